This is an optimization exercise on Yosys and OpenROAD, whose aim is small area, not a production implementation.
Function was checked by simulation only, so behaviour that the tests miss may differ from the original.
The runs stand in the order in which they began. Some may have run side by side, so a run need not build on the results above it, and the first need not be the original design.
Not every run is shown, and edits may drop behaviour that the tests do not exercise.

==> flow/design.v <==
module key_scan(
	input							clk   ,        
	input							rst_n ,        
	input			[4:0]		   key_in,
	output      [4:0]	   	key_out
);
reg [5:0]		timer;
reg [4:0]		new_key;
reg [4:0]		last_key;
wire				flag_up;
always @(posedge clk,negedge rst_n)
begin
	if(!rst_n)
	begin
		timer <=6'd0;
		new_key <= 5'b11111;
	end
	else if(timer == 6'd49)
	begin	
		timer <=6'd0;
		new_key[0] <= key_in[0];
		new_key[1] <= key_in[1];
		new_key[2] <= key_in[2];
		new_key[3] <= key_in[3];
		new_key[4] <= key_in[4];
	end
	else	timer <= timer + 1'b1;
end
always @(posedge clk,negedge rst_n)
if(!rst_n)
	last_key <= 5'b11111;
else
begin
	last_key[0] <= new_key[0];
	last_key[1] <= new_key[1];
	last_key[2] <= new_key[2];
	last_key[3] <= new_key[3];
	last_key[4] <= new_key[4];
end
assign			key_out[0] = (last_key[0])&~new_key[0];
assign			key_out[1] = (last_key[1])&~new_key[1];
assign			key_out[2] = (last_key[2])&~new_key[2];
assign			key_out[3] = (last_key[3])&~new_key[3];
assign			key_out[4] = (~last_key[4])&new_key[4];
endmodule
module count(
	input 					clk  ,     
	input 					rst_n,     
	input			[4:0]		key,
	output 	reg			flag,				 
	output 	reg			flag_001,		 
	output	reg			flag_0001,		 
	output	reg			flag_10s			 
);
parameter    MAX_NUM = 9'd500;    
reg	[8:0]	cnt;						     
always@(posedge clk or negedge rst_n) begin
	if(!rst_n) begin
		cnt  <= 9'b0;
		flag <= 1'b0;
	end
	else if(cnt < MAX_NUM - 1'b1) begin
		cnt  <= cnt + 1'b1;
		flag <= 1'b0;
	end
	else begin
		cnt  <= 9'b0;
		flag <= 1'b1;
	end
end
reg [2:0]			cnt_001;
always@(posedge clk or negedge rst_n ) begin
	if(!rst_n) begin
		cnt_001  <= 3'b0;
		flag_001 <= 1'b0;
	end
	else if(cnt_001 < 3'd5 - 1'b1) begin
		cnt_001  <= cnt_001 + 1'b1;
		flag_001 <= 1'b0;
	end
	else begin
		cnt_001  <= 3'b0;
		flag_001 <= 1'b1;
	end
end
reg [25:0]			cnt_0001;
always@(posedge clk or negedge rst_n ) begin
	if(!rst_n) begin
		cnt_0001  <= 26'b0;
		flag_0001 <= 1'b0;
	end
	else if(cnt_0001 < 26'd500 - 1'b1) begin
		cnt_0001  <= cnt_0001 + 1'b1;
		flag_0001 <= 1'b0;
	end
	else begin
		cnt_0001  <= 26'b0;
		flag_0001 <= 1'b1;
	end
end
reg			[3:0]		cnt_10s;
always@(posedge clk or negedge rst_n ) begin
	if(!rst_n) begin
		cnt_10s  <= 4'd0;
		flag_10s <= 1'b0;
	end
	else if(|key)
		cnt_10s <= 4'd0;
	else 
	begin
		if(flag)
		begin
			if(cnt_10s == 4'd10)
			begin
				cnt_10s <= 4'd0;
				flag_10s <= 1'b1;
			end
			else
			begin
				cnt_10s <= cnt_10s + 1'b1;
				flag_10s <= 1'b0;
			end
		end
	end
end
endmodule
module mode_clock(
	input							clk   ,        
	input							rst_n ,        
	input			[4:0]		   key,
	input			[3:0]			mode_set,
	input			[5:0]			mode_seg,
	input							set,
	input							flag,
	output		reg[23:0]	clock_data,
	output						flag_24h_clk
);
reg						flag_1s;
reg						flag_10s;
reg						flag_60s;
reg						flag_10m;
reg						flag_60m;
reg						flag_10h;
reg						flag_24h;
reg						set_clock;
reg						flag_10s_t0;
reg						flag_10s_t1;
reg						flag_60s_t0;
reg						flag_60s_t1;
reg						flag_10m_t0;
reg						flag_10m_t1;
reg						flag_60m_t0;
reg						flag_60m_t1;
reg						flag_10h_t0;
reg						flag_10h_t1;
reg						flag_24h_t0;
reg						flag_24h_t1;
wire						flag_10s_clk;
wire						flag_60s_clk;
wire						flag_10m_clk;
wire						flag_60m_clk;
wire						flag_10h_clk;
always@(posedge clk,negedge rst_n)
if(!rst_n)
begin
	flag_10s_t0 <= 1'b0;
	flag_10s_t1 <= 1'b0;
	flag_60s_t0 <= 1'b0;
	flag_60s_t1 <= 1'b0;
	flag_10m_t0 <= 1'b0;
	flag_10m_t1 <= 1'b0;
	flag_60m_t0 <= 1'b0;
	flag_60m_t1 <= 1'b0;
	flag_10h_t0 <= 1'b0;
	flag_10h_t1 <= 1'b0;
	flag_24h_t0 <= 1'b0;
	flag_24h_t1 <= 1'b0;
end
else
begin
	flag_10s_t0 <= flag_10s;
	flag_10s_t1 <= flag_10s_t0;
	flag_60s_t0 <= flag_60s;
	flag_60s_t1 <= flag_60s_t0;
	flag_10m_t0 <= flag_10m;
	flag_10m_t1 <= flag_10m_t0;
	flag_60m_t0 <= flag_60m;
	flag_60m_t1 <= flag_60m_t0;
	flag_10h_t0 <= flag_10h;
	flag_10h_t1 <= flag_10h_t0;
	flag_24h_t0 <= flag_24h;
	flag_24h_t1 <= flag_24h_t0;
end
assign flag_10s_clk = ~flag_10s_t1&flag_10s_t0;
assign flag_60s_clk = ~flag_60s_t1&flag_60s_t0;
assign flag_10m_clk = ~flag_10m_t1&flag_10m_t0;
assign flag_60m_clk = ~flag_60m_t1&flag_60m_t0;
assign flag_10h_clk = ~flag_10h_t1&flag_10h_t0;
assign flag_24h_clk = ~flag_24h_t1&flag_24h_t0;
always @(posedge clk , negedge rst_n)
begin
	if(!rst_n)
	begin
		clock_data[3:0] <= 4'd0; 
		flag_10s <= 1'b0;
	end
	else if(mode_set[0]&set)
	begin
		if(~mode_seg[0])
		begin
			if(key[2])
			begin
				if(clock_data[3:0] < 4'd9)
					clock_data[3:0] <= clock_data[3:0] + 1'b1;
				else
					clock_data[3:0] <= 4'd0;
			end
			else if(key[3])
			begin
				if(clock_data[3:0] > 4'd0)
					clock_data[3:0] <= clock_data[3:0] - 1'b1;
				else	
					clock_data[3:0] <= 4'd9;
			end
		end
	end
	else if(flag)
	begin
		if(clock_data[3:0] == 4'd9)
		begin
			flag_10s <= 1'b1;
			clock_data[3:0] <= 4'd0;
		end
		else 
		begin
			clock_data[3:0] <= clock_data[3:0] + 1'd1;
			flag_10s <= 1'b0;
		end
	end
	else
	begin
		flag_10s <= 1'b0;
	end
end
always @(posedge clk , negedge rst_n)
begin
	if(!rst_n)
	begin
		clock_data[7:4] <= 4'd0;
		flag_60s <= 1'b0;
	end
	else if(mode_set[0]&set)
	begin
		if(~mode_seg[1])
		begin
			if(key[2])
			begin
				if(clock_data[7:4] < 4'd5)
					clock_data[7:4] <= clock_data[7:4] + 1'b1;
				else
					clock_data[7:4] <= 4'd0;
			end
			else if(key[3])
			begin
				if(clock_data[7:4] > 4'd0)
					clock_data[7:4] <= clock_data[7:4] - 1'b1;
				else	
					clock_data[7:4] <= 4'd5;
			end
		end
	end
	else if(flag_10s_clk)
	begin
		if(clock_data[7:4] == 4'd5)
		begin
			flag_60s <= 1'b1;
			clock_data[7:4] <= 4'd0;
		end
		else 
		begin
			flag_60s <= 1'b0;
			clock_data[7:4] <= clock_data[7:4] + 1'd1;
		end
	end
	else
	begin
		flag_60s <= 1'b0;
	end
end
always @(posedge clk , negedge rst_n)
begin
	if(!rst_n)
	begin
		clock_data[11:8] <= 4'd0;
		flag_10m <= 1'b0;
	end
	else if(mode_set[0]&set)
	begin
		if(~mode_seg[2])
		begin
			if(key[2])
			begin
				if(clock_data[11:8] < 4'd9)
					clock_data[11:8] <= clock_data[11:8] + 1'b1;
				else
					clock_data[11:8] <= 4'd0;
			end
			else if(key[3])
			begin
				if(clock_data[11:8] > 4'd0)
					clock_data[11:8] <= clock_data[11:8] - 1'b1;
				else	
					clock_data[11:8] <= 4'd9;
			end
		end
	end
	else if(flag_60s_clk)
	begin
		if(clock_data[11:8] == 4'd9)
		begin
			clock_data[11:8] <= 4'd0;
			flag_10m <= 1'b1;
		end
		else 
		begin
			clock_data[11:8] <= clock_data[11:8] + 1'd1;
			flag_10m <= 1'b0;
		end
	end
	else
	begin
		flag_10m <= 1'b0;
	end
end
always @(posedge clk ,negedge rst_n)
begin
	if(!rst_n)
	begin
		clock_data[15:12] <= 4'd0;
		flag_60m <= 1'b0;
	end
	else if(mode_set[0]&set)
	begin
		if(~mode_seg[3])
		begin
			if(key[2])
			begin
				if(clock_data[15:12] < 4'd5)
					clock_data[15:12] <= clock_data[15:12] + 1'b1;
				else
					clock_data[15:12] <= 4'd0;
			end
			else if(key[3])
			begin
				if(clock_data[15:12] > 4'd0)
					clock_data[15:12] <= clock_data[15:12] - 1'b1;
				else	
					clock_data[15:12] <= 4'd5;
			end
		end
	end
	else if(flag_10m_clk)
	begin
		if(clock_data[15:12] == 4'd5)
		begin
			clock_data[15:12] <= 4'd0;
			flag_60m <= 1'b1;
		end
		else 
		begin
			clock_data[15:12] <= clock_data[15:12] + 1'd1;
			flag_60m <= 1'b0;
		end
	end
	else
	begin
		flag_60m <= 1'b0;
	end
end
always @(posedge clk ,negedge rst_n)
begin
	if(!rst_n)
	begin
		clock_data[19:16] <= 4'd6;
		flag_10h <= 1'b0;
	end
	else if(mode_set[0]&set)
	begin
		if(~mode_seg[4])
		begin
			if(clock_data[23:20] == 4'd0 || clock_data[23:20] == 4'd1)
			begin
				if(key[2])
				begin
					if(clock_data[19:16] < 4'd9)
						clock_data[19:16] <= clock_data[19:16] + 1'b1;
					else 
						clock_data[19:16] <= 4'd0;
				end
				if(key[3])
				begin
					if(clock_data[19:16] > 4'd0)
						clock_data[19:16] <= clock_data[19:16] - 1'b1;
					else 
						clock_data[19:16] <= 4'd9;
				end
			end
			else if(clock_data[23:20] == 4'd2)
			begin
				if(key[2])
				begin
					if(clock_data[19:16] < 4'd3)
						clock_data[19:16] <= clock_data[19:16] + 1'b1;
					else 
						clock_data[19:16] <= 4'd0;
				end
				if(key[3])
				begin
					if(clock_data[19:16] > 4'd0)
						clock_data[19:16] <= clock_data[19:16] - 1'b1;
					else 
						clock_data[19:16] <= 4'd3;
				end
			end
		end
	end
	else if(flag_60m_clk)
	begin
		if(clock_data[23:20] == 4'd0||clock_data[23:20] == 4'd1)
		begin
			if(clock_data[19:16] == 4'd9)
			begin
				clock_data[19:16] <= 4'd0;
				flag_10h <= 1'b1;
			end
			else 
			begin
				clock_data[19:16] <= clock_data[19:16] + 1'b1;
				flag_10h <= 1'b0;
			end
		end
		else if(clock_data[23:20] == 4'd2)
		begin
			if(clock_data[19:16] == 4'd3)
			begin
				clock_data[19:16] <= 4'd0;
				flag_10h <= 1'b1;
			end
			else 
			begin
				clock_data[19:16] <= clock_data[19:16] + 1'b1;
				flag_10h <= 1'b0;
			end
		end
	end
	else
	begin
		flag_10h <= 1'b0;
	end
end
always @(posedge clk ,negedge rst_n)
begin
	if(!rst_n)
	begin
		clock_data[23:20] <= 4'd0;
		flag_24h <= 1'b0;
	end
	else if(mode_set[0]&set)
	begin
		if(~mode_seg[5])
		begin
			if(clock_data[19:16] > 4'd3)
			begin
				if(key[2])
				begin
					if(clock_data[23:20] < 4'd1)
						clock_data[23:20]<= clock_data[23:20] +1'b1;
					else
						clock_data[23:20]<= 4'd0;
				end
				else if(key[3])
				begin
					if(clock_data[23:20] > 4'd0)
						clock_data[23:20]<= clock_data[23:20] - 1'b1;
					else
						clock_data[23:20]<= 4'd1;
				end
			end
			else if(clock_data[19:16] <= 4'd3)
			begin
				if(key[2])
				begin
					if(clock_data[23:20] < 4'd2)
						clock_data[23:20]<= clock_data[23:20] +1'b1;
					else
						clock_data[23:20]<= 4'd0;
				end
				else if(key[3])
				begin
					if(clock_data[23:20] > 4'd0)
						clock_data[23:20]<= clock_data[23:20] - 1'b1;
					else
						clock_data[23:20]<= 4'd2;
				end
			end			 
		end
	end
	else if(flag_10h_clk)
	begin
		if(clock_data[23:20] == 4'd2)
		begin
			clock_data[23:20] <= 4'd0;
			flag_24h <= 1'b1;
		end
		else 
		begin
			clock_data[23:20] <= clock_data[23:20] + 1'd1;
			flag_24h <= 1'b0;
		end
	end
	else
	begin
		flag_24h <= 1'b0;
	end
end
endmodule
module mode_date(
	input							clk   ,        
	input							rst_n ,        
	input			[4:0]		   key,
	input			[3:0]			mode_set,
	input			[5:0]			mode_seg,
	input							set,
	input							flag_24h_clk,
	output		reg[23:0]	date_data
);
reg								flag_d;
reg								flag_m;
reg								flag_d_t0;
reg								flag_d_t1;
reg								flag_m_t0;
reg								flag_m_t1;
wire								flag_d_clk;
wire								flag_m_clk;
always@(posedge clk,negedge rst_n)
if(!rst_n)
begin
	flag_d_t0 <= 1'b0;
	flag_d_t1 <= 1'b0;
	flag_m_t0 <= 1'b0;
	flag_m_t1 <= 1'b0;
end
else
begin
	flag_d_t0 <= flag_d;
	flag_d_t1 <= flag_d_t0;	
	flag_m_t0 <= flag_m;
	flag_m_t1 <= flag_m_t0;
end
assign  flag_d_clk = ~flag_d_t1&flag_d_t0;
assign  flag_m_clk = ~flag_m_t1&flag_m_t0;
always @(posedge clk,negedge rst_n)
begin
	if(!rst_n)
	begin
		date_data[7:0] <= 8'd22;
		flag_d <= 1'b0;
	end
	else if(mode_set[1]&set)
	begin
		if(mode_seg == 6'b111100)
		begin
			if(date_data[15:8] == 8'd1 ||
				date_data[15:8] == 8'd3 ||
				date_data[15:8] == 8'd5 ||
				date_data[15:8] == 8'd7 ||
				date_data[15:8] == 8'd8 ||
				date_data[15:8] == 8'd10||
				date_data[15:8] == 8'd12
			)
			begin
				if(key[2])
				begin
					if(date_data[7:0] < 8'd31)
						date_data[7:0]<= date_data[7:0] + 1'b1;
					else	
						date_data[7:0] <= 8'd1;
				end
				else if(key[3])
				begin
					if(date_data[7:0] > 8'd1)
						date_data[7:0] <= date_data[7:0] -1'b1;
					else
						date_data[7:0] <= 8'd31;
				end
			end
			else if(date_data[15:8] == 8'd4 ||
					  date_data[15:8] == 8'd6 ||
					  date_data[15:8] == 8'd9 ||
					  date_data[15:8] == 8'd11
			)
			begin
				if(key[2])
				begin
					if(date_data[7:0] < 8'd30)
						date_data[7:0]<= date_data[7:0] + 1'b1;
					else	
						date_data[7:0] <= 8'd1;
				end
				else if(key[3])
				begin
					if(date_data[7:0] > 8'd1)
						date_data[7:0] <= date_data[7:0] -1'b1;
					else
						date_data[7:0] <= 8'd30;
				end
			end
			else if(date_data[15:8] == 8'd2)
			begin
				if(key[2])
				begin
					if(date_data[7:0] < 8'd28)
						date_data[7:0]<= date_data[7:0] + 1'b1;
					else	
						date_data[7:0] <= 8'd1;
				end
				else if(key[3])
				begin
					if(date_data[7:0] > 8'd1)
						date_data[7:0] <= date_data[7:0] -1'b1;
					else
						date_data[7:0] <= 8'd28;
				end
			end
		end
	end
	else if(flag_24h_clk)
	begin
		if(date_data[15:8] == 8'd1 ||
			date_data[15:8] == 8'd3 ||
			date_data[15:8] == 8'd5 ||
			date_data[15:8] == 8'd7 ||
			date_data[15:8] == 8'd8 ||
			date_data[15:8] == 8'd10||
			date_data[15:8] == 8'd12
		)
		begin
			if(date_data[7:0] >= 8'd31)
			begin
				date_data[7:0] <= 8'd1;
				flag_d <= 1'b1;
			end
			else
			begin
				date_data[7:0] <= date_data[7:0] + 1'b1;
				flag_d <= 1'b0;
			end
		end	
		else if(date_data[15:8] == 8'd4 ||
				  date_data[15:8] == 8'd6 ||
				  date_data[15:8] == 8'd9 ||
				  date_data[15:8] == 8'd11
		)
		begin
			if(date_data[7:0] >= 8'd30)
			begin
				date_data[7:0] <= 8'd1;
				flag_d <= 1'b1;
			end
			else
			begin
				date_data[7:0] <= date_data[7:0] + 1'b1;
				flag_d <= 1'b0;
			end
		end
		else if(date_data[15:8] == 8'd2
		)
		begin
			if(date_data[7:0] >= 8'd28)
			begin
				date_data[7:0] <= 8'd1;
				flag_d <= 1'b1;
			end
			else
			begin
				date_data[7:0] <= date_data[7:0] + 1'b1;
				flag_d <= 1'b0;
			end
		end
	end
end
always @(posedge clk , negedge rst_n)
begin
	if(!rst_n)
	begin
		date_data[15:8] <= 8'd1; 
		flag_m <= 1'b0;
	end
	else if(mode_set[1]&set)
	begin
		if(mode_seg == 6'b110011)
		begin
			if(key[2])
			begin
				if(date_data[15:8] < 8'd12)
					date_data[15:8] <= date_data[15:8] + 1'b1;
				else
					date_data[15:8] <= 8'd1;
			end
			else if(key[3])
			begin
				if(date_data[15:8] > 8'd1 )
					date_data[15:8] <= date_data[15:8] - 1'b1;
				else
					date_data[15:8] <= 8'd12;
			end
		end
	end
	else if(flag_d_clk)
	begin
		if(date_data[15:8] == 8'd12)
		begin
			date_data[15:8] <= 8'd1;
			flag_m           <= 1'b1;
		end
		else
		begin	
			date_data[15:8] <= date_data[15:8]+1'b1;
			flag_m           <= 1'b0;	
		end
	end
end
always @(posedge clk , negedge rst_n)
begin
	if(!rst_n)
	begin
		date_data[23:16] <= 8'd21; 
	end
	else if(mode_set[1]&set)
	begin
		if(mode_seg == 6'b001111)
		begin
			if(key[2])
			begin
				if(date_data[23:16] < 8'd99)
					date_data[23:16] <= date_data[23:16] + 1'b1;
				else
					date_data[23:16] <= 8'd0;
			end
			else if(key[3])
			begin
				if(date_data[23:16] > 8'd0 )
					date_data[23:16] <= date_data[23:16] - 1'b1;
				else
					date_data[23:16] <= 8'd99;
			end
		end
	end
	else if(flag_m_clk)
	begin
		if(date_data[23:16] == 8'd99)
		begin
			date_data[23:16] <= 8'd0;
		end
		else
		begin	
			date_data[23:16] <= date_data[23:16]+1'b1;
		end
	end
end
endmodule
module mode_watch(
	input					clk,
	input					rst_n,
	input		[4:0]		key,
	input		[3:0]		mode_set,
	input		[5:0]		mode_seg,
	input					flag_001,
	output	reg	[23:0]	watch_data
);
reg						run;
always @(posedge clk, negedge rst_n)
begin
	if(!rst_n)
		run <= 1'b0;
	else if(mode_set[2] & key[3])
		run <= 1'b0;
	else if(mode_set[2] & key[2])
		run <= ~run;
end
always @(posedge clk, negedge rst_n)
begin
	if(!rst_n)
		watch_data <= 24'd0;
	else if(mode_set[2] & key[3])
		watch_data <= 24'd0;
	else if(run & flag_001)
	begin
		if(watch_data[3:0] != 4'd9)
			watch_data[3:0] <= watch_data[3:0] + 1'b1;
		else
		begin
			watch_data[3:0] <= 4'd0;
			if(watch_data[7:4] != 4'd9)
				watch_data[7:4] <= watch_data[7:4] + 1'b1;
			else
			begin
				watch_data[7:4] <= 4'd0;
				if(watch_data[11:8] != 4'd9)
					watch_data[11:8] <= watch_data[11:8] + 1'b1;
				else
				begin
					watch_data[11:8] <= 4'd0;
					if(watch_data[15:12] != 4'd5)
						watch_data[15:12] <= watch_data[15:12] + 1'b1;
					else
					begin
						watch_data[15:12] <= 4'd0;
						if(watch_data[19:16] != 4'd9)
							watch_data[19:16] <= watch_data[19:16] + 1'b1;
						else
						begin
							watch_data[19:16] <= 4'd0;
							if(watch_data[23:20] != 4'd5)
								watch_data[23:20] <= watch_data[23:20] + 1'b1;
							else
								watch_data[23:20] <= 4'd0;
						end
					end
				end
			end
		end
	end
end
endmodule
module mode_alarm(
	input							clk   ,        
	input							rst_n ,        
	input			[4:0]		   key,
	input			[3:0]			mode_set,
	input			[5:0]			mode_seg,
	input							set,
	input			[23:0]		clock_data,
	output		reg[19:0]		alarm_data_1,
	output		reg[19:0]		alarm_data_2,
	output		reg[3:0]			alarm_data_mode,
	output		[1:0]				alarm_up_clk
);
reg		[1:0]			alarm_make_t0	;
reg		[1:0]			alarm_make_t1	;
reg		[1:0]			alarm_make		;
always@(posedge clk,negedge rst_n)
if(!rst_n)
begin
	alarm_make_t0 <= 2'b00;
	alarm_make_t1 <= 2'b00;
end
else
begin
	alarm_make_t0[0] <= alarm_make[0]	;
	alarm_make_t1[0] <= alarm_make_t0[0];
	alarm_make_t0[1] <= alarm_make[1]	;
	alarm_make_t1[1] <= alarm_make_t0[1];
end
assign	alarm_up_clk[0] = ~alarm_make_t1[0]&alarm_make_t0[0];
assign	alarm_up_clk[1] = ~alarm_make_t1[1]&alarm_make_t0[1];
always@(posedge clk or negedge rst_n) 
begin
	if(!rst_n) 
	begin
		alarm_make[1:0] <= 2'b00;
	end
	else if(clock_data[23:0] == {alarm_data_1[15:0],8'd1})  
	begin
		if(alarm_data_1[19:16] == 4'd1)
		begin
			alarm_make[0] <= 1'b1; 
		end
		else if(alarm_data_1[19:16] == 4'd2)
		begin
			alarm_make[1] <= 1'b1; 
		end
	end
	else if(clock_data[23:0] == {alarm_data_2[15:0],8'd1})  
	begin
		if(alarm_data_2[19:16] == 4'd1)
		begin
			alarm_make[0] <= 1'b1; 
		end
		else if(alarm_data_2[19:16] == 4'd2)
		begin
			alarm_make[1] <= 1'b1; 
		end
	end
	else
		alarm_make <= 2'b00;
end
always @(posedge	clk,negedge rst_n)
begin
	if(!rst_n)
		alarm_data_mode[3:0] <= 4'd1;
	else if(mode_set == 4'b1000)
	begin
		if(key[2]&set)
		begin
			if(~mode_seg[0])
			begin
				if(alarm_data_mode[3:0] < 4'd2)
					alarm_data_mode[3:0] <= alarm_data_mode[3:0] + 1'd1;
				else
					alarm_data_mode[3:0]<=4'd1;
			end
		end
		if(key[3]&set)
		begin
			if(~mode_seg[0])
			begin
				if(alarm_data_mode[3:0] > 4'd1)
					alarm_data_mode[3:0] <= alarm_data_mode[3:0] - 1'd1;
				else
					alarm_data_mode[3:0]<=4'd2;
			end
		end		
	end
end
always @(posedge	clk,negedge rst_n)
begin
	if(!rst_n)begin
		alarm_data_1[19:16] <= 4'd1;
		alarm_data_1[3:0]		<=4'd0;
		alarm_data_1[7:4]		<=4'd1;
		alarm_data_1[11:8]	<=4'd6;
		alarm_data_1[15:12]	<=4'd0;
	end
	else 
	begin
		if(mode_set[3]&set)
		begin
			if(key[2])
			begin
				if(alarm_data_mode[3:0] == 4'd1)
				begin
					if(~mode_seg[1])begin
						if(alarm_data_1[19:16] < 4'd2)
							alarm_data_1[19:16] <= alarm_data_1[19:16] +1'b1;
						else	
							alarm_data_1[19:16] <= 1'd0;
					end			
					else if(~mode_seg[2])begin
						if(alarm_data_1[3:0] < 4'd9)
							alarm_data_1[3:0] <= alarm_data_1[3:0] +1'b1;
						else	
							alarm_data_1[3:0] <= 1'd0;
					end
					else if(~mode_seg[3])begin
						if(alarm_data_1[7:4] < 3'd5)
							alarm_data_1[7:4] <= alarm_data_1[7:4] +1'b1;	
						else
							alarm_data_1[7:4] <= 1'd0;
					end
					else if(~mode_seg[4])begin
						if(alarm_data_1[11:8] < 2'd3)
							alarm_data_1[11:8] <= alarm_data_1[11:8] +1'b1;
						else	
							alarm_data_1[11:8] <= 1'd0;
					end
					else if(~mode_seg[5])begin
						if(alarm_data_1[15:12] < 2'd2)
							alarm_data_1[15:12] <= alarm_data_1[15:12] +1'b1;
						else
							alarm_data_1[15:12] <=1'd0;
					end
				end
			end
			else if(key[3])
			begin
				if(alarm_data_mode[3:0] == 4'd1)
				begin
					if(~mode_seg[1])begin
						if(alarm_data_1[19:16] > 1'd0)
							alarm_data_1[19:16] <= alarm_data_1[19:16] -1'b1;
						else	
							alarm_data_1[19:16] <= 4'd2;
					end
					else if(~mode_seg[2])begin
						if(alarm_data_1[3:0] > 1'd0)
							alarm_data_1[3:0] <= alarm_data_1[3:0] -1'b1;
						else	
							alarm_data_1[3:0] <= 4'd9;
					end
					else if(~mode_seg[3])begin
						if(alarm_data_1[7:4] > 1'd0)
							alarm_data_1[7:4] <= alarm_data_1[7:4] -1'b1;	
						else
							alarm_data_1[7:4] <= 3'd5;
					end
					else if(~mode_seg[4])begin
						if(alarm_data_1[11:8] > 1'd0)
							alarm_data_1[11:8] <= alarm_data_1[11:8] -1'b1;
						else	
							alarm_data_1[11:8] <= 2'd3;
					end
					else if(~mode_seg[5])begin
						if(alarm_data_1[15:12] > 1'd0)
							alarm_data_1[15:12] <= alarm_data_1[15:12]-1'b1;
						else
							alarm_data_1[15:12] <=2'd2;
					end
				end
			end
		end	
	end
end
always @(posedge	clk,negedge rst_n)
begin
	if(!rst_n)begin
		alarm_data_2[19:16] <= 4'd0;
		alarm_data_2[3:0]		<=4'd5;
		alarm_data_2[7:4]		<=4'd1;
		alarm_data_2[11:8]	<=4'd6;
		alarm_data_2[15:12]	<=4'd0;
	end
	else 
	begin
		if(mode_set[3]&set)
		begin
			if(key[2])
			begin
				if(alarm_data_mode[3:0] == 4'd2)
				begin
					if(~mode_seg[1])begin
						if(alarm_data_2[19:16] < 4'd2)
							alarm_data_2[19:16] <= alarm_data_2[19:16] +1'b1;
						else	
							alarm_data_2[19:16] <= 1'd0;
					end			
					else if(~mode_seg[2])begin
						if(alarm_data_2[3:0] < 4'd9)
							alarm_data_2[3:0] <= alarm_data_2[3:0] +1'b1;
						else	
							alarm_data_2[3:0] <= 1'd0;
					end
					else if(~mode_seg[3])begin
						if(alarm_data_2[7:4] < 3'd5)
							alarm_data_2[7:4] <= alarm_data_2[7:4] +1'b1;	
						else
							alarm_data_2[7:4] <= 1'd0;
					end
					else if(~mode_seg[4])begin
						if(alarm_data_2[11:8] < 2'd3)
							alarm_data_2[11:8] <= alarm_data_2[11:8] +1'b1;
						else	
							alarm_data_2[11:8] <= 1'd0;
					end
					else if(~mode_seg[5])begin
						if(alarm_data_2[15:12] < 2'd2)
							alarm_data_2[15:12] <= alarm_data_2[15:12] +1'b1;
						else
							alarm_data_2[15:12] <=1'd0;
					end
				end
			end
			else if(key[3])
			begin
				if(alarm_data_mode[3:0] == 4'd2)
				begin
					if(~mode_seg[1])begin
						if(alarm_data_2[19:16] > 1'd0)
							alarm_data_2[19:16] <= alarm_data_2[19:16] -1'b1;
						else	
							alarm_data_2[19:16] <= 4'd2;
					end
					else if(~mode_seg[2])begin
						if(alarm_data_2[3:0] > 1'd0)
							alarm_data_2[3:0] <= alarm_data_2[3:0] -1'b1;
						else	
							alarm_data_2[3:0] <= 4'd9;
					end
					else if(~mode_seg[3])begin
						if(alarm_data_2[7:4] > 1'd0)
							alarm_data_2[7:4] <= alarm_data_2[7:4] -1'b1;	
						else
							alarm_data_2[7:4] <= 3'd5;
					end
					else if(~mode_seg[4])begin
						if(alarm_data_2[11:8] > 1'd0)
							alarm_data_2[11:8] <= alarm_data_2[11:8] -1'b1;
						else	
							alarm_data_2[11:8] <= 2'd3;
					end
					else if(~mode_seg[5])begin
						if(alarm_data_2[15:12] > 1'd0)
							alarm_data_2[15:12] <= alarm_data_2[15:12]-1'b1;
						else
							alarm_data_2[15:12] <=2'd2;
					end
				end
			end
		end	
	end
end
endmodule
module alarm(	
			input						clk 	,
			input						rst_n	,
			input		[4:0]			key	,
			input		[1:0]			alarm_up_clk,
			input		[23:0]		clock_data,
			output					beer
);
localparam 	L_1=7'd95,
				L_2=7'd85,
				L_3=7'd76,
				L_4=7'd72,
				L_5=7'd64,
				L_6=7'd57,
				L_7=7'd51,
				M_1=7'd48,
				M_2=7'd43,
				M_3=7'd38,
				M_4=7'd36,
				M_5=7'd32,
				M_6=7'd28,
				M_7=7'd25,
				H_1=7'd24,
				H_2=7'd21,
				H_3=7'd19,
				H_4=7'd18,
				H_5=7'd16,
				H_6=7'd14,
				H_7=7'd13,
				O	 =7'd0	 ;
 reg flag_en_1,flag_en_2,flag_en_key;
 reg	[6:0]	state_key	;
 reg	 [7:0] 	state			;
 reg	[3:0]	clock_data_t;
 reg	flag_en_1_re,flag_en_2_re;
 always@(posedge clk, negedge rst_n) begin
	  if(!rst_n)
	  begin
			flag_en_1 <= 1'b0;
			flag_en_2 <= 1'b0;
			flag_en_key <= 1'b0;
			flag_en_1_re <= 1'b0;
			flag_en_2_re <= 1'b0;
			clock_data_t <= 4'd0;
	  end
	  else if(alarm_up_clk[0])   
			flag_en_1 <= 1'b1;
	  else if(alarm_up_clk[1])   
			flag_en_2 <= 1'b1;
	  else if(key)
	  begin
			  flag_en_key <= 1'b1;
			  if(key[2]&(flag_en_1|flag_en_2))
			  begin
					 flag_en_1 <= 1'b0;
					 flag_en_2 <= 1'b0;
					 flag_en_1_re <= 1'b0;
					 flag_en_2_re <= 1'b0;
					 clock_data_t <= 4'd0;
			  end
			  else if(key[3]&flag_en_1 == 1'b1)
			  begin
					flag_en_1 <= 1'b0;
					flag_en_1_re <= 1'b1;
					clock_data_t <= clock_data[11:8];
			  end
			  else if(key[3]&flag_en_2 == 1'b1)
			  begin
					flag_en_2 <= 1'b0;
					flag_en_2_re <= 1'b1;
					clock_data_t <= clock_data[11:8];
			  end
	  end
	  else if((clock_data[11:8] - clock_data_t == 4'd5||clock_data_t - clock_data[11:8]==4'd5)&flag_en_1_re == 1'b1)
	  begin
			flag_en_1 <= 1'b1;
	  end
	  else if((clock_data[11:8] - clock_data_t == 4'd5||clock_data_t - clock_data[11:8]==4'd5)&flag_en_2_re == 1'b1)
	  begin
			flag_en_2 <= 1'b1;
	  end
	  else if(flag_en_1&flag_en_2)
		begin
				flag_en_2 <= 1'b0;
				flag_en_1 <= 1'b1;
		end
	  else if(state_key == 7'd69)
			flag_en_key <= 1'b0;
	  else
	  begin
			clock_data_t <= clock_data_t;
			flag_en_key <= flag_en_key;
			flag_en_1 <= flag_en_1;
			flag_en_2 <= flag_en_2;
	  end
 end 
 reg beep_r;    
 reg [6:0] count, pitch;			 
 reg [6:0] count1;					 
reg	[6:0] TIME;   
 assign beer = beep_r;
 always@(posedge clk, negedge rst_n) begin
	  if(!rst_n) begin
			count <= 7'h0;
			beep_r <= 1'b0;
			state_key <= 7'd0;
	  end 
	  else if(flag_en_1|flag_en_2) begin
			count <= count + 1'b1;
			if(count == pitch) begin
				 count <= 7'h0;
				 beep_r <= !beep_r;
			end 
	  end
	  else if(flag_en_key)
	  begin
			state_key <= state_key + 1'b1;
			begin
				count <= count +1'b1;
				if(count == M_3)
				begin	
					 count <= 7'h0;
					 beep_r <= !beep_r;
				end
		   end
			if(state_key == 7'd69)
				state_key <= 7'd0;
	  end
	  else begin
			count <= 7'h0;
			beep_r <= 1'b0;            
	  end 
 end 
 always@(posedge clk, negedge rst_n) begin
	  if(!rst_n) begin
			count1 <= 7'd0;
			state <= 8'd0;
	  end
	  else if(flag_en_1|flag_en_2) begin
			if(count1 < TIME) 
				 count1 <= count1 + 1'b1;
			else begin
				 count1 <= 7'd0;
				 if(state == 8'd65)
					  state <= 8'd0;
				 else
					  state <= state + 1'b1;        
			end         
	  end 
	  else begin
			count1 <= 7'd0;
			state <= 8'd0;
	  end            
 end 
 always@(posedge	clk, negedge rst_n) 
 begin
	 if(!rst_n)
	 begin
		  TIME <= 7'd0;
		  pitch <= 7'd0;
	 end
	 else if(flag_en_1)
	 begin
		  TIME <= 7'd120;
		  case(state)
				8'd0		:	pitch <=M_1;
				8'd1		:	pitch <=H_1;
				8'd2		:	pitch <=M_7;
				8'd3		:	pitch <=M_5;
				8'd4		:	pitch <=M_2;
				8'd5		:	pitch <=M_2;
				8'd6		:	pitch <=M_2;
				8'd7		:	pitch <=M_3;
				8'd8		:	pitch <=M_3;
				8'd9		:	pitch <=M_3;
				8'd10		:	pitch <=	O;
				8'd11		:	pitch <=M_1;
				8'd12		:	pitch <=H_1;
				8'd13		:	pitch <=M_7;
				8'd14		:	pitch <=M_5;
				8'd15		:	pitch <=M_2;
				8'd16		:	pitch <=M_2;
				8'd17		:	pitch <=M_2;
				8'd18		:	pitch <=M_2;
				8'd19		:	pitch <=M_1;
				8'd20		:	pitch <=M_2;
				8'd21		:	pitch <=M_5;
				8'd22		:	pitch <=M_5;
				8'd23		:	pitch <=M_3;
				8'd24		:	pitch <=M_3;
				8'd25		:	pitch <=M_3;
				8'd26		:	pitch <=O;	
				8'd27		:	pitch <=L_6;
				8'd28		:	pitch <=L_6;
				8'd29		:	pitch <=L_7;
				8'd30		:	pitch <=M_1;
				8'd31		:	pitch <=M_3;
				8'd32		:	pitch <=M_6;
				8'd33		:	pitch <=M_6;
				8'd34		:	pitch <=O;
				8'd35		:	pitch <=L_6;
				8'd36 	:	pitch <=L_6;
				8'd37		:	pitch <=L_7;
				8'd38		:	pitch <=M_1;
				8'd39		:	pitch <=M_3;
				8'd40		:	pitch <=M_5;
				8'd41		:	pitch <=M_5; 
				8'd42		:	pitch <=O;
				8'd43		:	pitch <=L_5;
				8'd44		:	pitch <=L_6;
				8'd45		:	pitch <=L_7;
				8'd46		:	pitch <=M_1;
				8'd47		:	pitch <=M_3;
				8'd48		:	pitch <=M_6;
				8'd49		:	pitch <=M_5;
				8'd50		:	pitch <=M_6;
				8'd51 	:	pitch <=M_7;
				8'd52		:	pitch <=H_1;
				8'd53		:	pitch <=M_7;
				8'd54		:	pitch <=H_1;
				8'd55		:	pitch <=H_2;
				8'd56		:	pitch <=M_7;	
				8'd57		:	pitch <=M_7;
				8'd58		:	pitch <=M_7;
				8'd59		:	pitch <= O ;
				default	:	pitch <= 7'd0; 
		  endcase
	 end
	 else if(flag_en_2)
	 begin
		  TIME <= 7'd90;
		  case(state)
				8'd0		: pitch <= H_1;
				8'd1		: pitch <= H_1;
				8'd2		: pitch <= O;
				8'd3		: pitch <= H_1;
				8'd4		: pitch <= H_1;
				8'd5		: pitch <= O;
				8'd6		: pitch <= H_1;		  
				8'd7		: pitch <= H_1;	
				8'd8		: pitch <= O;	
				8'd9		: pitch <= M_3;					
				8'd10		: pitch <= M_4;					
				8'd11		: pitch <= M_5;					
				8'd12		: pitch <= M_6;
				8'd13		: pitch <= M_5;				
				8'd14		: pitch <= M_3;
				8'd15		: pitch <= M_5;
				8'd16		: pitch <= M_5;
				8'd17	   : pitch <= H_1;
				8'd18    : pitch <= H_2;
				8'd19    : pitch <= H_3;
				8'd20    : pitch <= H_3;
				8'd21    : pitch <= H_3;
				8'd22    : pitch <= H_3;
				8'd23    : pitch <= H_3;
				8'd24    : pitch <= H_3;
				8'd25 	: pitch <= H_1;
				8'd26 	: pitch <= H_2;
				8'd27 	: pitch <= H_3;
				8'd28 	: pitch <= H_2;
				8'd29 	: pitch <= H_2;
				8'd30 	: pitch <= H_1;
				8'd31 	: pitch <= H_2;
				8'd32 	: pitch <= H_2;
				8'd33 	: pitch <= H_3;
				8'd34 	: pitch <= H_2;
				8'd35		: pitch <= H_1;
				8'd36		: pitch <= H_1;
				8'd37		: pitch <= H_1;
				8'd38		: pitch <= H_1;
				8'd39 	: pitch <= H_1;		  
				8'd40		: pitch <= H_1;	
				8'd41		: pitch <= M_3;					
				8'd42		: pitch <= M_4;					
				8'd43		: pitch <= M_5;					
				8'd44		: pitch <= M_6;
				8'd45		: pitch <= M_5;				
				8'd46		: pitch <= M_3;
				8'd47		: pitch <= M_5;
				8'd48		: pitch <= M_5;
				8'd49	   : pitch <= H_1;
				8'd50    : pitch <= H_2;
				8'd51		: pitch <= H_3;
				8'd52		: pitch <= H_3;
				8'd53		: pitch <= H_3;
				8'd54		: pitch <= H_3;
				8'd55		: pitch <= O;
				8'd56		: pitch <= H_2;
				8'd57		: pitch <= H_2;
				8'd58		: pitch <= H_2;
				8'd59		: pitch <= H_2;
				8'd60		: pitch <= O;
				8'd61		: pitch <= H_1;
				8'd62		: pitch <= H_1;
				8'd63		: pitch <= H_1;
				8'd64		: pitch <= H_1;
				8'd65    : pitch <= O;
				default:                     pitch <= 7'd0; 
		  endcase
	 end
 end 
endmodule 
module seg_led(
	input							clk   ,        
	input							rst_n ,        
	input			[5:0]					mode_seg,
	input			[3:0]					mode_set,
	input									flag_s,
	input			[23:0]				clock_data,  			 
	input			[23:0]				watch_data,
	input			[23:0]				date_data,
	input			[19:0]		alarm_data_1,
	input			[19:0]		alarm_data_2,
	input			[3:0]			alarm_data_mode,
	output		reg[5:0]			seg_sel,		 
	output		reg[7:0]			seg_led,		 
	output		reg[3:0]			led
);
localparam	MAX_NUM	  = 4'd10;    
reg		[3:0]				cnt0;
reg		[23:0]				num;			   
reg								flag;			   
reg		[2:0]					cnt_sel;		   
reg      [3:0]             num_disp;	   
reg								dot_disp;      
always@(posedge clk or negedge rst_n) begin
	if(!rst_n)begin
		num <= 24'b0;
		led <= 4'b0000;
	end
	else if(mode_set == 4'b0001)
	begin
		led <= 4'b0001;
		num[23:20] <= clock_data[23:20];
		num[19:16] <= clock_data[19:16];
		num[15:12] <= clock_data[15:12];
		num[11:8]  <= clock_data[11:8];
		num[7:4]   <= clock_data[7:4];
		num[3:0]   <= clock_data[3:0];
	end
	else if(mode_set == 4'b0010)
	begin
		led <= 4'b0010;
		num[23:20] <= date_data[23:16]/8'd10;
		num[19:16] <= date_data[23:16]%8'd10;
		num[15:12] <= date_data[15:8]/8'd10;
		num[11:8]  <= date_data[15:8]%8'd10;
		num[7:4]   <= date_data[7:0]/8'd10;
		num[3:0]   <= date_data[7:0]%8'd10;
	end
	else if(mode_set == 4'b0100)
	begin
		led <= 4'b0100;
		num[23:20] <= watch_data[23:20];
		num[19:16] <= watch_data[19:16];
		num[15:12] <= watch_data[15:12];
		num[11:8]  <= watch_data[11:8];
		num[7:4]   <= watch_data[7:4];
		num[3:0]   <= watch_data[3:0];
	end
	else if(mode_set == 4'b1000)
	begin
		led <= 4'b1000;
		if(alarm_data_mode[3:0] == 4'd1)
		begin
			num[23:20] <= alarm_data_1[15:12];
			num[19:16] <= alarm_data_1[11:8];
			num[15:12] <= alarm_data_1[7:4];
			num[11:8]  <= alarm_data_1[3:0];
			num[7:4]   <= alarm_data_1[19:16];
			num[3:0]   <= alarm_data_mode[3:0];
		end
		if(alarm_data_mode[3:0] == 4'd2)
		begin
			num[23:20] <= alarm_data_2[15:12];
			num[19:16] <= alarm_data_2[11:8];
			num[15:12] <= alarm_data_2[7:4];
			num[11:8]  <= alarm_data_2[3:0];
			num[7:4]   <= alarm_data_2[19:16];
			num[3:0]   <= alarm_data_mode[3:0];
		end
	end
end
always@(posedge clk or negedge rst_n) begin
	if(!rst_n) begin
		cnt0 <= 4'b0;
		flag <= 1'b0;
	end
	else if(cnt0 < MAX_NUM - 1'b1) begin
		cnt0 <= cnt0 + 1'b1;
		flag <= 1'b0;
	end
	else begin
		cnt0 <= 4'b0;
		flag <= 1'b1;
	end
end
always @ (posedge clk or negedge rst_n) begin
    if (rst_n == 1'b0)
        cnt_sel <= 3'b0;
    else if(flag) begin
        if(cnt_sel < 3'd5)
            cnt_sel <= cnt_sel + 1'b1;
        else
            cnt_sel <= 3'b0;
    end
    else
        cnt_sel <= cnt_sel;
end
always@(posedge clk or negedge rst_n)
begin
	if(!rst_n) 
	begin
		seg_sel  <= 6'b111111;            
		num_disp <= 4'b0; 
		dot_disp <= 1'b1;                 
	end
	else 
	begin
		case (cnt_sel)
			3'd0 :begin
				if(flag_s||mode_seg[0])
				begin
					seg_sel  <= 6'b111110;    
					num_disp <= num[3:0];    
					dot_disp <= 1'b1;
				end
				else seg_sel  <= 6'b111111;
			end
			3'd1 :begin
				if(flag_s||mode_seg[1])
				begin
					seg_sel  <= 6'b111101;   
					num_disp <= num[7:4];    
					dot_disp <= 1'b1;
				end
				else seg_sel  <= 6'b111111;
			end
			3'd2 :begin
				if(flag_s||mode_seg[2])
				begin
					seg_sel  <= 6'b111011;   
					num_disp <= num[11:8];    
					dot_disp <= 1'b0;
				end
				else
				begin
					seg_sel  <= 6'b111011;
					num_disp <= 8'd10;
					dot_disp <= 1'b0;
				end
			end
			3'd3 :begin
				if(flag_s||mode_seg[3])
				begin
					seg_sel  <= 6'b110111;   
					num_disp <= num[15:12];    
					dot_disp <= 1'b1;
				end
				else seg_sel  <= 6'b111111;
			end
			3'd4 :begin
				if(flag_s||mode_seg[4])
				begin
					seg_sel  <= 6'b101111;   
					num_disp <= num[19:16];    
					dot_disp <= 1'b0;
				end
				else
				begin
					seg_sel  <= 6'b101111;
					num_disp <= 8'd10;
					dot_disp <= 1'b0;
				end
			end
			3'd5 :begin
				if(flag_s||mode_seg[5])
				begin
					seg_sel  <= 6'b011111;   
					num_disp <= num[23:20];    
					dot_disp <= 1'b1;
				end 
				else seg_sel  <= 6'b111111;
			end
			default :begin
			  seg_sel  <= 6'b111111;
			  num_disp <= 4'b0;
			  dot_disp <= 1'b1;
			end
		endcase
	end
end
always @ (posedge clk or negedge rst_n) begin
    if (!rst_n)begin
        seg_led <= 8'hc0;
	 end 
    else begin
        case (num_disp)
            4'd0 : seg_led <= {dot_disp,7'b1000000};  
            4'd1 : seg_led <= {dot_disp,7'b1111001};  
            4'd2 : seg_led <= {dot_disp,7'b0100100};  
            4'd3 : seg_led <= {dot_disp,7'b0110000};  
            4'd4 : seg_led <= {dot_disp,7'b0011001};  
            4'd5 : seg_led <= {dot_disp,7'b0010010};  
            4'd6 : seg_led <= {dot_disp,7'b0000010};  
            4'd7 : seg_led <= {dot_disp,7'b1111000};  
            4'd8 : seg_led <= {dot_disp,7'b0000000};  
            4'd9 : seg_led <= {dot_disp,7'b0010000};  
				4'd10: seg_led <= {dot_disp,7'b1111111};  
            default: 
						 seg_led <= {dot_disp,7'b1000000};
        endcase
    end
end
endmodule
module mode_sel(
	input							clk   ,        
	input							rst_n ,        
	input 		[4:0]			key   ,
	input							flag_10s,
	output   reg   [3:0] 	mode_set,		 
	output	reg				set,				 
	output	reg				flag_s,			 
	output	reg[5:0]			mode_seg			 
);
always @(posedge clk,negedge rst_n)
begin
	if(!rst_n)
	begin 
		mode_set <= 4'b0001;		 
	end
	else if(flag_10s)
		mode_set <= 4'b0001;
	else if(key[4] == 1'b1 & set == 1'b0) 
	begin
		if(mode_set == 4'b1000)
			mode_set <= 4'b0001;
		else
			mode_set <= mode_set<<1;
	end
	else 
		mode_set <= mode_set;
end
always @(posedge clk,negedge rst_n)
begin
	if(!rst_n)
		set <= 1'b0;	 
	else if(key[0] == 1'b1)
	begin
		if(mode_set[2])
			set <= 1'b0;
		else
			set <= ~set;
	end
end
reg				set_t0;
reg				set_t1;
wire				set_clk;
always@(posedge clk,negedge rst_n)
if(!rst_n)
begin
	set_t0 <= 1'b0;
	set_t1 <= 1'b0;
end
else
begin
	set_t0 <= set;
	set_t1 <= set_t0;
end
assign set_clk =  ~set_t1&set_t0;
always@(posedge clk,negedge rst_n)
begin
	if(!rst_n)
	begin
		mode_seg <= 6'b111110;
	end
	else if(set_clk)
	begin
		if(mode_set == 4'b0010)
			mode_seg <= 6'b111100;
		else
			mode_seg <= 6'b111110;
	end
	else if(set)
	begin
		if(mode_set == 4'b0010)
		begin
			if(key[1])
			begin	
				if(mode_seg == 6'b001111)
					mode_seg <= 6'b111100;
				else 
					mode_seg <= (mode_seg  << 2)|6'b000011;
			end
		end
		else
		begin
			if(key[1])
			begin	
				if(mode_seg == 6'b011111)
					mode_seg <= 6'b111110;
				else 
					mode_seg <= (mode_seg  << 1)|6'b000001;
			end
		end
	end
	else
		mode_seg <= 6'b111110;	
end
reg [8:0]		pwm_seg;
always@(posedge clk or negedge rst_n) 
begin
	if(!rst_n) 
	begin
		pwm_seg <= 9'd0;
		flag_s <= 1'b1;
	end
	else if(set == 1'b1)
	begin
		if(pwm_seg <= 9'd200) 
		begin
			pwm_seg <= pwm_seg + 1'd1;
			flag_s <= 1'b1;
		end
		else if(pwm_seg <= 9'd300)
		begin
			pwm_seg <= pwm_seg + 1'd1;
			flag_s <= 1'b0;
		end
		else if(pwm_seg < 9'd500)
		begin
			pwm_seg <= pwm_seg + 1'd1;
			flag_s <= 1'b1;
		end
		else begin
			pwm_seg <= 9'd0;
			flag_s <= 1'b0;
		end
	end
	else if(set == 1'b0) 
	begin
		flag_s <= 1'b1;
	end
end
endmodule
module top(
    input            sys_clk  ,        
    input            sys_rst_n,        
	 input	[4:0]		key_in,
    output    [5:0]  seg_sel  ,        
    output    [7:0]  seg_led 	,        
	 output	  [3:0]	led		,
	 output				beer
);
wire    [23:0]  clock_data;                  
wire		[4:0]   key;									 
wire    [3:0]   mode_set;							 
wire    [5:0]   mode_seg;							 
wire				 set;
wire				 flag;
wire				 flag_s;
wire				 flag_001;
wire				 flag_0001;
wire				 flag_10s;
wire				 flag_24h_clk;
wire	  [23:0]	 date_data;							 
wire	  [23:0]	 watch_data;						 
wire	  [19:0]	 alarm_data_1;
wire	  [19:0]	 alarm_data_2;
wire	  [3:0]	 alarm_data_mode;
wire	  [1:0]	 alarm_up_clk;
key_scan u_key_scan(
		.clk			(sys_clk),
		.rst_n		(sys_rst_n),
		.key_in		(key_in),				 
		.key_out		(key)	   		   	 
);
count u_count(
		.clk			(sys_clk),
		.rst_n		(sys_rst_n),
		.key			(key),
		.flag			(flag),					 
		.flag_001 	(flag_001),				 
		.flag_0001	(flag_0001),			 
		.flag_10s	(flag_10s)				 
);
mode_clock u_clock(
		.clk			(sys_clk),
		.rst_n		(sys_rst_n),
		.key			(key),				 
		.mode_set	(mode_set),			 
		.mode_seg	(mode_seg),			 
		.set			(set),				 
		.flag_24h_clk		(flag_24h_clk), 
		.flag					(flag),		 
		.clock_data			(clock_data)	 
);
mode_date u_date(
		.clk				(sys_clk),
		.rst_n			(sys_rst_n),
		.key				(key),				 
		.mode_set		(mode_set),			 
		.mode_seg		(mode_seg),			 
		.set				(set),				 
		.flag_24h_clk	(flag_24h_clk),
		.date_data		(date_data)			 
);
mode_watch u_watch(
		.clk				(sys_clk),
		.rst_n			(sys_rst_n),
		.key				(key),				 
		.mode_set		(mode_set),			 
		.mode_seg		(mode_seg),			 
		.flag_001		(flag_001),			 
		.watch_data		(watch_data)		 
);
mode_alarm uu_alarm(
		.clk			(sys_clk),
		.rst_n		(sys_rst_n),
		.key			(key),				 
		.mode_set	(mode_set),			 
		.mode_seg	(mode_seg),			 
		.set			(set),				 
		.clock_data	(clock_data), 
		.alarm_data_1			(alarm_data_1),	 
		.alarm_data_2			(alarm_data_2),	 
		.alarm_data_mode		(alarm_data_mode), 
		.alarm_up_clk			(alarm_up_clk)	 
);
alarm  alarm_music(
		.clk				(sys_clk),
		.rst_n			(sys_rst_n),
		.key				(key),					 
		.clock_data		(clock_data),
		.alarm_up_clk	(alarm_up_clk),		 
		.beer				(beer) 
);
seg_led u_seg_led(
		.clk			(sys_clk),
		.rst_n		(sys_rst_n),
		.mode_seg	(mode_seg),	 
		.flag_s		(flag_s),	 
		.mode_set	(mode_set),  
		.seg_sel		(seg_sel),	 
		.seg_led		(seg_led),	 
		.led			(led),
		.clock_data			(clock_data),		 
		.date_data			(date_data),		 
		.watch_data			(watch_data),		 
		.alarm_data_1		(alarm_data_1),	 
		.alarm_data_2		(alarm_data_2),	 
		.alarm_data_mode	(alarm_data_mode)	 
);
mode_sel u_mode(
		.clk			(sys_clk),
		.rst_n		(sys_rst_n),
		.key			(key),			 
		.flag_10s	(flag_10s),		
		.mode_set	(mode_set),		 
		.set			(set),			 
		.flag_s		(flag_s),		 
		.mode_seg	(mode_seg)		 
);
endmodule
==> flow/run.sh <==
#!/bin/bash
# synth_recipe.tcl (not shown) runs the flow's synth.tcl, then flattens the netlist and writes it again
# the make line also repeats each setting of config.mk as NAME=value (left out here)
make -C /OpenROAD-flow-scripts/flow DESIGN_CONFIG=/design/flow/config.mk WORK_HOME=/design/flow/orfs CLKGATE_MAP_FILE= SYNTH_SCRIPT=/design/flow/synth_recipe.tcl finish
==> flow/config.mk <==
export PLATFORM = sky130hd
export DESIGN_NAME = top
export DESIGN_NICKNAME = top
export VERILOG_FILES = /design/flow/design.v
export SDC_FILE = /design/flow/constraint.sdc
export NUM_CORES = 4
export LEC_CHECK = 0
export CAP_MARGIN = 20
export CORE_MARGIN = 2
export CORE_UTILIZATION = 40
export SLEW_MARGIN = 20
==> flow/constraint.sdc <==
create_clock -name core_clock -period 10.0 [get_ports {sys_clk}]
set_input_delay 2.0000 -clock core_clock [delete_from_list [all_inputs] [get_ports {sys_clk}]]
set_output_delay 2.0000 -clock core_clock [all_outputs]
set_load 0.01 [all_outputs]
==> metrics.cfg, run 1 <==
[run_status]
status = complete, no violations

[synth]
synth.distinct_cells = 90
ys_warn_count = 9
syn_area_sq_mm = 0.02151
async_flop_share_pct = 100.0
ys_seq_area_share_pct = 36.22
synth_nets = 2757
synth-main-ff-cell = dfrtp_1
synth_cells = 2629
avgSynthCellArea_sq_um = 8.180
ys_ff_latch = 309
synth-edff-count = 0

[route]
drtPass1Iterations = 6
drc_errors = 0
viasPerCell = 6.005
ant_nets = 0
first_iter_violations = 1732
wl_mm = 61.30
routedWlPerCell_microns = 18.89
dr_total_vias = 19492

[global_route]
gr-max-usage-layer = met2
use_met2_pct = 34.68
grt_use_met1_pct = 29.98
grt_max_degree = 169
grt.overflow.total = 0
track_usage_pct = 21.73
use_met3_pct = 2.680
antenna_found_initial = 0
first_global_vias = 18231
grt_pass1_wl_mm = 99.39

[finish]
area_growth_pct = 9.000
drive_gt1_share_pct = 7.349
diodes = 0
fillCellCount = 5190
stdcell_area_sq_mm = 0.02344
nets = 2659

[min_path]
min_path_type = reg -> reg
min_from = u_clock.flag_10m_t0

[timing]
setup_tns_ns = 0
setup_viol = 0
max_freq_mhz = 277.4
finalHoldViolCount = 0
rsz0062_at_grt = false
relSlewSlack_pct = 25.48
setup_ws_ns = 6.394
min_period_over_period_pct = 36.06
tightest_slew_ns = 1.118
fin_skew_ns = 0.04074
slew_viol_final = 0
min_period_ns = 3.606

[placed_design]
dpl-instance-area_sq_mm = 0.02206
place_hpwl_mm = 42.52
io_buffers = 25
gp_congestion = 0.9215
pre_cts_slack_ns = 6.555

[floorplanning]
initial_core_util_pct = 40.68
die_w_microns = 235.9
num_io_pins = 26
die-area_sq_mm = 0.05563
fp.dieH_microns = 235.9
rows = 84
coreArea_sq_mm = 0.05287

[clock_tree]
cts_num_sinks = 309
ctsLongestPathBuffers = 3
root_buffer = clkbuf_16
cts_hold_buffers = 0
htreeDepth = 2
cts_buffers = 39
cts_resized = 0
clkLatencyLatePin_ns = 0.57
path_clk_slew_ns = 0.05
tritoncts = yes
cts_setup_buffers = 0

[critical_path]
cp_max_fo = 1
crit_start = u_seg_led.seg_sel[1]
path_cells = clkdlybuf4s50_1
r2r-start = u_mode.mode_set[1]
start_kind = flop
crit_family = flip-flops
cp-end-kind = output port
slowest_stage = dfstp_2
required_ns = 8.00
cp_data_arrival_time_ns = 1.61
worstPathBufferInverterCount = 1
critical_path_class = reg -> out
critPathMaxStageDelay_ns = 0.52

[flow_run]
drv_cap = 0

-- metrics by stage --
step	hold slack, ns	utilization, %	instances
final	0.3675	44.34	3246
after global placement	0.3511	41.74	3177
after CTS	0.3689	44.26	3245
after global routing	0.3801	44.34	3246
after detailed placement	0.3598	41.74	3177
after floorplan	0.3463	-	2629
-- worst paths after layout --
kind / end / depth (start not counted) / slack [ns]
max reg2reg: u_seg_led.num[19] / 7 / 6.73
max: seg_sel[1] / 1 / 6.39
min reg2reg: u_clock.flag_10m_t1 / 0 / 0.37
min: u_clock.flag_10m_t1 / 0 / 0.37
min in group asynchronous: alarm_music.pitch[1] / 1 / 1.38
max in group asynchronous: u_clock.flag_60s_t1 / 2 / 7.13
-- layer usage --
layer / vias to the layer above / wire (microns)
met3: 102 / 3126
li1: 9312 / -
met4: 0 / 2038
met2: 552 / 28110
met5: - / 0
met1: 9526 / 28030
-- cells in the mapped netlist, types with 8 or more instances --
library cell / n / share of area, %
mux2i_1: 26 / 1.2
xor2_1: 46 / 1.9
or2_2: 10 / 0.29
a211oi_1: 30 / 1.0
or3_1: 18 / 0.52
nand3_1: 96 / 2.2
nor4_1: 20 / 0.58
a22oi_1: 15 / 0.52
o41ai_1: 9 / 0.37
o32ai_1: 8 / 0.33
o22ai_1: 29 / 0.84
buf_2: 25 / 0.58
o21ai_0: 256 / 6.0
o221ai_1: 18 / 0.73
xnor2_1: 43 / 1.8
nand2b_1: 44 / 1.3
nor3_1: 73 / 1.7
o2111ai_1: 11 / 0.45
a21oi_1: 170 / 4.0
a311oi_1: 9 / 0.37
nor4b_1: 9 / 0.37
ha_1: 119 / 6.9
o31ai_1: 38 / 1.3
a221oi_1: 17 / 0.69
a21o_1: 18 / 0.63
and2_1: 12 / 0.35
nand2_1: 281 / 4.9
a31oi_1: 51 / 1.5
dfstp_2: 45 / 5.5
clkbuf_1: 145 / 2.5
o211ai_1: 26 / 0.91
nand3b_1: 17 / 0.59
and3_1: 26 / 0.76
dfrtp_1: 264 / 31
buf_1: 12 / 0.21
nor2b_1: 31 / 0.90
nor2_1: 263 / 4.6
nand4_1: 9 / 0.26
nor3b_1: 16 / 0.56
mux2_2: 18 / 0.94
or4_1: 9 / 0.31
a22o_1: 18 / 0.73
inv_1: 105 / 1.8
-- kinds of logic after synthesis --
| family | synth area share, % |
|---|---|
| AO/OA/AOI/OAI | 24.08 |
| flip-flops | 36.22 |
| multiplexers | 2.257 |
| buffers and inverters | 5.259 |
| adder cells (fa/ha/maj) | 7.209 |
| AND/OR/NAND/NOR | 21.35 |
| XOR/XNOR | 3.625 |
-- worst reg2reg max path, cell delays in order (launching register included) --
cell and delay (ns):
dfrtp_1 0.56, or2_2 0.47, nor2_1 0.15, and2_0 0.67
or3_1 0.74, o21ai_0 0.21, a211oi_1 0.26, a31oi_1 0.10
-- final cells by class --
| class | count | area, sq um | area share (%) |
|---|---|---|---|
| multi-input combinational | 2029 | 12620 | 53.85 |
| sequential | 309 | 7789 | 33.23 |
| clock buffer | 45 | 1028 | 4.388 |
| tap | 688 | 860.8 | 3.672 |
| timing repair buffer | 44 | 430.4 | 1.836 |
| inverter | 108 | 405.4 | 1.729 |
| clock inverter | 23 | 305.3 | 1.302 |
-- placed cells by master, fill, tap and decap left out, drive strengths merged, types with 29 or more instances in the layout --
cell / n
a31oi: 51
o21ai: 260
nand3: 96
nor2: 263
nor3: 73
xor2: 46
nor2b: 31
o31ai: 38
inv: 106
clkbuf: 45
o22ai: 29
xnor2: 43
nand2b: 44
nand2: 281
ha: 119
dfrtp: 264
a21oi: 171
a211oi: 31
dfstp: 45
-- state kept, by name, summed over array words and instances, names as in the netlist, 6 cells and up --
register and flops:
alarm_music.pitch 7, u_key_scan.timer 6, u_seg_led.seg_led 8, alarm_music.state_key 7
uu_alarm.alarm_data_2 20, u_seg_led.seg_sel 6, u_mode.pwm_seg 9, u_mode.mode_seg 6
u_clock.clock_data 24, u_seg_led.num 24, u_date.date_data 24, alarm_music.state 8
alarm_music.count1 7, alarm_music.count 7, u_watch.watch_data 24, uu_alarm.alarm_data_1 20
u_count.cnt 9
Power of run 1 is not shown: the default activity estimate is doubtful for this run.
==> run 2: changes to the inputs <==
==> flow/design.v (replaced) <==
module top(
    input            sys_clk,
    input            sys_rst_n,
    input      [4:0] key_in,
    output reg [5:0] seg_sel,
    output     [7:0] seg_led,
    output reg [3:0] led,
    output           beer
);
reg [2:0] ta;
reg       tb5;
reg [2:0] tc;
reg [3:0] td;
wire a0 = ~ta[2] & ~ta[1] & ~ta[0];
wire a1 = ~ta[2] & ~ta[1] &  ta[0];
wire a2 = ~ta[2] &  ta[1] & ~ta[0];
wire a3 = ~ta[2] &  ta[1] &  ta[0];
wire a4 =  ta[2] & ~ta[0];
wire tc_0 = (tc == 3'd0);
wire tc_1 = (tc == 3'd1);
wire tc_4 = tc[2];
wire d0 = (td == 4'd0);
wire d9 = td[3] & td[0];
always @(posedge sys_clk or negedge sys_rst_n)
    if (!sys_rst_n) begin
        ta  <= 3'd7;
        tb5 <= 1'b0;
        tc  <= 3'd0;
        td  <= 4'd0;
    end else begin
        ta <= {~ta[2] & ta[1] & ta[0], ~ta[2] & (ta[1] ^ ta[0]), ~(ta[2] ^ ta[0])};
        if (a4) tb5 <= ~tb5;
        if (a4 & tb5) tc <= tc_4 ? 3'd0 : tc + 3'd1;
        if (a4 & tb5 & tc_4) td <= d9 ? 4'd0 : td + 4'd1;
    end
wire f001  = a0;                        
wire fseg  = a0 & ~tb5;                 
wire ksamp = a4 & tb5 & tc_4;             
wire f1s   = fseg & tc_0 & d0;            
wire p2_50 = a2 & ~tb5 & tc_0;            
wire pz  = d0;
wire p2  = pz & tc_0 & ~tb5 & a2;
wire p4  = pz & tc_0 & ~tb5 & a4;
wire p6  = pz & tc_0 &  tb5 & a1;
wire p8  = pz & tc_0 &  tb5 & a3;
wire p10 = pz & tc_1 & ~tb5 & a0;
wire p12 = pz & tc_1 & ~tb5 & a2;
wire p14 = pz & tc_1 & ~tb5 & a4;
wire p16 = pz & tc_1 &  tb5 & a1;
wire t_even = ~(ta[0] ^ tb5);           
reg [4:0] nk, lk;
always @(posedge sys_clk or negedge sys_rst_n)
    if (!sys_rst_n) nk <= 5'h1f;
    else if (ksamp) nk <= key_in;
always @(posedge sys_clk or negedge sys_rst_n)
    if (!sys_rst_n) lk <= 5'h1f;
    else lk <= nk;
wire [4:0] key = {~lk[4] & nk[4], lk[3:0] & ~nk[3:0]};
wire anykey = |key;
reg [3:0] c10;
reg       f10;
always @(posedge sys_clk or negedge sys_rst_n)
    if (!sys_rst_n) begin
        c10 <= 4'd0;
        f10 <= 1'b0;
    end else if (anykey)
        c10 <= 4'd0;
    else if (f1s) begin
        if (c10[3] & c10[1]) begin
            c10 <= 4'd0;
            f10 <= 1'b1;
        end else begin
            c10 <= c10 + 4'd1;
            f10 <= 1'b0;
        end
    end
reg [1:0] md;                           
reg       set;
wire mclk = (md == 2'd0);
wire mdate = (md == 2'd1);
wire mwatch = (md == 2'd2);
wire malarm = (md == 2'd3);
always @(posedge sys_clk or negedge sys_rst_n)
    if (!sys_rst_n) md <= 2'd0;
    else if (f10) md <= 2'd0;
    else if (key[4] & ~set) md <= md + 2'd1;
always @(posedge sys_clk or negedge sys_rst_n)
    if (!sys_rst_n) set <= 1'b0;
    else if (key[0]) set <= mwatch ? 1'b0 : ~set;
reg [5:0] mseg;
always @(posedge sys_clk or negedge sys_rst_n)
    if (!sys_rst_n) mseg <= 6'b111110;
    else if (set) begin
        if (mdate & p2_50 & (mseg == 6'b111110))
            mseg <= 6'b111100;
        else if (key[1]) begin
            if (mdate)
                mseg <= (mseg == 6'b001111) ? 6'b111100 : {mseg[3:0], 2'b11};
            else
                mseg <= (mseg == 6'b011111) ? 6'b111110 : {mseg[4:0], 1'b1};
        end
    end else
        mseg <= 6'b111110;
reg [8:0] pwm;
reg       fs;
always @(posedge sys_clk or negedge sys_rst_n)
    if (!sys_rst_n) begin
        pwm <= 9'd0;
        fs  <= 1'b1;
    end else if (set) begin
        if (pwm <= 9'd200) begin
            pwm <= pwm + 9'd1;
            fs  <= 1'b1;
        end else if (pwm <= 9'd300) begin
            pwm <= pwm + 9'd1;
            fs  <= 1'b0;
        end else if (pwm < 9'd500) begin
            pwm <= pwm + 9'd1;
            fs  <= 1'b1;
        end else begin
            pwm <= 9'd0;
            fs  <= 1'b0;
        end
    end else
        fs <= 1'b1;
reg [3:0] s1;
reg [2:0] s10;
reg [3:0] m1;
reg [2:0] m10;
reg [3:0] h1;
reg [1:0] h10;
wire cs = mclk & set;
wire ds = mdate & set;
reg G;
reg [1:0] dT;
reg [3:0] dO;
reg       mT;
reg [3:0] mO;
reg [3:0] yT;
reg [3:0] yO;
reg       fd, fm;
wire m31 = mT ? ~mO[0] : (mO == 4'd1 || mO == 4'd3 || mO == 4'd5 || mO == 4'd7 || mO == 4'd8);
wire m30 = mT ? (mO == 4'd1) : (mO == 4'd4 || mO == 4'd6 || mO == 4'd9);
wire mfeb = ~mT & (mO == 4'd2);
wire day31 = (dT == 2'd3) & dO[0];
wire day30p = (dT == 2'd3);
wire day28p = (dT == 2'd3) | ((dT == 2'd2) & dO[3]);
wire day1 = (dT == 2'd0) & (dO == 4'd1);
wire droll = m31 ? day31 : m30 ? day30p : mfeb ? day28p : 1'b0;
wire mon12 = mT & (mO == 4'd2);
always @(posedge sys_clk or negedge sys_rst_n)
    if (!sys_rst_n) G <= 1'b0;
    else if (f1s) G <= ~cs & (s1 == 4'd9);
    else if (p2)  G <= G & ~cs & (s10 == 3'd5);
    else if (p4)  G <= G & ~cs & (m1 == 4'd9);
    else if (p6)  G <= G & ~cs & (m10 == 3'd5);
    else if (p8)  G <= G & ~cs & (h10[1] ? (h1 == 4'd3) : (h1 == 4'd9));
    else if (p10) G <= G & ~cs & (h10 == 2'd2);
    else if (p12) G <= G & ~ds & droll & ~fd;
    else if (p14) G <= G & ~ds & mon12 & ~fm;
wire k2 = key[2];
wire k3 = key[3];
always @(posedge sys_clk or negedge sys_rst_n)
    if (!sys_rst_n) s1 <= 4'd0;
    else if (cs) begin
        if (~mseg[0]) begin
            if (k2) s1 <= (s1 < 4'd9) ? s1 + 4'd1 : 4'd0;
            else if (k3) s1 <= (s1 > 4'd0) ? s1 - 4'd1 : 4'd9;
        end
    end else if (f1s)
        s1 <= (s1 == 4'd9) ? 4'd0 : s1 + 4'd1;
always @(posedge sys_clk or negedge sys_rst_n)
    if (!sys_rst_n) s10 <= 3'd0;
    else if (cs) begin
        if (~mseg[1]) begin
            if (k2) s10 <= (s10 < 3'd5) ? s10 + 3'd1 : 3'd0;
            else if (k3) s10 <= (s10 > 3'd0) ? s10 - 3'd1 : 3'd5;
        end
    end else if (G & p2)
        s10 <= (s10 == 3'd5) ? 3'd0 : s10 + 3'd1;
always @(posedge sys_clk or negedge sys_rst_n)
    if (!sys_rst_n) m1 <= 4'd0;
    else if (cs) begin
        if (~mseg[2]) begin
            if (k2) m1 <= (m1 < 4'd9) ? m1 + 4'd1 : 4'd0;
            else if (k3) m1 <= (m1 > 4'd0) ? m1 - 4'd1 : 4'd9;
        end
    end else if (G & p4)
        m1 <= (m1 == 4'd9) ? 4'd0 : m1 + 4'd1;
always @(posedge sys_clk or negedge sys_rst_n)
    if (!sys_rst_n) m10 <= 3'd0;
    else if (cs) begin
        if (~mseg[3]) begin
            if (k2) m10 <= (m10 < 3'd5) ? m10 + 3'd1 : 3'd0;
            else if (k3) m10 <= (m10 > 3'd0) ? m10 - 3'd1 : 3'd5;
        end
    end else if (G & p6)
        m10 <= (m10 == 3'd5) ? 3'd0 : m10 + 3'd1;
always @(posedge sys_clk or negedge sys_rst_n)
    if (!sys_rst_n) h1 <= 4'd6;
    else if (cs) begin
        if (~mseg[4]) begin
            if (~h10[1]) begin
                if (k3) h1 <= (h1 > 4'd0) ? h1 - 4'd1 : 4'd9;
                else if (k2) h1 <= (h1 < 4'd9) ? h1 + 4'd1 : 4'd0;
            end else begin
                if (k3) h1 <= (h1 > 4'd0) ? h1 - 4'd1 : 4'd3;
                else if (k2) h1 <= (h1 < 4'd3) ? h1 + 4'd1 : 4'd0;
            end
        end
    end else if (G & p8) begin
        if (~h10[1]) h1 <= (h1 == 4'd9) ? 4'd0 : h1 + 4'd1;
        else         h1 <= (h1 == 4'd3) ? 4'd0 : h1 + 4'd1;
    end
always @(posedge sys_clk or negedge sys_rst_n)
    if (!sys_rst_n) h10 <= 2'd0;
    else if (cs) begin
        if (~mseg[5]) begin
            if (h1 > 4'd3) begin
                if (k2) h10 <= (h10 < 2'd1) ? h10 + 2'd1 : 2'd0;
                else if (k3) h10 <= (h10 > 2'd0) ? h10 - 2'd1 : 2'd1;
            end else begin
                if (k2) h10 <= (h10 < 2'd2) ? h10 + 2'd1 : 2'd0;
                else if (k3) h10 <= (h10 > 2'd0) ? h10 - 2'd1 : 2'd2;
            end
        end
    end else if (G & p10)
        h10 <= (h10 == 2'd2) ? 2'd0 : h10 + 2'd1;
wire [1:0] dT_inc = (dO == 4'd9) ? dT + 2'd1 : dT;
wire [3:0] dO_inc = (dO == 4'd9) ? 4'd0 : dO + 4'd1;
wire [1:0] dT_dec = (dO == 4'd0) ? dT - 2'd1 : dT;
wire [3:0] dO_dec = (dO == 4'd0) ? 4'd9 : dO - 4'd1;
always @(posedge sys_clk or negedge sys_rst_n)
    if (!sys_rst_n) begin
        dT <= 2'd2;
        dO <= 4'd2;
        fd <= 1'b0;
    end else if (ds) begin
        if (mseg == 6'b111100) begin
            if (k2) begin
                if ((m31 & ~day31) | (m30 & ~day30p) | (mfeb & ~day28p)) begin
                    dT <= dT_inc; dO <= dO_inc;
                end else if (m31 | m30 | mfeb) begin
                    dT <= 2'd0; dO <= 4'd1;
                end
            end else if (k3) begin
                if (~day1) begin
                    dT <= dT_dec; dO <= dO_dec;
                end else if (m31) begin
                    dT <= 2'd3; dO <= 4'd1;
                end else if (m30) begin
                    dT <= 2'd3; dO <= 4'd0;
                end else if (mfeb) begin
                    dT <= 2'd2; dO <= 4'd8;
                end
            end
        end
    end else if (G & p12) begin
        if (droll) begin
            dT <= 2'd0; dO <= 4'd1;
            fd <= 1'b1;
        end else begin
            dT <= dT_inc; dO <= dO_inc;
            fd <= 1'b0;
        end
    end
always @(posedge sys_clk or negedge sys_rst_n)
    if (!sys_rst_n) begin
        mT <= 1'b0;
        mO <= 4'd1;
        fm <= 1'b0;
    end else if (ds) begin
        if (mseg == 6'b110011) begin
            if (k2) begin
                if (mon12) begin mT <= 1'b0; mO <= 4'd1; end
                else if (mO == 4'd9) begin mT <= 1'b1; mO <= 4'd0; end
                else mO <= mO + 4'd1;
            end else if (k3) begin
                if (~mT & (mO == 4'd1)) begin mT <= 1'b1; mO <= 4'd2; end
                else if (mT & (mO == 4'd0)) begin mT <= 1'b0; mO <= 4'd9; end
                else mO <= mO - 4'd1;
            end
        end
    end else if (G & p14) begin
        if (mon12) begin
            mT <= 1'b0; mO <= 4'd1;
            fm <= 1'b1;
        end else begin
            if (mO == 4'd9) begin mT <= 1'b1; mO <= 4'd0; end
            else mO <= mO + 4'd1;
            fm <= 1'b0;
        end
    end
wire y99 = (yT == 4'd9) & (yO == 4'd9);
wire y00 = (yT == 4'd0) & (yO == 4'd0);
always @(posedge sys_clk or negedge sys_rst_n)
    if (!sys_rst_n) begin
        yT <= 4'd2;
        yO <= 4'd1;
    end else if (ds) begin
        if (mseg == 6'b001111) begin
            if (k2) begin
                if (y99) begin yT <= 4'd0; yO <= 4'd0; end
                else if (yO == 4'd9) begin yT <= yT + 4'd1; yO <= 4'd0; end
                else yO <= yO + 4'd1;
            end else if (k3) begin
                if (y00) begin yT <= 4'd9; yO <= 4'd9; end
                else if (yO == 4'd0) begin yT <= yT - 4'd1; yO <= 4'd9; end
                else yO <= yO - 4'd1;
            end
        end
    end else if (G & p16) begin
        if (y99) begin yT <= 4'd0; yO <= 4'd0; end
        else if (yO == 4'd9) begin yT <= yT + 4'd1; yO <= 4'd0; end
        else yO <= yO + 4'd1;
    end
reg       run;
reg [3:0] w0, w1, w2, w4;
reg [2:0] w3, w5;
wire wclr = mwatch & k3;
always @(posedge sys_clk or negedge sys_rst_n)
    if (!sys_rst_n) run <= 1'b0;
    else if (wclr) run <= 1'b0;
    else if (mwatch & k2) run <= ~run;
always @(posedge sys_clk or negedge sys_rst_n)
    if (!sys_rst_n) begin
        w0 <= 4'd0; w1 <= 4'd0; w2 <= 4'd0; w3 <= 3'd0; w4 <= 4'd0; w5 <= 3'd0;
    end else if (wclr) begin
        w0 <= 4'd0; w1 <= 4'd0; w2 <= 4'd0; w3 <= 3'd0; w4 <= 4'd0; w5 <= 3'd0;
    end else if (run & f001) begin
        if (w0 != 4'd9) w0 <= w0 + 4'd1;
        else begin
            w0 <= 4'd0;
            if (w1 != 4'd9) w1 <= w1 + 4'd1;
            else begin
                w1 <= 4'd0;
                if (w2 != 4'd9) w2 <= w2 + 4'd1;
                else begin
                    w2 <= 4'd0;
                    if (w3 != 3'd5) w3 <= w3 + 3'd1;
                    else begin
                        w3 <= 3'd0;
                        if (w4 != 4'd9) w4 <= w4 + 4'd1;
                        else begin
                            w4 <= 4'd0;
                            w5 <= (w5 != 3'd5) ? w5 + 3'd1 : 3'd0;
                        end
                    end
                end
            end
        end
    end
reg       amode;                         
reg [1:0] a1t, a2t;
reg [3:0] a1m1, a2m1;
reg [2:0] a1m10, a2m10;
reg [2:0] a1h1, a2h1;
reg [1:0] a1h10, a2h10;
wire aset = malarm & set;
always @(posedge sys_clk or negedge sys_rst_n)
    if (!sys_rst_n) amode <= 1'b0;
    else if (aset & ~mseg[0] & (k2 | k3)) amode <= ~amode;
always @(posedge sys_clk or negedge sys_rst_n)
    if (!sys_rst_n) begin
        a1t <= 2'd1; a1m1 <= 4'd0; a1m10 <= 3'd1; a1h1 <= 3'd6; a1h10 <= 2'd0;
    end else if (aset & ~amode) begin
        if (k2) begin
            if (~mseg[1])      a1t   <= (a1t < 2'd2)   ? a1t + 2'd1   : 2'd0;
            else if (~mseg[2]) a1m1  <= (a1m1 < 4'd9)  ? a1m1 + 4'd1  : 4'd0;
            else if (~mseg[3]) a1m10 <= (a1m10 < 3'd5) ? a1m10 + 3'd1 : 3'd0;
            else if (~mseg[4]) a1h1  <= (a1h1 < 3'd3)  ? a1h1 + 3'd1  : 3'd0;
            else if (~mseg[5]) a1h10 <= (a1h10 < 2'd2) ? a1h10 + 2'd1 : 2'd0;
        end else if (k3) begin
            if (~mseg[1])      a1t   <= (a1t > 2'd0)   ? a1t - 2'd1   : 2'd2;
            else if (~mseg[2]) a1m1  <= (a1m1 > 4'd0)  ? a1m1 - 4'd1  : 4'd9;
            else if (~mseg[3]) a1m10 <= (a1m10 > 3'd0) ? a1m10 - 3'd1 : 3'd5;
            else if (~mseg[4]) a1h1  <= (a1h1 > 3'd0)  ? a1h1 - 3'd1  : 3'd3;
            else if (~mseg[5]) a1h10 <= (a1h10 > 2'd0) ? a1h10 - 2'd1 : 2'd2;
        end
    end
always @(posedge sys_clk or negedge sys_rst_n)
    if (!sys_rst_n) begin
        a2t <= 2'd0; a2m1 <= 4'd5; a2m10 <= 3'd1; a2h1 <= 3'd6; a2h10 <= 2'd0;
    end else if (aset & amode) begin
        if (k2) begin
            if (~mseg[1])      a2t   <= (a2t < 2'd2)   ? a2t + 2'd1   : 2'd0;
            else if (~mseg[2]) a2m1  <= (a2m1 < 4'd9)  ? a2m1 + 4'd1  : 4'd0;
            else if (~mseg[3]) a2m10 <= (a2m10 < 3'd5) ? a2m10 + 3'd1 : 3'd0;
            else if (~mseg[4]) a2h1  <= (a2h1 < 3'd3)  ? a2h1 + 3'd1  : 3'd0;
            else if (~mseg[5]) a2h10 <= (a2h10 < 2'd2) ? a2h10 + 2'd1 : 2'd0;
        end else if (k3) begin
            if (~mseg[1])      a2t   <= (a2t > 2'd0)   ? a2t - 2'd1   : 2'd2;
            else if (~mseg[2]) a2m1  <= (a2m1 > 4'd0)  ? a2m1 - 4'd1  : 4'd9;
            else if (~mseg[3]) a2m10 <= (a2m10 > 3'd0) ? a2m10 - 3'd1 : 3'd5;
            else if (~mseg[4]) a2h1  <= (a2h1 > 3'd0)  ? a2h1 - 3'd1  : 3'd3;
            else if (~mseg[5]) a2h10 <= (a2h10 > 2'd0) ? a2h10 - 2'd1 : 2'd2;
        end
    end
wire sec01 = (s10 == 3'd0) & (s1 == 4'd1);
wire cmp1 = sec01 & (h10 == a1h10) & (h1 == {1'b0, a1h1}) & (m10 == a1m10) & (m1 == a1m1);
wire cmp2 = sec01 & (h10 == a2h10) & (h1 == {1'b0, a2h1}) & (m10 == a2m10) & (m1 == a2m1);
reg  [1:0] mk, up;
reg  [1:0] mk_n;
always @(*) begin
    mk_n = mk;
    if (cmp1) begin
        if (a1t == 2'd1) mk_n[0] = 1'b1;
        else if (a1t == 2'd2) mk_n[1] = 1'b1;
    end else if (cmp2) begin
        if (a2t == 2'd1) mk_n[0] = 1'b1;
        else if (a2t == 2'd2) mk_n[1] = 1'b1;
    end else
        mk_n = 2'b00;
end
always @(posedge sys_clk or negedge sys_rst_n)
    if (!sys_rst_n) begin
        mk <= 2'b00;
        up <= 2'b00;
    end else if (t_even) begin
        mk <= mk_n;
        up <= mk_n & ~mk;
    end else
        up <= 2'b00;
reg       en1, en2, enk, re1, re2;
reg [3:0] ct;
reg [6:0] sk;
wire [3:0] dm1 = m1 - ct;
wire [3:0] dm2 = ct - m1;
wire d5 = (dm1 == 4'd5) | (dm2 == 4'd5);
wire sk69 = (sk == 7'd69);
always @(posedge sys_clk or negedge sys_rst_n)
    if (!sys_rst_n) begin
        en1 <= 1'b0; en2 <= 1'b0; enk <= 1'b0; re1 <= 1'b0; re2 <= 1'b0;
        ct <= 4'd0;
    end else if (up[0])
        en1 <= 1'b1;
    else if (up[1])
        en2 <= 1'b1;
    else if (anykey) begin
        enk <= 1'b1;
        if (k2 & (en1 | en2)) begin
            en1 <= 1'b0; en2 <= 1'b0; re1 <= 1'b0; re2 <= 1'b0;
            ct <= 4'd0;
        end else if (k3 & en1) begin
            en1 <= 1'b0; re1 <= 1'b1;
            ct <= m1;
        end else if (k3 & en2) begin
            en2 <= 1'b0; re2 <= 1'b1;
            ct <= m1;
        end
    end else if (d5 & re1)
        en1 <= 1'b1;
    else if (d5 & re2)
        en2 <= 1'b1;
    else if (en1 & en2)
        en2 <= 1'b0;
    else if (sk69)
        enk <= 1'b0;
reg       beep_r;
reg [6:0] cnt, pitch, c1;
reg [6:0] st;
reg [1:0] tm;                            
wire ring = en1 | en2;
assign beer = beep_r;
always @(posedge sys_clk or negedge sys_rst_n)
    if (!sys_rst_n) begin
        cnt <= 7'd0;
        beep_r <= 1'b0;
        sk <= 7'd0;
    end else if (ring) begin
        if (cnt == pitch) begin
            cnt <= 7'd0;
            beep_r <= ~beep_r;
        end else
            cnt <= cnt + 7'd1;
    end else if (enk) begin
        sk <= sk69 ? 7'd0 : sk + 7'd1;
        if (cnt == 7'd38) begin
            cnt <= 7'd0;
            beep_r <= ~beep_r;
        end else
            cnt <= cnt + 7'd1;
    end else begin
        cnt <= 7'd0;
        beep_r <= 1'b0;
    end
wire c1lt = tm[0] ? (c1 < 7'd120) : tm[1] ? (c1 < 7'd90) : 1'b0;
always @(posedge sys_clk or negedge sys_rst_n)
    if (!sys_rst_n) begin
        c1 <= 7'd0;
        st <= 7'd0;
    end else if (ring) begin
        if (c1lt) c1 <= c1 + 7'd1;
        else begin
            c1 <= 7'd0;
            st <= (st == 7'd65) ? 7'd0 : st + 7'd1;
        end
    end else begin
        c1 <= 7'd0;
        st <= 7'd0;
    end
localparam L_5=7'd64, L_6=7'd57, L_7=7'd51,
           M_1=7'd48, M_2=7'd43, M_3=7'd38, M_4=7'd36, M_5=7'd32, M_6=7'd28, M_7=7'd25,
           H_1=7'd24, H_2=7'd21, H_3=7'd19, O=7'd0;
reg [6:0] tune1, tune2;
always @(*) begin
    case (st)
        7'd0: tune1 = M_1;   7'd1: tune1 = H_1;   7'd2: tune1 = M_7;   7'd3: tune1 = M_5;
        7'd4: tune1 = M_2;   7'd5: tune1 = M_2;   7'd6: tune1 = M_2;   7'd7: tune1 = M_3;
        7'd8: tune1 = M_3;   7'd9: tune1 = M_3;   7'd10: tune1 = O;    7'd11: tune1 = M_1;
        7'd12: tune1 = H_1;  7'd13: tune1 = M_7;  7'd14: tune1 = M_5;  7'd15: tune1 = M_2;
        7'd16: tune1 = M_2;  7'd17: tune1 = M_2;  7'd18: tune1 = M_2;  7'd19: tune1 = M_1;
        7'd20: tune1 = M_2;  7'd21: tune1 = M_5;  7'd22: tune1 = M_5;  7'd23: tune1 = M_3;
        7'd24: tune1 = M_3;  7'd25: tune1 = M_3;  7'd26: tune1 = O;    7'd27: tune1 = L_6;
        7'd28: tune1 = L_6;  7'd29: tune1 = L_7;  7'd30: tune1 = M_1;  7'd31: tune1 = M_3;
        7'd32: tune1 = M_6;  7'd33: tune1 = M_6;  7'd34: tune1 = O;    7'd35: tune1 = L_6;
        7'd36: tune1 = L_6;  7'd37: tune1 = L_7;  7'd38: tune1 = M_1;  7'd39: tune1 = M_3;
        7'd40: tune1 = M_5;  7'd41: tune1 = M_5;  7'd42: tune1 = O;    7'd43: tune1 = L_5;
        7'd44: tune1 = L_6;  7'd45: tune1 = L_7;  7'd46: tune1 = M_1;  7'd47: tune1 = M_3;
        7'd48: tune1 = M_6;  7'd49: tune1 = M_5;  7'd50: tune1 = M_6;  7'd51: tune1 = M_7;
        7'd52: tune1 = H_1;  7'd53: tune1 = M_7;  7'd54: tune1 = H_1;  7'd55: tune1 = H_2;
        7'd56: tune1 = M_7;  7'd57: tune1 = M_7;  7'd58: tune1 = M_7;
        default: tune1 = O;
    endcase
    case (st)
        7'd0: tune2 = H_1;   7'd1: tune2 = H_1;   7'd2: tune2 = O;     7'd3: tune2 = H_1;
        7'd4: tune2 = H_1;   7'd5: tune2 = O;     7'd6: tune2 = H_1;   7'd7: tune2 = H_1;
        7'd8: tune2 = O;     7'd9: tune2 = M_3;   7'd10: tune2 = M_4;  7'd11: tune2 = M_5;
        7'd12: tune2 = M_6;  7'd13: tune2 = M_5;  7'd14: tune2 = M_3;  7'd15: tune2 = M_5;
        7'd16: tune2 = M_5;  7'd17: tune2 = H_1;  7'd18: tune2 = H_2;  7'd19: tune2 = H_3;
        7'd20: tune2 = H_3;  7'd21: tune2 = H_3;  7'd22: tune2 = H_3;  7'd23: tune2 = H_3;
        7'd24: tune2 = H_3;  7'd25: tune2 = H_1;  7'd26: tune2 = H_2;  7'd27: tune2 = H_3;
        7'd28: tune2 = H_2;  7'd29: tune2 = H_2;  7'd30: tune2 = H_1;  7'd31: tune2 = H_2;
        7'd32: tune2 = H_2;  7'd33: tune2 = H_3;  7'd34: tune2 = H_2;  7'd35: tune2 = H_1;
        7'd36: tune2 = H_1;  7'd37: tune2 = H_1;  7'd38: tune2 = H_1;  7'd39: tune2 = H_1;
        7'd40: tune2 = H_1;  7'd41: tune2 = M_3;  7'd42: tune2 = M_4;  7'd43: tune2 = M_5;
        7'd44: tune2 = M_6;  7'd45: tune2 = M_5;  7'd46: tune2 = M_3;  7'd47: tune2 = M_5;
        7'd48: tune2 = M_5;  7'd49: tune2 = H_1;  7'd50: tune2 = H_2;  7'd51: tune2 = H_3;
        7'd52: tune2 = H_3;  7'd53: tune2 = H_3;  7'd54: tune2 = H_3;  7'd55: tune2 = O;
        7'd56: tune2 = H_2;  7'd57: tune2 = H_2;  7'd58: tune2 = H_2;  7'd59: tune2 = H_2;
        7'd60: tune2 = O;    7'd61: tune2 = H_1;  7'd62: tune2 = H_1;  7'd63: tune2 = H_1;
        7'd64: tune2 = H_1;
        default: tune2 = O;
    endcase
end
always @(posedge sys_clk or negedge sys_rst_n)
    if (!sys_rst_n) begin
        tm <= 2'd0;
        pitch <= 7'd0;
    end else if (en1) begin
        tm <= 2'd1;
        pitch <= tune1;
    end else if (en2) begin
        tm <= 2'd2;
        pitch <= tune2;
    end
reg [2:0] ksel;
wire [2:0] knext = fseg ? ((ksel == 3'd5) ? 3'd0 : ksel + 3'd1) : ksel;
wire [2:0] a_h1  = amode ? a2h1  : a1h1;
wire [1:0] a_h10 = amode ? a2h10 : a1h10;
wire [2:0] a_m10 = amode ? a2m10 : a1m10;
wire [3:0] a_m1  = amode ? a2m1  : a1m1;
wire [1:0] a_t   = amode ? a2t   : a1t;
reg [3:0] dsel;
always @(*) begin
    case (md)
        2'd0: case (knext)
                3'd0: dsel = s1;
                3'd1: dsel = {1'b0, s10};
                3'd2: dsel = m1;
                3'd3: dsel = {1'b0, m10};
                3'd4: dsel = h1;
                default: dsel = {2'b00, h10};
              endcase
        2'd1: case (knext)
                3'd0: dsel = dO;
                3'd1: dsel = {2'b00, dT};
                3'd2: dsel = mO;
                3'd3: dsel = {3'b000, mT};
                3'd4: dsel = yO;
                default: dsel = yT;
              endcase
        2'd2: case (knext)
                3'd0: dsel = w0;
                3'd1: dsel = w1;
                3'd2: dsel = w2;
                3'd3: dsel = {1'b0, w3};
                3'd4: dsel = w4;
                default: dsel = {1'b0, w5};
              endcase
        default: case (knext)
                3'd0: dsel = {2'b00, amode, ~amode};
                3'd1: dsel = {2'b00, a_t};
                3'd2: dsel = a_m1;
                3'd3: dsel = {1'b0, a_m10};
                3'd4: dsel = {1'b0, a_h1};
                default: dsel = {2'b00, a_h10};
              endcase
    endcase
end
reg [3:0] X, nd, ndq;
reg       dot, dotq;
wire vis = fs | mseg[ksel];
wire k24 = (ksel == 3'd2) | (ksel == 3'd4);
always @(posedge sys_clk or negedge sys_rst_n)
    if (!sys_rst_n) begin
        ksel <= 3'd0;
        X <= 4'd0;
        seg_sel <= 6'b111111;
        nd <= 4'd0;
        dot <= 1'b1;
        ndq <= 4'd0;
        dotq <= 1'b1;
        led <= 4'b0000;
    end else begin
        ksel <= knext;
        X <= dsel;
        seg_sel <= (vis | k24) ? ~(6'b000001 << ksel) : 6'b111111;
        if (vis) nd <= X;
        else if (k24) nd <= 4'd10;
        if (k24) dot <= 1'b0;
        else if (vis) dot <= 1'b1;
        ndq <= nd;
        dotq <= dot;
        led <= {malarm, mwatch, mdate, mclk};
    end
reg [6:0] seg7;
always @(*)
    case (ndq)
        4'd1: seg7 = 7'b1111001;
        4'd2: seg7 = 7'b0100100;
        4'd3: seg7 = 7'b0110000;
        4'd4: seg7 = 7'b0011001;
        4'd5: seg7 = 7'b0010010;
        4'd6: seg7 = 7'b0000010;
        4'd7: seg7 = 7'b1111000;
        4'd8: seg7 = 7'b0000000;
        4'd9: seg7 = 7'b0010000;
        4'd10: seg7 = 7'b1111111;
        default: seg7 = 7'b1000000;
    endcase
assign seg_led = {dotq, seg7};
endmodule
--- a/flow/config.mk
+++ b/flow/config.mk
@@ -7,2 +7,3 @@
 export LEC_CHECK = 0
+export ABC_AREA = 1
 export CAP_MARGIN = 20
==> run 2 against run 1 <==
Still clean. First-iteration DRC count is 26% lower. Maximum frequency fell by 13%. Area after synthesis shrank 30%. Critical path type unchanged. Via count down 29%. Cell area down 29%. Sequential share of layout area is 0.14 points lower. Final cell count down 24%.
==> metrics.cfg, run 2 <==
[global_route]
gr-max-usage-layer = met2  ; unchanged
grt_pass1_wl_mm = 69.58  ; was 99.39 mm
first_global_vias = 13173  ; was 18231
grt.overflow.total = 0  ; unchanged
grt_use_met1_pct = 31.92  ; was 29.98%
track_usage_pct = 22.00  ; was 21.73%
antenna_found_initial = 0  ; unchanged
grt_max_degree = 96  ; was 169
use_met2_pct = 34.53  ; was 34.68%
use_met3_pct = 2.470  ; was 2.680%

[floorplanning]
coreArea_sq_mm = 0.03679  ; was 0.05287 sq mm
initial_core_util_pct = 40.82  ; was 40.68%
die_w_microns = 197.7  ; was 235.9 microns
num_io_pins = 26  ; unchanged
fp.dieH_microns = 197.7  ; was 235.9 microns
rows = 70  ; was 84
die-area_sq_mm = 0.03910  ; was 0.05563 sq mm

[critical_path]
worstPathBufferInverterCount = 3  ; was 1
cpMostUsedCell = inv_1
critPathMaxStageDelay_ns = 0.56  ; was 0.52 ns
cp-end-kind = output port  ; unchanged
path_cells = inv_1, ha_1, inv_1, nor2_1, nand2_1, o211ai_1, clkdlybuf4s50_1  ; was clkdlybuf4s50_1
start_kind = flop  ; unchanged
required_ns = 8.00  ; about the same
crit_family = buffers and inverters  ; was flip-flops
cp_data_arrival_time_ns = 2.17  ; was 1.61 ns
slowest_stage = clkdlybuf4s50_1  ; was dfstp_2
critical_path_class = reg -> out  ; unchanged
cp_max_fo = 4  ; was 1

[synth]
synthAdderAreaFrac_pct = 9.683  ; was 7.209%
synth-xor-area-share_pct = 3.200  ; was 3.625%
synth_top_area_share_pct = 29.00  ; was 30.72%
yosys.area_share.simple_pct = 21.63  ; was 21.35%
yosys-top-cells-count = nand2_1 (333), inv_1 (281), nor2_1 (198)  ; was nand2_1 (281), dfrtp_1 (264), nor2_1 (263)
synth_cells = 1971  ; was 2629
synth_compound_area_share_pct = 20.00  ; was 24.08%
synth_nets = 2093  ; was 2757
ys_warn_count = 1  ; was 9
synthMuxAreaShare_pct = 0.2667  ; was 2.257%
synth-main-ff-cell = dfrtp_1  ; unchanged
ys_ff_latch = 217  ; was 309
synth_top_family_by_area = simple AND/OR/NAND/NOR gates  ; was compound AO/OA/AOI/OAI gates
ys_seq_area_share_pct = 36.53  ; was 36.22%
yosysMostFrequentCell = nand2_1  ; unchanged
synth.distinct_cells = 66  ; was 90
synth.largest_area_cell = dfrtp_1  ; unchanged
avgSynthCellArea_sq_um = 7.618  ; was 8.180 sq um
yosys-top-cells-area = dfrtp_1 (29%), ha_1 (9.4%), nand2_1 (8.3%)  ; was dfrtp_1 (31%), ha_1 (6.9%), o21ai_0 (6.0%)
syn_area_sq_mm = 0.01501  ; was 0.02151 sq mm
async_flop_share_pct = 100.0  ; unchanged
synth-edff-count = 0  ; unchanged

[timing]
rsz0062_at_grt = false  ; unchanged
max_freq_mhz = 239.9  ; was 277.4 MHz
slew_viol_final = 0  ; unchanged
setup_tns_ns = 0  ; unchanged
hold_slack_ns = 0.3656  ; was 0.3675 ns
setup_ws_ns = 5.832  ; was 6.394 ns
min_period_ns = 4.168  ; was 3.606 ns
tightest_slew_ns = 1.071  ; was 1.118 ns
relSlewSlack_pct = 28.40  ; was 25.48%
fin_skew_ns = 0.02390  ; was 0.04074 ns
finalHoldViolCount = 0  ; unchanged
min_period_over_period_pct = 41.68  ; was 36.06%
setup_viol = 0  ; unchanged

[clock_tree]
cts_num_sinks = 217  ; was 309
cts_resized = 0  ; unchanged
cts_setup_buffers = 0  ; unchanged
path_clk_slew_ns = 0.05  ; about the same
tritoncts = yes  ; unchanged
root_buffer = clkbuf_16  ; unchanged
ctsLongestPathBuffers = 3  ; unchanged
cts_buffers = 27  ; was 39
clkLatencyLatePin_ns = 0.55  ; was 0.57 ns
cts_hold_buffers = 0  ; unchanged
htreeDepth = 1  ; was 2

[route]
dr_total_vias = 13785  ; was 19492
viasPerCell = 5.576  ; was 6.005
first_iter_violations = 1281  ; was 1732
drtPass1Iterations = 5  ; was 6
routedWlPerCell_microns = 17.19  ; was 18.89 microns
ant_nets = 0  ; unchanged
drc_errors = 0  ; unchanged
wl_mm = 42.48  ; was 61.30 mm

[placed_design]
gp_congestion = 0.9370  ; was 0.9215
place_hpwl_mm = 31.20  ; was 42.52 mm
pre_cts_slack_ns = 6.376  ; was 6.555 ns
io_buffers = 25  ; unchanged

[finish]
diodes = 0  ; unchanged
area_growth_pct = 10.39  ; was 9.000%
utilization_pct = 45.06  ; was 44.34%
drive_gt1_share_pct = 6.337  ; was 7.349%
top_register = pwm
mostFrequentLayoutCells = nand2_1 (333), inv_1 (281), nor2_1 (197), o21ai_0 (197), dfrtp_1 (174)  ; was nand2_1 (281), dfrtp_1 (264), nor2_1 (263)
final_common_cell = nand2_1  ; unchanged
nets = 2106  ; was 2659
fillCellCount = 3615  ; was 5190
largest_register_ffs = 9

[flow_run]
drv_cap = 0  ; unchanged

[min_path]
min_path_type = reg -> reg  ; unchanged

[run_status]
status = complete, no violations  ; unchanged

-- run 2: final timing paths --
kind	start	endpoint	slack (ns)	cells after the start
max reg2reg	lk[2]	m1[3]	6.64	9
min	nk[4]	lk[4]	0.37	0
min reg2reg	nk[4]	lk[4]	0.37	0
min in group asynchronous	sys_rst_n	pitch[6]	1.49	1
max	ndq[0]	seg_led[3]	5.83	7
max in group asynchronous	sys_rst_n	a1t[1]	7.07	2
-- run 2: routing by layer --
layer  wire [microns]  vias to the layer above
met5                0                        -
met2            18530                      456
met4             1220                        0
li1                 -                     6709
met1            20320                     6521
met3             2411                       99
-- run 2: worst reg2reg max path, stage by stage, from the launching register on --
cell and delay (ns):
dfstp_2 0.51, inv_1 0.04, nor2_2 0.06, buf_4 0.44, inv_1 0.11, buf_4 0.30, nand2_1 0.24, inv_1 0.25
o32ai_1 0.98, a41oi_1 0.23
-- run 2: kinds of logic (layout without fill, tap and decap cells) --
logic type | after synthesis | after routing
and+or+nand+nor | 749 | 749
AOI/OAI and AO/OA | 492 | 492
buffers and inverters | 340 | 373
DFF | 217 | 217
adders and majority gates | 115 | 115
xor gates and xnor gates | 54 | 54
muxes | 4 | 4
-- run 2: metrics by stage --
stage,cells,instance area [sq um]
after floorplan,1971,15010
after global placement,2423,15700
after detailed placement,2423,15700
after CTS,2472,16570
after global routing,2472,16570
final,2472,16570
-- run 2: area by class of cell --
type                       instances  area (sq um)  area share (%)
clock buffer                      40         774.5           4.673
timing repair buffer              31         300.3           1.812
tap                              468         585.6           3.533
multi-input combinational       1414          8227           49.63
sequential                       217          5484           33.09
inverter                         293          1105           6.666
clock inverter                     9         98.84          0.5964
Power of run 2 is not shown: the default activity estimate is doubtful for this run.

## afterwards: timing with drivers on the ports
In the flow no input, the clock included, has a driving cell. The finished layouts below were timed again as built, in two steps.
Step 1, drivers: a clkbuf_16 drives sys_clk and a buf_2 each remaining input, both assumed.
Step 2 also shifts input and output timing later by t, the mid clock arrival at the registers, as if the neighbouring blocks saw the same clock.
Three values: no drivers, after step 1, after step 2; two values: the first two.
run | t (ns) | setup slack, ns | hold WS [ns] | clock arrival spread, ns | worst register clock-pin slew, ns
run 1 | 0.613 | 6.394 / 6.333 / 6.531 | 0.367 / 0.367 / 0.367 | 0.043 / 0.043 | 0.07 / 0.07
run 2 | 0.590 | 5.832 / 5.780 / 6.370 | 0.366 / 0.366 / 0.366 | 0.024 / 0.024 | 0.06 / 0.06
After both steps every run listed still meets setup and hold. The worst setup slack also covers recovery checks on asynchronous resets.
